What follows belongs to an exercise in optimizing a design on an open flow for small area and a short achievable clock period; a production flow would make more cautious choices. At most, simulation tests tie the RTL to the original design; equivalence was not proved. Order is by start time. A run may have started before the one above it ended, and the first run may already hold edits. Not every run is shown, and edits may drop behaviour that the tests do not exercise. No functional check of the RTL was part of runs 2 and 3. Power figures rest on the tool's default switching activity, not on a simulated workload.

--- design.v ---
module sdp_1clk_ram #(
  parameter int P_DATA_WIDTH = 8,
  parameter int P_ADDR_WIDTH = 4
) (
  input  logic clk_i,
  input  logic wr_i,
  input  logic [P_ADDR_WIDTH-1:0] addr_wr_i,
  input  logic [P_DATA_WIDTH-1:0] data_wr_i,
  input  logic rd_i,
  input  logic [P_ADDR_WIDTH-1:0] addr_rd_i,
  output logic [P_DATA_WIDTH-1:0] data_rd_o
); 
  (* ramstyle = "M10K" *) logic [P_DATA_WIDTH-1:0] ram [2**P_ADDR_WIDTH];
  always_ff @(posedge clk_i) begin
    if (wr_i) ram[addr_wr_i] <= data_wr_i;
    if (rd_i) data_rd_o <= ram[addr_rd_i];
  end
endmodule
module sync_fifo_core #(
  parameter int P_DATA_WIDTH = 32,
  parameter int P_ADDR_WIDTH = 7,
  parameter int P_FWFT = 0
) (
  input  logic clk_i,
  input  logic rst_i,
  input  logic wr_i,
  input  logic [P_DATA_WIDTH-1:0] data_i,
  input  logic rd_i,
  output logic [P_DATA_WIDTH-1:0] data_o,
  output logic [P_ADDR_WIDTH:0] fill_level_o,
  output logic empty_o,
  output logic full_o
);
  logic [P_ADDR_WIDTH:0] wr_ptr;
  logic [P_ADDR_WIDTH:0] rd_ptr;
  logic wr_fifo_mem;
  logic rd_fifo_mem;
  wire [P_DATA_WIDTH-1:0] data_raw;
  sdp_1clk_ram #(
    .P_DATA_WIDTH(P_DATA_WIDTH),
    .P_ADDR_WIDTH(P_ADDR_WIDTH)
  ) u_sdp_1clk_ram (
    .clk_i(clk_i),
    .wr_i(wr_fifo_mem),
    .addr_wr_i(wr_ptr[P_ADDR_WIDTH-1:0]),
    .data_wr_i(data_i),
    .rd_i(rd_fifo_mem),
    .addr_rd_i(rd_ptr[P_ADDR_WIDTH-1:0]),
    .data_rd_o(data_o)
  );
  assign full_o       = ({~wr_ptr[P_ADDR_WIDTH],wr_ptr[P_ADDR_WIDTH-1:0]} == rd_ptr);
  assign fill_level_o = (wr_ptr - rd_ptr);
  assign wr_fifo_mem = (wr_i & ~full_o);
  generate
    if (P_FWFT == 1) begin: g_fwft_fifo
      logic has_data;
      assign has_data = (wr_ptr != rd_ptr);
      assign rd_fifo_mem = ((rd_i | empty_o) & has_data);
      always_ff @(posedge clk_i) begin
        if (rst_i) begin
          empty_o <= 1;
        end else begin
          if (rd_fifo_mem) begin
            empty_o <= 0;
          end else if (rd_i) begin
            empty_o <= 1;
          end
        end
      end
    end else begin: g_no_fwft_fifo
      assign empty_o     = (wr_ptr == rd_ptr);
      assign rd_fifo_mem = (rd_i & ~empty_o);
    end
  endgenerate
  always_ff @(posedge clk_i) begin
    if (rst_i) begin
      wr_ptr <= 0; 
      rd_ptr <= 0;
    end else begin
      if (wr_fifo_mem) wr_ptr <= wr_ptr + 1;
      if (rd_fifo_mem) rd_ptr <= rd_ptr + 1;
    end
  end
endmodule
module arbiter #(
  parameter int P_WIDTH = 3  
) (
  input  logic               clk_i,
  input  logic               rst_i,
  input  logic [P_WIDTH-1:0] request_i,
  output logic [P_WIDTH-1:0] grant_o
);
  logic [P_WIDTH-1:0]        last_grant; 
  logic [P_WIDTH-1:0]        cur_priority;
  logic [P_WIDTH*2-1:0]      carry_chain;
  logic [P_WIDTH-1:0]        temp_grant;
  logic [P_WIDTH-1:0]        hold;
  logic [P_WIDTH - 1:0]      next_priority;
  always_comb begin  
    for (int i = 0; i < (P_WIDTH*2); i++) begin
      if (i == 0) carry_chain[i] = 0;  
      else        carry_chain[i] = (~request_i[(i-1)%P_WIDTH] & (carry_chain[i-1] | cur_priority[(i-1)%P_WIDTH]));
    end
  end
  assign temp_grant = (request_i & (carry_chain[P_WIDTH*2-1:P_WIDTH] | cur_priority)) | (request_i & (carry_chain[P_WIDTH-1:0] | cur_priority));
  assign hold = request_i & last_grant;
  assign grant_o = (|hold) ? hold : temp_grant;
  assign next_priority = (|grant_o) ? {grant_o[P_WIDTH-2:0], grant_o[P_WIDTH-1]} : cur_priority;
  always_ff @(posedge clk_i) begin
    if(rst_i) begin
      last_grant   <= 0;
      cur_priority <= 1;  
    end else begin
      last_grant   <= grant_o;  
      cur_priority <= next_priority;  
    end
  end
endmodule
module crossbar #(
  parameter int P_QUEUE_ADDR_WIDTH = 12  
) (
  input  logic clk_i,
  input  logic rst_i,
  input  logic [3:0][7:0] rx_data,
  input  logic [3:0]      rx_done,  
  input  logic [3:0][2:0] rx_dest,  
  output logic [3:0][7:0] tx_data,
  output logic [3:0]      tx_ctrl  
);
  logic [3:0][2:0] requests_tx;
  logic [3:0][2:0] grants_tx;
  logic [2:0][3:0]      vc_empty;
  logic [2:0][3:0]      vc_read;  
  logic [2:0][3:0]      vc_write;
  logic [2:0][3:0]      vc_eof_delay;
  logic [2:0][3:0][8:0] vc_data; 
  logic [2:0][3:0][8:0] vc_temp;  
  logic [3:0][3:0] tx_delay_countdown;  
  generate  
    genvar tx;
    genvar rx_idx;
    for (tx = 0; tx < 4; tx++) begin: g_tx_dimension
      for (rx_idx = 0; rx_idx < 3; rx_idx++) begin: g_rx_dimension
        localparam int rx_p = (rx_idx>=tx) ? (rx_idx+1) : rx_idx;  
        sync_fifo_core #(
          .P_DATA_WIDTH(9),  
          .P_ADDR_WIDTH(P_QUEUE_ADDR_WIDTH),
          .P_FWFT(1)
        ) u_sync_fifo_core (
          .clk_i(clk_i),
          .rst_i(rst_i),
          .wr_i(vc_write[rx_idx][tx]),
          .data_i({rx_done[rx_p],rx_data[rx_p]}),
          .rd_i(vc_read[rx_idx][tx]),
          .data_o(vc_temp[rx_idx][tx]),
          .fill_level_o(),
          .empty_o(vc_empty[rx_idx][tx]),
          .full_o()
        );
      end: g_rx_dimension
      arbiter #(.P_WIDTH(3)) arbiter_tx (
        .clk_i(clk_i),
        .rst_i(rst_i),
        .request_i(requests_tx[tx]),
        .grant_o(grants_tx[tx])
      );
    end: g_tx_dimension
  endgenerate
  always_comb begin
    for (int tx = 0; tx < 4; tx++) begin: tx_comb
      for (int rx_idx = 0; rx_idx < 3; rx_idx++) begin: rx_comb
        vc_write[rx_idx][tx] = ((rx_dest[(rx_idx>=tx) ? (rx_idx+1) : rx_idx] == (3)'(tx)) || (rx_dest[(rx_idx>=tx) ? (rx_idx+1) : rx_idx] == 3'h4));
        vc_data[rx_idx][tx] = (vc_empty[rx_idx][tx] == 0) ? vc_temp[rx_idx][tx] : 9'h0;  
      end: rx_comb
      if (tx_delay_countdown[tx] == 0) begin
      requests_tx[tx] = {~vc_empty[2][tx] & ~vc_eof_delay[2][tx], ~vc_empty[1][tx] & ~vc_eof_delay[1][tx], ~vc_empty[0][tx] & ~vc_eof_delay[0][tx]};
      end else begin
        requests_tx[tx] = 3'b000;  
      end
      {vc_read[2][tx], vc_read[1][tx], vc_read[0][tx]} = grants_tx[tx];
      unique case (grants_tx[tx])
        3'b001: begin  
          tx_data[tx] = vc_data[0][tx][7:0];
          tx_ctrl[tx] = 1'b1;
        end
        3'b010: begin  
          tx_data[tx] = vc_data[1][tx][7:0];
          tx_ctrl[tx] = 1'b1;
        end
        3'b100: begin  
          tx_data[tx] = vc_data[2][tx][7:0];
          tx_ctrl[tx] = 1'b1;
        end
        default: begin  
          tx_data[tx] = 8'b0;
          tx_ctrl[tx] = 1'b0;
        end
      endcase
    end: tx_comb
  end
  always_ff @(posedge clk_i) begin
    if (rst_i) begin
      vc_eof_delay <= 0;  
      tx_delay_countdown <= 0;  
    end else begin  
      for (int tx = 0; tx < 4; tx++) begin: tx_sequential
        if (tx_delay_countdown[tx] > 0) begin  
          tx_delay_countdown[tx] <= tx_delay_countdown[tx] - 4'h1;
        end else if (vc_data[0][tx][8] | vc_data[1][tx][8] | vc_data[2][tx][8]) begin  
          tx_delay_countdown[tx] <= 12;  
        end
        for (int rx_idx = 0; rx_idx < 3; rx_idx++) begin: rx_sequential
          vc_eof_delay[rx_idx][tx] <= vc_data[rx_idx][tx][8];  
        end: rx_sequential
      end: tx_sequential
    end
  end
endmodule
module crossbar_top (
  input  logic        clk_i,
  input  logic        rst_i,
  input  logic [31:0] rx_data,   
  input  logic [3:0]  rx_done,   
  input  logic [11:0] rx_dest,   
  output logic [31:0] tx_data,   
  output logic [3:0]  tx_ctrl    
);
  crossbar #(.P_QUEUE_ADDR_WIDTH(6)) u_crossbar (
    .clk_i  (clk_i),
    .rst_i  (rst_i),
    .rx_data(rx_data),
    .rx_done(rx_done),
    .rx_dest(rx_dest),
    .tx_data(tx_data),
    .tx_ctrl(tx_ctrl)
  );
endmodule
--- run.sh ---
#!/bin/bash
# synth_recipe.tcl (not shown) runs the flow's synth.tcl, then flattens the netlist and writes it again
# the make line also repeats each setting of config.mk as NAME=value (left out here)
make -C /OpenROAD-flow-scripts/flow DESIGN_CONFIG=/design/flow/config.mk WORK_HOME=/design/flow/orfs CLKGATE_MAP_FILE= SYNTH_SCRIPT=/design/flow/synth_recipe.tcl finish
--- config.mk ---
export PLATFORM = sky130hd
export DESIGN_NAME = crossbar_top
export DESIGN_NICKNAME = crossbar_top
export VERILOG_FILES = /design/flow/design.v
export SDC_FILE = /design/flow/constraint.sdc
export NUM_CORES = 4
export LEC_CHECK = 0
export CAP_MARGIN = 20
export CORE_MARGIN = 2
export CORE_UTILIZATION = 40
export SLEW_MARGIN = 20
--- constraint.sdc ---
create_clock -name core_clock -period 5.5 [get_ports {clk_i}]
set_input_delay 1.1000 -clock core_clock [delete_from_list [all_inputs] [get_ports {clk_i}]]
set_output_delay 1.1000 -clock core_clock [all_outputs]
set_load 0.01 [all_outputs]
==> flow_metrics.py, run 1 <==
metrics = {
    "run_status": {
        "status": "finished clean",
    },
    "pwr": {
        "p_total_mw": 134,
        "ir_worst_vdd_v": 0.000373,
        "p_leak_nw": 97.3,
        "powerDensity_nw_per_um2": 418,
    },
    "sta": {
        "report.final.slew_viol_count": 0,
        "worst_pin_slew_ns": 1.24,
        "fin_crit_ns": 5.33,
        "finalHoldViolations": 0,
        "fmax_ghz": 0.188,
        "finalCritPeriodShare_pct": 96.9,
        "fin_skew_ns": 0.0369,
        "hold_ws_ns": 0.344,
        "setup_viol": 0,
        "setup_tns_ns": 0,
        "relSlewSlack_pct": 17.4,
    },
    "clocking": {
        "cts_hold_buf": 0,
        "clock_sinks": 7252,
        "cts-root-buf": "clkbuf_16",
        "clk_latency_ns": 1.11,
        "numCtsBuffers": 722,
        "h-tree-depth": 6,
        "cts_tree": "done",
        "cts_max_path_buffers": 4,
        "clk_pin_slew_ns": 0.07,
    },
    "global_route": {
        "grt_antenna_before_repair": 25,
        "met3_usage_pct": 2.89,
        "grt_pass1_vias": 132140,
        "grt_busiest_layer": "met2",
        "grt_max_degree": 153,
        "gr-usage-met2_pct": 28.7,
        "grt_use_total_pct": 18.0,
        "met1_usage_pct": 26.4,
        "grt-ovfl-total": 0,
        "grt_first_pass_wirelength_mm": 953,
    },
    "synth": {
        "ys_ff_latch": 7252,
        "netlist_top_cells_count": "7,020 x edfxtp_1, 2,160 x mux4_2, 988 x nor2_1",
        "yosysWarnings": 4,
        "syn_avg_cell_area_um2": 22.1,
        "yosysTopAreaCell": "edfxtp_1",
        "synth.most_common_cell": "edfxtp_1",
        "async_reset_ff_share_pct": 0,
        "yosysTopAreaCellShare_pct": 75.0,
        "synth-main-ff-cell": "edfxtp_1",
        "synthTopCellsByArea": "edfxtp_1 75%, mux4_2 17%, dfxtp_1 1.7%",
        "synth_cell_types": 73,
        "syn_area_um2": 281000,
        "synth_edf_count": 7020,
        "yosysSeqAreaShare_pct": 76.6,
        "syn_inst": 12732,
        "syn-num-nets": 12806,
    },
    "place": {
        "hpwl_mm": 390,
        "place_area_um2": 297000,
        "gp_congestion": 0.834,
        "port_buffers": 85,
    },
    "die": {
        "core_area_um2": 700000,
        "io_pins": 86,
        "row_count": 307,
        "die_h_um": 842,
        "initial_utilization_pct": 40.2,
        "die_x_um": 842,
        "die_area_um2": 710000,
    },
    "critical_path": {
        "path_max_fanout": 15,
        "start_kind": "flip-flop",
        "worstSetupPathType": "flip-flop to output pin",
        "worstPathArrival_ns": 4.23,
        "cp.required_ns": 4.40,
        "cp-end-kind": "output pin",
    },
    "routing": {
        "drtPass1Iterations": 6,
        "vias": 130944,
        "drc_errors": 0,
        "wire_per_inst_um": 28.0,
        "ant_nets": 0,
        "dr.first_iter.drc_count": 14112,
        "finalWirelength_mm": 656,
        "viasPerCell": 5.59,
    },
    "cells_and_area": {
        "final_area_um2": 321000,
        "drive_above_1_share_pct": 29.4,
        "final_util_pct": 45.8,
        "area_delta_synth_final_pct": 14.0,
        "final_nets": 13602,
    },
    "job": {
        "maxCapViolations": 0,
    },
    "min_path": {
        "hp-class": "primary input to flip-flop",
    },
}
-- worst max-delay path, cell delays in order, from the launching register on --
cell             delay (ns)
dfxtp_1                0.37
or4_1                  0.71
nor3_4                 0.26
o211a_1                0.24
a21oi_1                0.08
buf_4                  0.20
nand2b_1               0.29
o221ai_1               0.34
clkdlybuf4s50_1        0.63
-- path summary, 6_finish.rpt --
check	endpoint	slack, ns	start	depth (start not counted)
setup / recovery	tx_data[19]	0.17	u_crossbar.tx_delay_countdown[8]	8
setup reg to reg	flip-flop	1.47	flip-flop	6
hold reg to reg	flip-flop	0.50	flip-flop	2
hold / removal	flip-flop	0.34	rst_i	2
-- cell families (layout without fill, tap and decap cells) --
logic type | Yosys count | count (layout) | share of synthesized area, %
xor gates and xnor gates | 159 | 159 | 0.495
other | 0 | 10 | 0
adders and majority gates | 24 | 24 | 0.107
and+or+nand+nor | 1790 | 1790 | 2.91
buffers and inverters | 814 | 2219 | 1.15
muxes | 2206 | 2206 | 17.5
AOI/OAI and AO/OA | 487 | 487 | 1.24
DFF | 7252 | 7252 | 76.6
-- metal layers --
metal  vias to the layer above  share of wire (%)
met5                         -              0.073
met4                        12                2.1
met3                       790                6.4
met2                      4402                 48
met1                     70700                 43
li1                      55040                  -
-- stage by stage --
step | setup WS, ns | std cells
5_1_grt | -0.0277 | 23408
4_1_cts | 0.0567 | 23405
6_report | 0.170 | 23417
3_3_place_gp | 0.676 | 22072
2_1_floorplan | 2.05 | 12732
3_5_place_dp | 0.579 | 22072
-- power by group --
part,internal (mW),total (mW),switching [mW]
Clock,27.9,48.9,21.0
Combinational,10.4,21.9,11.5
Sequential,61.5,63.1,1.58
-- layout by cell type (no fill, tap or decap), drive strengths merged, types with 24 or more instances in the layout --
cell type and instances:
xor2 124, nor3 32, clkbuf 875, clkdlybuf4s50 48, nand3 106, o221ai 32, nand2 268, a21oi 77
buf 778, dfxtp 232, nand4 62, a22oi 216, xnor2 35, nand3b 58, nor2b 57, mux4 2160
clkinv 337, inv 90, o21ai 60, or3b 31, or3 53, bufinv 68, nor2 988, edfxtp 7020
ha 24
-- timing repair --
item / 4_1_cts / 5_1_grt
endpoints found under the setup margin: 0 / 34
hold endpoints to repair: 0 / 0
setup buffers: 0 / 2
gates resized for setup: 0 / 10
-- area by class of cell --
type	instances	area (um^2)
antenna	10	25.0
tap	9270	11600
inverter	60	228
multi-input combinational	4666	62600
fill	57812	379000
sequential	7252	216000
clock inverter	458	4500
timing repair buffer	826	7050
clock buffer	875	19000
==> inputs of run 2 (changes only) <==
==> design.v (replaced) <==
module sdp_1clk_ram #(
  parameter int P_DATA_WIDTH = 9,
  parameter int P_DEPTH      = 63
) (
  input  logic                    clk_i,
  input  logic                    wr_i,
  input  logic [P_DATA_WIDTH-1:0] data_wr_i,
  input  logic [P_DEPTH-1:0]      sel_i,
  output logic [P_DATA_WIDTH-1:0] data_rd_o
);
  logic [P_DEPTH*P_DATA_WIDTH-1:0] sh_q;
  always_ff @(posedge clk_i)
    if (wr_i) sh_q <= {sh_q[(P_DEPTH-1)*P_DATA_WIDTH-1:0], data_wr_i};
  always_comb begin
    data_rd_o = '0;
    for (int i = 0; i < P_DEPTH; i++)
      data_rd_o = data_rd_o | ({P_DATA_WIDTH{sel_i[i]}} & sh_q[i*P_DATA_WIDTH +: P_DATA_WIDTH]);
  end
endmodule
module sync_fifo_core #(
  parameter int P_DATA_WIDTH = 9
) (
  input  logic clk_i,
  input  logic rst_i,
  input  logic wr_i,                         
  input  logic [P_DATA_WIDTH-1:0] data_i,
  input  logic rd_i,                         
  output logic [P_DATA_WIDTH-1:0] head_o,    
  output logic empty_o,                      
  output logic [P_DATA_WIDTH-1:0] head_n_o,  
  output logic empty_n_o                     
);
  localparam int D = 63;
  logic [6:0] cnt;
  logic [P_DATA_WIDTH-1:0] head, nh, rdata, nh_n, head_n;
  logic empty;
  logic full, has_data, wrm, rdm, empty_n, sh_en, nh_from_in;
  logic [D-1:0] sel;
  assign full       = cnt[6];
  assign has_data   = (cnt != 7'd0);
  assign wrm        = wr_i & ~full;
  assign rdm        = (rd_i | empty) & has_data;
  assign empty_n    = ~rdm & (rd_i | empty);
  assign head_n     = rdm ? nh : head;
  assign nh_from_in = rdm ? (cnt == 7'd1) : (cnt == 7'd0);
  assign sh_en      = wrm & ~nh_from_in;
  assign nh_n       = nh_from_in ? data_i : (rdm ? rdata : nh);
  always_comb
    for (int i = 0; i < D; i++) sel[i] = (cnt == 7'(i + 2));
  sdp_1clk_ram #(.P_DATA_WIDTH(P_DATA_WIDTH), .P_DEPTH(D)) u_ram (
    .clk_i    (clk_i),
    .wr_i     (sh_en),
    .data_wr_i(data_i),
    .sel_i    (sel),
    .data_rd_o(rdata)
  );
  always_ff @(posedge clk_i) begin
    if (rst_i) begin
      cnt   <= 7'd0;
      empty <= 1'b1;
    end else begin
      cnt   <= cnt + 7'(wrm) - 7'(rdm);
      empty <= empty_n;
    end
  end
  always_ff @(posedge clk_i) begin
    head <= head_n;
    nh   <= nh_n;
  end
  assign head_o    = head;
  assign empty_o   = empty;
  assign head_n_o  = head_n;
  assign empty_n_o = empty_n;
endmodule
module arbiter #(
  parameter int P_WIDTH = 3
) (
  input  logic               clk_i,
  input  logic               rst_i,
  input  logic [P_WIDTH-1:0] request_n_i,  
  output logic [P_WIDTH-1:0] grant_o,      
  output logic [P_WIDTH-1:0] grant_n_o     
);
  logic [P_WIDTH-1:0] grant_q, prio_q, prio_n, hold, rr;
  logic [P_WIDTH*2-1:0] carry;
  assign prio_n = (|grant_q) ? {grant_q[P_WIDTH-2:0], grant_q[P_WIDTH-1]} : prio_q;
  always_comb begin
    for (int i = 0; i < P_WIDTH*2; i++) begin
      if (i == 0) carry[i] = 1'b0;
      else        carry[i] = ~request_n_i[(i-1)%P_WIDTH] & (carry[i-1] | prio_n[(i-1)%P_WIDTH]);
    end
  end
  assign rr        = request_n_i & (carry[P_WIDTH*2-1:P_WIDTH] | carry[P_WIDTH-1:0] | prio_n);
  assign hold      = request_n_i & grant_q;
  assign grant_n_o = (|hold) ? hold : rr;
  always_ff @(posedge clk_i) begin
    if (rst_i) begin
      grant_q <= '0;
      prio_q  <= P_WIDTH'(1);
    end else begin
      grant_q <= grant_n_o;
      prio_q  <= prio_n;
    end
  end
  assign grant_o = grant_q;
endmodule
module crossbar #(
  parameter int P_QUEUE_ADDR_WIDTH = 6
) (
  input  logic clk_i,
  input  logic rst_i,
  input  logic [3:0][7:0] rx_data,
  input  logic [3:0]      rx_done,
  input  logic [3:0][2:0] rx_dest,
  output logic [3:0][7:0] tx_data,
  output logic [3:0]      tx_ctrl
);
  logic [11:0]     empty, empty_n, vdone, req_n, grant, grant_n, wr;
  logic [11:0][8:0] head, head_n;
  logic [3:0][3:0] cd, cd_n;
  logic [3:0][7:0] txd_n, txd_q;
  logic [3:0]      txc_q;
  genvar tx, k;
  generate
    for (tx = 0; tx < 4; tx++) begin: g_tx
      for (k = 0; k < 3; k++) begin: g_q
        localparam int RX = (k >= tx) ? (k + 1) : k;
        localparam int Q  = 3*tx + k;
        assign wr[Q] = (rx_dest[RX] == 3'(tx)) || (rx_dest[RX] == 3'd4);
        sync_fifo_core #(.P_DATA_WIDTH(9)) u_q (
          .clk_i    (clk_i),
          .rst_i    (rst_i),
          .wr_i     (wr[Q]),
          .data_i   ({rx_done[RX], rx_data[RX]}),
          .rd_i     (grant[Q]),
          .head_o   (head[Q]),
          .empty_o  (empty[Q]),
          .head_n_o (head_n[Q]),
          .empty_n_o(empty_n[Q])
        );
        assign vdone[Q] = ~empty[Q] & head[Q][8];
      end
      assign cd_n[tx] = (cd[tx] != 4'd0) ? (cd[tx] - 4'd1) :
                        ((|vdone[3*tx +: 3]) ? 4'd12 : 4'd0);
      assign req_n[3*tx +: 3] = {3{cd_n[tx] == 4'd0}} & ~empty_n[3*tx +: 3] & ~vdone[3*tx +: 3];
      arbiter #(.P_WIDTH(3)) u_arb (
        .clk_i      (clk_i),
        .rst_i      (rst_i),
        .request_n_i(req_n[3*tx +: 3]),
        .grant_o    (grant[3*tx +: 3]),
        .grant_n_o  (grant_n[3*tx +: 3])
      );
      assign txd_n[tx] = ({8{grant_n[3*tx+0]}} & head_n[3*tx+0][7:0]) |
                         ({8{grant_n[3*tx+1]}} & head_n[3*tx+1][7:0]) |
                         ({8{grant_n[3*tx+2]}} & head_n[3*tx+2][7:0]);
      always_ff @(posedge clk_i) begin
        if (rst_i) begin
          cd[tx]    <= 4'd0;
          txd_q[tx] <= 8'd0;
          txc_q[tx] <= 1'b0;
        end else begin
          cd[tx]    <= cd_n[tx];
          txd_q[tx] <= txd_n[tx];
          txc_q[tx] <= |grant_n[3*tx +: 3];
        end
      end
    end
  endgenerate
  assign tx_data = txd_q;
  assign tx_ctrl = txc_q;
endmodule
module crossbar_top (
  input  logic        clk_i,
  input  logic        rst_i,
  input  logic [31:0] rx_data,   
  input  logic [3:0]  rx_done,   
  input  logic [11:0] rx_dest,   
  output logic [31:0] tx_data,   
  output logic [3:0]  tx_ctrl    
);
  crossbar #(.P_QUEUE_ADDR_WIDTH(6)) u_crossbar (
    .clk_i  (clk_i),
    .rst_i  (rst_i),
    .rx_data(rx_data),
    .rx_done(rx_done),
    .rx_dest(rx_dest),
    .tx_data(tx_data),
    .tx_ctrl(tx_ctrl)
  );
endmodule
--- a/config.mk
+++ b/config.mk
@@ -7,5 +7,9 @@
 export LEC_CHECK = 0
+export ABC_CLOCK_PERIOD_IN_PS = 2000
 export CAP_MARGIN = 20
 export CORE_MARGIN = 2
-export CORE_UTILIZATION = 40
+export CORE_UTILIZATION = 60
+export CTS_CLUSTER_DIAMETER = 80
+export CTS_CLUSTER_SIZE = 30
+export SETUP_SLACK_MARGIN = 2.5
 export SLEW_MARGIN = 20
==> run 2 against run 1 <==
Compared with the run above:
- clock-buffer cell count shrank 481
- still clean on timing, DRC and antenna
- via count is 25% higher
- total power shrank 1.3%
- register-to-register slack better by 0.90 ns
==> flow_metrics.py, run 2 <==
metrics = {
    "sta": {
        "fin_crit_ns": 3.13,
        "relSlewSlack_pct": 15.0,
        "finalCritPeriodShare_pct": 57.0,
        "finalHoldViolations": 0,
        "worst_pin_slew_ns": 1.27,
        "setup_viol": 0,
        "fin_skew_ns": 0.0539,
        "fmax_ghz": 0.319,
        "setup_ws_ns": 2.37,
        "report.final.slew_viol_count": 0,
        "setup_tns_ns": 0,
        "rsz0062_at_grt": "true",
    },
    "place": {
        "port_buffers": 85,
        "gp_congestion": 0.981,
        "placed_cells": 20642,
        "dp_slack_ns": 1.05,
        "hpwl_mm": 573,
    },
    "synth": {
        "ys_ff_latch": 7192,
        "yosysTopAreaCellShare_pct": 79.6,
        "yosysTopAreaCell": "edfxtp_1",
        "synth.most_common_cell": "edfxtp_1",
        "syn_avg_cell_area_um2": 18.3,
        "netlist_top_cells_count": "6,924 x edfxtp_1, 1,905 x a22oi_1, 914 x nor2_1",
        "syn_inst": 14313,
        "async_reset_ff_share_pct": 0,
        "synthTopCellsByArea": "edfxtp_1 80%, a22oi_1 5.5%, a22o_1 2.3%",
        "syn_area_um2": 261000,
        "syn-num-nets": 14531,
        "yosysSeqAreaShare_pct": 81.6,
        "synth_edf_count": 6924,
        "yosysWarnings": 4,
        "synth-main-ff-cell": "edfxtp_1",
        "synth_cell_types": 76,
    },
    "run_status": {
        "status": "finished clean",
    },
    "clocking": {
        "cts_max_path_buffers": 4,
        "cts-root-buf": "clkbuf_16",
        "clk_latency_ns": 1.03,
        "cts_tree": "done",
        "clk_pin_slew_ns": 0.12,
        "clock_sinks": 7192,
        "h-tree-depth": 5,
        "numCtsBuffers": 287,
    },
    "critical_path": {
        "crit_buf_inv": 3,
        "cp-end-kind": "flip-flop",
        "cp_top_family": "simple AND/OR/NAND/NOR gates",
        "worstPathArrival_ns": 3.91,
        "start_kind": "flip-flop",
        "worstSetupPathType": "flip-flop to flip-flop",
        "path_max_fanout": 6,
        "slowest_stage": "nor2_2",
        "rr_startpoint": "u_crossbar.g_tx[0].g_q[0].u_q.cnt[2]",
        "crit_chain": "inv_4, ha_4, or3b_4, buf_4, nor2_2, buf_4, a22oi_1, nand4_1, nor3_1, nand2_1, o22a_1",
        "cp_slowest_stage_delay_ns": 0.56,
        "crit_path_frequent_cell": "buf_4",
        "worstSetupStartpoint": "u_crossbar.g_tx[0].g_q[0].u_q.cnt[2]",
        "cp.required_ns": 6.28,
    },
    "cells_and_area": {
        "fillers": 28579,
        "final_nets": 15808,
        "final_cell_mix": "6,924 x edfxtp_1, 1,904 x a22oi_1, 1,040 x buf_4",
        "area_delta_synth_final_pct": 12.0,
        "layout.cells.most_common": "edfxtp_1",
        "area.sequential_um2": 213000,
        "reg_top3": "u_crossbar.g_tx.g_q.u_q.u_ram.sh_q (6804), u_crossbar.g_tx.g_q.u_q.head (108), u_crossbar.g_tx.g_q.u_q.nh (108)",
        "final-instance-count-excl-fill": 21536,
        "largest_reg_flops": 6804,
        "drive_above_1_share_pct": 17.4,
        "largest-register": "u_crossbar.g_tx.g_q.u_q.u_ram.sh_q",
        "multiInputGateArea_um2": 51500,
    },
    "routing": {
        "dr.first_iter.drc_count": 32452,
        "drc_errors": 0,
        "finalWirelength_mm": 884,
        "drtPass1Iterations": 9,
        "ant_nets": 0,
        "wire_per_inst_um": 41.0,
        "vias": 164016,
        "viasPerCell": 7.62,
    },
    "die": {
        "die_x_um": 664,
        "row_count": 242,
        "core_area_um2": 434000,
        "die_h_um": 664,
        "io_pins": 86,
        "die_area_um2": 441000,
        "initial_utilization_pct": 60.2,
    },
    "global_route": {
        "grt-ovfl-total": 0,
        "grt_use_total_pct": 38.8,
        "grt_first_pass_wirelength_mm": 1190,
        "grt_max_degree": 196,
        "grt_pass1_vias": 151603,
        "grt_antenna_before_repair": 66,
    },
    "pwr": {
        "powerDensity_nw_per_um2": 451,
        "p_leak_nw": 88.8,
        "ir_worst_vdd_v": 0.000355,
    },
    "min_path": {
        "hp-class": "flip-flop to flip-flop",
        "min-delay-start": "u_crossbar.g_tx[0].g_q[1].u_q.nh[8]",
    },
    "job": {
        "maxCapViolations": 0,
    },
}
-- run 2: kinds of logic after synthesis --
| group | Yosys count | synth area share, % |
|---|---|---|
| muxes | 104 | 0.420 |
| and+or+nand+nor | 2615 | 5.02 |
| DFF | 7192 | 81.6 |
| xor gates and xnor gates | 54 | 0.181 |
| adders and majority gates | 168 | 0.839 |
| AOI/OAI and AO/OA | 3724 | 11.2 |
| buffers and inverters | 456 | 0.679 |
-- run 2: cell type report --
cell class | count | area share [%]
antenna | 57 | 0.0487
clock buffer | 394 | 2.75
clock inverter | 50 | 0.194
inverter | 197 | 0.260
multi-input combinational | 6667 | 17.6
sequential | 7192 | 72.9
tap | 5734 | 2.45
timing repair buffer | 1245 | 3.76
-- run 2: stage by stage --
step	hold slack (ns)	instance area [um^2]	power (mW)	utilization [%]
after floorplan	0.400	261000	90.6	-
final	0.425	293000	132	67.5
after detailed placement	0.405	277000	101	63.7
after CTS	0.429	289000	129	66.7
after global routing	0.441	293000	135	67.4
after global placement	0.404	276000	100	63.7
-- run 2: metal layers --
layer,vias up,wire length [um],track usage (%)
met5,-,568,0.358
met4,56,63400,21.6
met3,3401,127000,11.4
met2,15289,385000,56.8
met1,82580,308000,52.6
li1,62690,-,-
-- run 2: path summary, 6_finish.rpt --
path / end / slack [ns] / cells after the start
worst max-delay path: u_crossbar.g_tx[0].g_q[0].u_q.nh[7] / 2.37 / 11
worst min-delay path: u_crossbar.g_tx[0].g_q[1].u_q.head[8] / 0.43 / 0
worst max register to register: u_crossbar.g_tx[0].g_q[0].u_q.nh[7] / 2.37 / 11
worst min register to register: u_crossbar.g_tx[0].g_q[1].u_q.head[8] / 0.43 / 0
-- run 2: power breakdown --
group          switching, mW  leakage (nW)  internal (mW)
clock                   16.6          4.19           10.8
combinational           19.3          22.8           9.05
sequential              5.22          61.8           71.1
total                   41.1          88.8           91.0
-- run 2: what timing repair did --
action                                   CTS  global route
endpoints found under the setup margin  3227          1315
endpoints found under the hold margin      0             0
setup buffers                            177           209
cloned                                     3             3
pin swaps                                 88           178
resized for setup                        691           347
hold buffers                               0             0
==> inputs of run 3 (changes only) <==
--- a/design.v
+++ b/design.v
@@ -33,3 +33,3 @@
   localparam int D = 63;
-  logic [6:0] cnt;
+  logic [6:0] cnt, cnt_inc, cnt_dec;
   logic [P_DATA_WIDTH-1:0] head, nh, rdata, nh_n, head_n;
@@ -38,2 +38,7 @@
   logic [D-1:0] sel;
+  always_comb
+    for (int i = 0; i < 7; i++) begin
+      cnt_inc[i] = cnt[i] ^ ((cnt & 7'((1 << i) - 1)) == 7'((1 << i) - 1));
+      cnt_dec[i] = cnt[i] ^ ((cnt & 7'((1 << i) - 1)) == 7'd0);
+    end
   assign full       = cnt[6];
@@ -61,3 +66,4 @@
     end else begin
-      cnt   <= cnt + 7'(wrm) - 7'(rdm);
+      if (wrm & ~rdm)      cnt <= cnt_inc;
+      else if (rdm & ~wrm) cnt <= cnt_dec;
       empty <= empty_n;
==> run 3 against run 2 <==
Compared with the run above:
- first-iteration DRC count is 4.7% lower
- clock-buffer cell count is 29 higher
- total power is 10% higher
- synthesized area is 2.2% higher
- critical path type is now primary input to flip-flop
- largest power group unchanged
==> flow_metrics.py, run 3 <==
metrics = {
    "clocking": {
        "h-tree-depth": 5,
        "cts-root-buf": "clkbuf_16",
        "cts_tree": "done",
        "numCtsBuffers": 289,
        "clk_latency_ns": 1.02,
        "clk_pin_slew_ns": 0.11,
        "clock_sinks": 7192,
        "cts_max_path_buffers": 4,
    },
    "global_route": {
        "grt_pass1_vias": 156057,
        "grt_max_degree": 139,
        "grt-ovfl-total": 0,
        "grt_antenna_before_repair": 47,
        "grt_use_total_pct": 34.7,
        "grt_first_pass_wirelength_mm": 1140,
    },
    "cells_and_area": {
        "final_util_pct": 65.9,
        "final-instance-count-excl-fill": 21637,
        "drive_above_1_share_pct": 12.1,
        "largest-register": "u_crossbar.g_tx.g_q.u_q.u_ram.sh_q",
        "area_delta_synth_final_pct": 9.19,
        "final_cell_mix": "6,924 x edfxtp_1, 1,635 x a22oi_1, 720 x buf_4",
        "largest_reg_flops": 6804,
        "layout.cells.most_common": "edfxtp_1",
        "reg_top3": "u_crossbar.g_tx.g_q.u_q.u_ram.sh_q (6804), u_crossbar.g_tx.g_q.u_q.head (108), u_crossbar.g_tx.g_q.u_q.nh (108)",
        "final_nets": 15571,
        "final_area_um2": 291000,
        "fillers": 30015,
    },
    "synth": {
        "yosysWarnings": 4,
        "synth.most_common_cell": "edfxtp_1",
        "synth_compound_area_share_pct": 12.9,
        "synth_edf_count": 6924,
        "syn_area_um2": 267000,
        "synthXorXnorAreaFrac_pct": 0.243,
        "syn_inst": 15276,
        "syn-num-nets": 15338,
        "synth_top_family_by_area": "compound AO/OA/AOI/OAI gates",
        "async_reset_ff_share_pct": 0,
        "yosysSeqAreaShare_pct": 79.9,
        "synth-main-ff-cell": "edfxtp_1",
        "synthTopCellsByArea": "edfxtp_1 78%, a22oi_1 4.6%, dfxtp_1 2.0%",
        "synth-simple-area-share_pct": 4.78,
        "synthMuxAreaShare_pct": 0.445,
        "netlist_top_cells_count": "6,924 x edfxtp_1, 1,638 x a22oi_1, 787 x clkbuf_1",
        "synth_cell_types": 90,
        "ys_ff_latch": 7192,
        "yosysTopAreaCellShare_pct": 77.9,
        "yosysTopAreaCell": "edfxtp_1",
        "syn_avg_cell_area_um2": 17.5,
        "synthAdderAreaFrac_pct": 0.0562,
    },
    "sta": {
        "fin_crit_ns": 3.07,
        "setup_ws_ns": 2.43,
        "finalCritPeriodShare_pct": 55.7,
        "finalHoldViolations": 0,
        "fmax_ghz": 0.326,
        "relSlewSlack_pct": 21.2,
        "report.final.slew_viol_count": 0,
        "setup_tns_ns": 0,
        "hold_ws_ns": 0.434,
        "worst_pin_slew_ns": 1.18,
        "setup_viol": 0,
        "fin_skew_ns": 0.0658,
        "rsz0062_at_grt": "true",
    },
    "place": {
        "gp_congestion": 0.937,
        "dp_slack_ns": 1.09,
        "hpwl_mm": 501,
        "placed_cells": 20920,
        "port_buffers": 85,
        "place_area_um2": 279000,
    },
    "critical_path": {
        "crit_chain": "clkdlybuf4s50_1, xnor2_1, nor3_1, and2_4, buf_12",
        "reg2reg_setup_slack_ns": 2.45,
        "worstSetupPathType": "primary input to flip-flop",
        "cp_slowest_stage_delay_ns": 0.75,
        "r2r_end": "u_crossbar.g_tx[3].g_q[2].u_q.nh[8]",
        "path_max_fanout": 103,
        "cp_top_family": "simple AND/OR/NAND/NOR gates",
        "cp-end-kind": "flip-flop",
        "rr_startpoint": "u_crossbar.g_tx[3].g_q[2].u_q.cnt[6]",
        "slowest_stage": "nor3_1",
        "start_kind": "primary input",
        "reg2reg_depth": 8,
        "crit_buf_inv": 2,
        "worstSetupStartpoint": "rx_dest[1]",
        "worstPathArrival_ns": 3.71,
        "cp.required_ns": 6.15,
    },
    "routing": {
        "finalWirelength_mm": 810,
        "wire_per_inst_um": 37.4,
        "drc_errors": 0,
        "drtPass1Iterations": 9,
        "vias": 164411,
        "ant_nets": 0,
        "dr.first_iter.drc_count": 30935,
        "viasPerCell": 7.60,
    },
    "pwr": {
        "p_total_mw": 146,
        "p_leak_nw": 84.8,
        "p_seq_share_pct": 56.3,
        "ir_worst_vdd_v": 0.000388,
        "powerDensity_nw_per_um2": 500,
        "p_comb_share_pct": 24.9,
        "switchingPower_mw": 48.8,
        "clkPwrFrac_pct": 18.8,
        "sw_frac_of_total_pct": 33.5,
        "internal_power_mw": 97.0,
    },
    "die": {
        "die_h_um": 671,
        "initial_utilization_pct": 60.3,
        "core_area_um2": 442000,
        "die_x_um": 671,
        "row_count": 244,
        "die_area_um2": 450000,
        "io_pins": 86,
    },
    "min_path": {
        "min-delay-start": "u_crossbar.g_tx[3].g_q[1].u_q.nh[8]",
        "min_path_cells": 0,
        "holdPathEnd": "u_crossbar.g_tx[3].g_q[1].u_q.head[8]",
        "hp-class": "flip-flop to flip-flop",
    },
    "run_status": {
        "status": "finished clean",
    },
    "job": {
        "maxCapViolations": 0,
    },
}
==> run 3: changes by cell type after synthesis, sizes merged, moves of 162 or more <==
cell / previous run / this run
o21ai: 58 / 220
nand4: 472 / 201
o22ai: 2 / 176
a222oi: 35 / 228
a21oi: 149 / 392
buf: 63 / 258
a22oi: 1906 / 1638
a32oi: 1 / 450
a221oi: 688 / 330
nor2: 920 / 475
clkbuf: 196 / 788
a22o: 700 / 425
a31oi: 60 / 286
==> run 3: final cells by class <==
type	count	area, um^2	share of cell area (%)
well taps	5904	7390	2.53
repair buffers	965	9070	3.11
inverters	90	342	0.117
flip-flops and latches	7192	214000	73.3
clock buffers	423	8120	2.78
clock inverters	51	636	0.218
multi-input cells	6971	52300	17.9
diodes	41	103	0.0352
==> run 3: layer usage <==
| layer | vias to the layer above | GRT usage [%] | wire (um) |
|---|---|---|---|
| li1 | 64802 | - | - |
| met1 | 84344 | 51.6 | 312000 |
| met2 | 13256 | 50.8 | 356000 |
| met3 | 1985 | 7.60 | 106000 |
| met4 | 24 | 13.6 | 36400 |
| met5 | - | 0 | 177 |
==> run 3: timing repair <==
action / 4_1_cts / 5_1_grt
setup buffers: 102 / 74
resized for setup: 430 / 170
pin swaps: 53 / 25
endpoints found under the setup margin: 6681 / 1927
gates cloned: 23 / 3
hold buffers: 0 / 0
==> run 3: kinds of logic (layout without fill, tap and decap cells) <==
family / after synthesis / in the layout
simple gates: 2237 / 2260
xor+xnor: 74 / 74
flops: 7192 / 7192
compound gates: 4512 / 4512
mux: 113 / 113
buf+inv: 1136 / 1529
other cells: 0 / 41
fa+ha+maj: 12 / 12
==> run 3: worst max path at each step <==
stage,to,slack [ns],cells after the start
2_1_floorplan,u_crossbar.g_tx[3].g_q[0].u_q.u_ram.sh_q[0],-9.68,4
3_3_place_gp,u_crossbar.g_tx[3].g_q[1].u_q.u_ram.sh_q[270],1.17,7
3_5_place_dp,u_crossbar.g_tx[3].g_q[1].u_q.u_ram.sh_q[523],1.09,6
4_1_cts,u_crossbar.g_tx[0].g_q[1].u_q.nh[1],2.49,9
5_1_grt,u_crossbar.g_tx[1].g_q[0].u_q.nh[0],2.37,11
6_report,u_crossbar.g_tx[2].g_q[0].u_q.u_ram.sh_q[358],2.43,5
==> run 3: power by group through the flow <==
stage | clock network (mW) | logic [mW] | registers [mW]
after global placement | 0 | 32.8 | 82.5
after floorplan | 0 | 19.5 | 82.2
after detailed placement | 0 | 33.4 | 82.7
final | 27.4 | 36.2 | 82.1
after global routing | 29.5 | 37.8 | 82.7
after CTS | 27.8 | 34.6 | 81.8
==> inputs of run 4 (changes only) <==
--- a/design.v
+++ b/design.v
@@ -33,19 +33,16 @@
   localparam int D = 63;
-  logic [6:0] cnt, cnt_inc, cnt_dec;
+  logic [7:0] lo;
+  logic [8:0] hi;
   logic [P_DATA_WIDTH-1:0] head, nh, rdata, nh_n, head_n;
   logic empty;
-  logic full, has_data, wrm, rdm, empty_n, sh_en, nh_from_in;
+  logic full, has_data, wrm, rdm, up, dn, empty_n, sh_en, nh_from_in;
   logic [D-1:0] sel;
-  always_comb
-    for (int i = 0; i < 7; i++) begin
-      cnt_inc[i] = cnt[i] ^ ((cnt & 7'((1 << i) - 1)) == 7'((1 << i) - 1));
-      cnt_dec[i] = cnt[i] ^ ((cnt & 7'((1 << i) - 1)) == 7'd0);
-    end
-  assign full       = cnt[6];
-  assign has_data   = (cnt != 7'd0);
+  assign full       = hi[8];
   assign wrm        = wr_i & ~full;
   assign rdm        = (rd_i | empty) & has_data;
+  assign up         = wrm & ~rdm;
+  assign dn         = rdm & ~wrm;
   assign empty_n    = ~rdm & (rd_i | empty);
   assign head_n     = rdm ? nh : head;
-  assign nh_from_in = rdm ? (cnt == 7'd1) : (cnt == 7'd0);
+  assign nh_from_in = hi[0] & (rdm ? lo[1] : lo[0]);
   assign sh_en      = wrm & ~nh_from_in;
@@ -53,3 +50,3 @@
   always_comb
-    for (int i = 0; i < D; i++) sel[i] = (cnt == 7'(i + 2));
+    for (int i = 0; i < D; i++) sel[i] = lo[(i + 2) % 8] & hi[(i + 2) / 8];
   sdp_1clk_ram #(.P_DATA_WIDTH(P_DATA_WIDTH), .P_DEPTH(D)) u_ram (
@@ -63,7 +60,15 @@
     if (rst_i) begin
-      cnt   <= 7'd0;
+      lo       <= 8'd1;
+      hi       <= 9'd1;
+      has_data <= 1'b0;
       empty <= 1'b1;
     end else begin
-      if (wrm & ~rdm)      cnt <= cnt_inc;
-      else if (rdm & ~wrm) cnt <= cnt_dec;
+      if (up) begin
+        lo <= {lo[6:0], lo[7]};
+        if (lo[7]) hi <= {hi[7:0], 1'b0};
+      end else if (dn) begin
+        lo <= {lo[0], lo[7:1]};
+        if (lo[0]) hi <= {1'b0, hi[8:1]};
+      end
+      has_data <= up | (has_data & ~(dn & hi[0] & lo[1]));
       empty <= empty_n;
--- a/config.mk
+++ b/config.mk
@@ -7,9 +7,8 @@
 export LEC_CHECK = 0
-export ABC_CLOCK_PERIOD_IN_PS = 2000
 export CAP_MARGIN = 20
 export CORE_MARGIN = 2
-export CORE_UTILIZATION = 60
+export CORE_UTILIZATION = 55
 export CTS_CLUSTER_DIAMETER = 80
 export CTS_CLUSTER_SIZE = 30
-export SETUP_SLACK_MARGIN = 2.5
+export SETUP_SLACK_MARGIN = 2.8
 export SLEW_MARGIN = 20
==> run 4 against run 3 <==
Compared with the run above:
- still clean
- combinational power fell by 61%
- routed wire length fell by 2.9%
- core utilization fell by 6.2 points
- worst hold slack got worse by 0.0036 ns
- critical endpoint is now tx_ctrl[0]
- largest power group unchanged
==> flow_metrics.py, run 4 <==
metrics = {
    "critical_path": {
        "worstSetupPathType": "flip-flop to output pin",
        "crit_chain": "buf_6",
        "crit_buf_inv": 1,
        "reg2reg_depth": 6,
        "cp-end-kind": "output pin",
        "slowest_stage": "dfxtp_4",
        "path_max_fanout": 1,
        "worstPathArrival_ns": 1.71,
        "path_depth": 1,
        "start_kind": "flip-flop",
        "cp.required_ns": 4.40,
        "cp_top_family": "flip-flops",
        "cp_slowest_stage_delay_ns": 0.52,
    },
    "synth": {
        "synth.most_common_cell": "edfxtp_1",
        "netlist_top_cells_count": "6,924 x edfxtp_1, 1,118 x a22oi_1, 1,000 x nand3_1",
        "syn_avg_cell_area_um2": 16.8,
        "syn_inst": 16232,
        "async_reset_ff_share_pct": 0,
        "ys_ff_latch": 7324,
        "yosysSeqAreaShare_pct": 79.2,
        "synthTopCellsByArea": "edfxtp_1 76%, a22oi_1 3.1%, dfxtp_1 2.9%",
        "yosysTopAreaCell": "edfxtp_1",
        "synth_cell_types": 86,
        "syn_area_um2": 273000,
        "synth_edf_count": 6924,
        "synth-main-ff-cell": "edfxtp_1",
        "yosysTopAreaCellShare_pct": 76.3,
        "syn-num-nets": 16306,
        "yosysWarnings": 4,
    },
    "clocking": {
        "clk_pin_slew_ns": 0.11,
        "clk_latency_ns": 1.03,
        "cts_max_path_buffers": 4,
        "numCtsBuffers": 319,
        "cts_tree": "done",
        "h-tree-depth": 5,
        "clock_sinks": 7324,
        "cts-root-buf": "clkbuf_16",
    },
    "run_status": {
        "status": "finished clean",
    },
    "cells_and_area": {
        "drive_above_1_share_pct": 9.78,
        "final-instance-count-excl-fill": 22703,
        "largest-register": "u_crossbar.g_tx.g_q.u_q.u_ram.sh_q",
        "final_util_pct": 59.7,
        "fillers": 36651,
        "final_cell_mix": "6,924 x edfxtp_1, 1,118 x a22oi_1, 1,000 x nand3_1",
        "largest_reg_flops": 6804,
        "layout.cells.most_common": "edfxtp_1",
        "area_delta_synth_final_pct": 8.05,
        "final_nets": 16036,
    },
    "sta": {
        "fmax_ghz": 0.355,
        "setup_viol": 0,
        "setup_tns_ns": 0,
        "setup_ws_ns": 2.69,
        "finalCritPeriodShare_pct": 51.1,
        "report.final.slew_viol_count": 0,
        "hold_ws_ns": 0.430,
        "worst_pin_slew_ns": 1.28,
        "fin_crit_ns": 2.81,
        "fin_skew_ns": 0.0567,
        "relSlewSlack_pct": 14.3,
        "finalHoldViolations": 0,
        "rsz0062_at_grt": "true",
    },
    "routing": {
        "viasPerCell": 7.18,
        "dr.first_iter.drc_count": 28199,
        "ant_nets": 0,
        "vias": 162958,
        "drc_errors": 0,
        "finalWirelength_mm": 787,
        "drtPass1Iterations": 9,
        "wire_per_inst_um": 34.7,
    },
    "die": {
        "die_area_um2": 501000,
        "core_area_um2": 494000,
        "die_h_um": 708,
        "die_x_um": 708,
        "row_count": 258,
        "io_pins": 86,
        "initial_utilization_pct": 55.2,
    },
    "pwr": {
        "p_leak_nw": 90.1,
        "powerDensity_nw_per_um2": 388,
        "ir_worst_vdd_v": 0.000374,
    },
    "global_route": {
        "grt_use_total_pct": 30.2,
        "grt_max_degree": 171,
        "grt_antenna_before_repair": 37,
        "grt-ovfl-total": 0,
        "grt_first_pass_wirelength_mm": 1110,
        "grt_pass1_vias": 154760,
    },
    "place": {
        "dp_slack_ns": 1.09,
        "hpwl_mm": 471,
        "placed_cells": 22073,
        "gp_congestion": 0.864,
        "port_buffers": 85,
    },
    "min_path": {
        "min_path_cells": 0,
        "hp-class": "flip-flop to flip-flop",
    },
    "job": {
        "maxCapViolations": 0,
    },
}
==> run 4: cell types whose count changed in the layout (fill, tap and decap cells not counted), moves of 143 or more <==
cell      before   now
a222oi_1     228   371
a211oi_1      25   173
nand3_1      289  1000
a221oi_1     321   145
a22oi_1     1635  1118
buf_4        720   387
==> run 4: layout make-up <==
cell class                 instances  area (um^2)  area share (%)
sequential                      7324       216000            73.5
multi-input combinational       7463        51800            17.6
timing repair buffer             635         6730            2.29
inverter                         219          930           0.316
clock inverter                   129         1760           0.597
tap                             6500         8130            2.76
antenna                           16         40.0          0.0136
clock buffer                     417         8750            2.97
==> run 4: logic make-up (layout without fill, tap and decap cells) <==
logic type,Yosys count,count (layout),share of synthesized area [%]
compound gates,4314,4314,12.3
xor+xnor,6,6,0.0193
other cells,0,16,0
simple gates,2883,2886,5.35
fa+ha+maj,24,24,0.110
flops,7324,7324,79.2
mux,233,233,0.886
buf+inv,1448,1400,2.07
==> run 4: layer usage <==
metal | track usage (%) | vias to the layer above | share of wire, %
li1 | - | 66735 | -
met1 | 44.6 | 84265 | 41
met2 | 45.9 | 10614 | 45
met3 | 5.94 | 1322 | 11
met4 | 9.16 | 22 | 3.4
met5 | 0 | - | 0.018
==> run 4: repair_timing <==
item / CTS / global route
pin swaps: 7 / 5
cloned: 8 / 6
setup buffers: 30 / 24
hold buffers: 0 / 0
resized for setup: 539 / 158
endpoints found under the setup margin: 4652 / 1876
==> run 4: final timing paths <==
check	startpoint	to	slack (ns)
worst max-delay path	u_crossbar.txc_q[0]	tx_ctrl[0]	2.69
worst min register to register	u_crossbar.g_tx[1].g_q[2].u_q.nh[8]	u_crossbar.g_tx[1].g_q[2].u_q.head[8]	0.43
worst min-delay path	u_crossbar.g_tx[1].g_q[2].u_q.nh[8]	u_crossbar.g_tx[1].g_q[2].u_q.head[8]	0.43
worst max register to register	u_crossbar.g_tx[0].g_q[0].u_q.lo[5]	u_crossbar.g_tx[0].g_q[0].u_q.nh[0]	2.72
==> run 4: power by group <==
group	switching [mW]	internal (mW)	leakage [nW]	total (mW)
Combinational	9.86	4.25	19.0	14.1
Sequential	3.75	66.1	66.0	69.9
Clock	18.0	12.5	5.08	30.4
Total	31.6	82.8	90.1	114
==> run 4: through the flow <==
step / power [mW] / cell area [um^2]
floorplan: 78.2 / 273000
global placement: 84.2 / 282000
detailed placement: 84.3 / 282000
CTS: 114 / 294000
global route: 118 / 294000
finish: 114 / 295000
==> inputs of run 5 (changes only) <==
--- a/design.v
+++ b/design.v
@@ -47,3 +47,3 @@
   assign nh_from_in = hi[0] & (rdm ? lo[1] : lo[0]);
-  assign sh_en      = wrm & ~nh_from_in;
+  assign sh_en      = wrm;
   assign nh_n       = nh_from_in ? data_i : (rdm ? rdata : nh);
--- a/config.mk
+++ b/config.mk
@@ -9,6 +9,6 @@
 export CORE_MARGIN = 2
-export CORE_UTILIZATION = 55
-export CTS_CLUSTER_DIAMETER = 80
-export CTS_CLUSTER_SIZE = 30
-export SETUP_SLACK_MARGIN = 2.8
+export CORE_UTILIZATION = 50
+export CTS_CLUSTER_DIAMETER = 70
+export CTS_CLUSTER_SIZE = 24
+export SETUP_SLACK_MARGIN = 2.9
 export SLEW_MARGIN = 20
==> run 5 against run 4 <==
Compared with the run above:
- still clean on timing, DRC and antenna
- routed wire length decreased by 4.4%
- worst hold slack worse by 0.036 ns
- total power grew 6.1%
- largest cell class unchanged
- sequential power is 2% lower
- highest routed layer unchanged
- flip-flop and latch count did not move
- setup slack improved by 0.070 ns
- clock skew is 0.0050 ns higher
- clock-buffer cell count increased by 68
- synthesized cell count rose by 0.83%
==> flow_metrics.py, run 5 <==
metrics = {
    "run_status": {
        "status": "finished clean",
    },
    "synth": {
        "syn_area_um2": 272000,
        "yosysTopAreaCell": "edfxtp_1",
        "async_reset_ff_share_pct": 0,
        "synth_cell_types": 77,
        "syn_avg_cell_area_um2": 16.6,
        "yosysTopAreaCellShare_pct": 76.5,
        "syn_inst": 16366,
        "yosysSeqAreaShare_pct": 79.5,
        "syn-num-nets": 16440,
        "synth_edf_count": 6924,
        "synth-main-ff-cell": "edfxtp_1",
        "synth.most_common_cell": "edfxtp_1",
        "ys_ff_latch": 7324,
        "yosysWarnings": 4,
        "netlist_top_cells_count": "6,924 x edfxtp_1, 1,768 x a22oi_1, 1,262 x nand3_1",
        "synthTopCellsByArea": "edfxtp_1 77%, a22oi_1 4.9%, dfxtp_1 2.9%",
    },
    "place": {
        "gp_congestion": 0.830,
        "hpwl_mm": 428,
        "port_buffers": 85,
    },
    "cells_and_area": {
        "area.sequential_um2": 216000,
        "largest-register": "u_crossbar.g_tx.g_q.u_q.u_ram.sh_q",
        "final_cell_mix": "6,924 x edfxtp_1, 1,767 x a22oi_1, 1,250 x nand3_1",
        "largest_reg_flops": 6804,
        "multiInputGateArea_um2": 51900,
        "area_delta_synth_final_pct": 10.9,
        "drive_above_1_share_pct": 12.4,
        "layout.cells.most_common": "edfxtp_1",
        "final_nets": 16343,
        "fillers": 41909,
    },
    "sta": {
        "fmax_ghz": 0.365,
        "finalHoldViolations": 0,
        "setup_viol": 0,
        "setup_tns_ns": 0,
        "fin_crit_ns": 2.74,
        "rsz0062_at_grt": "true",
        "finalCritPeriodShare_pct": 49.9,
        "fin_skew_ns": 0.0617,
        "relSlewSlack_pct": 21.3,
        "report.final.slew_viol_count": 0,
        "hold_ws_ns": 0.394,
        "worst_pin_slew_ns": 1.18,
    },
    "critical_path": {
        "crit_buf_inv": 1,
        "cp_slowest_stage_delay_ns": 0.44,
        "start_kind": "flip-flop",
        "cp-end-kind": "output pin",
        "cp.required_ns": 4.40,
        "worstPathArrival_ns": 1.64,
        "slowest_stage": "dfxtp_4",
        "cp_top_family": "flip-flops",
        "worstSetupPathType": "flip-flop to output pin",
        "path_max_fanout": 1,
        "crit_chain": "buf_8",
    },
    "routing": {
        "drc_errors": 0,
        "vias": 162452,
        "finalWirelength_mm": 753,
        "drtPass1Iterations": 10,
        "wire_per_inst_um": 31.5,
        "viasPerCell": 6.80,
        "dr.first_iter.drc_count": 25906,
        "ant_nets": 0,
    },
    "clocking": {
        "clk_latency_ns": 1.07,
        "numCtsBuffers": 451,
        "cts_max_path_buffers": 4,
        "clock_sinks": 7324,
        "cts_tree": "done",
        "clk_pin_slew_ns": 0.09,
        "h-tree-depth": 5,
        "cts-root-buf": "clkbuf_16",
    },
    "die": {
        "initial_utilization_pct": 50.2,
        "row_count": 270,
        "core_area_um2": 541000,
        "io_pins": 86,
        "die_area_um2": 549000,
        "die_x_um": 741,
        "die_h_um": 741,
    },
    "global_route": {
        "grt-ovfl-total": 0,
        "grt_antenna_before_repair": 31,
        "grt_use_total_pct": 26.2,
        "grt_max_degree": 227,
        "grt_first_pass_wirelength_mm": 1080,
        "grt_pass1_vias": 154890,
    },
    "job": {
        "maxCapViolations": 0,
    },
    "pwr": {
        "powerDensity_nw_per_um2": 403,
        "p_leak_nw": 94.7,
        "p_total_mw": 121,
        "ir_worst_vdd_v": 0.000284,
    },
    "min_path": {
        "hp-class": "primary input to flip-flop",
    },
}
## run 5: cell count changes in the layout (fill, tap and decap cells not counted), sizes merged, moves of 101 or more
cell and delta:
a22oi +649, a32oi -496, nand3 +262, o22ai +139, a21oi +132, and2 -119, inv +119, and3 -104
a22o -101
## run 5: kinds of logic (layout without fill, tap and decap cells)
group / Yosys count / after routing / synth area share (%)
and+or+nand+nor: 2856 / 2857 / 5.21
buffers and inverters: 1471 / 1750 / 2.05
AOI/OAI and AO/OA: 4467 / 4467 / 12.3
xor gates and xnor gates: 6 / 6 / 0.0193
muxes: 218 / 218 / 0.826
adders and majority gates: 24 / 24 / 0.111
other: 0 / 23 / 0
DFF: 7324 / 7324 / 79.5
## run 5: final cells by class
| cell class | instances | share of cell area, % |
|---|---|---|
| antenna | 23 | 0.0191 |
| multi-input combinational | 7572 | 17.2 |
| sequential | 7324 | 71.8 |
| clock inverter | 345 | 1.29 |
| timing repair inverter | 1 | 0.00166 |
| timing repair buffer | 658 | 2.40 |
| tap | 7208 | 2.99 |
| clock buffer | 485 | 3.88 |
| inverter | 261 | 0.408 |
## run 5: layer usage
layer | share of wire, % | wire length, um | track usage (%)
met2 | 45 | 341000 | 39.9
met1 | 42 | 317000 | 39.6
met3 | 9.7 | 72800 | 3.81
met5 | 0.0049 | 37 | 0
met4 | 2.9 | 21800 | 7.12
## run 5: timing repair
action                     4_1_cts  5_1_grt
setup endpoints to repair     4195     2411
buffers inserted                82       49
pin swaps                       20       28
gates cloned                    12       10
gates resized for setup        560      213
hold buffers                     0        0
## run 5: per-stage QoR
step / std cells / worst slack [ns] / cell area, um^2 / utilization, %
floorplan: 16366 / -5.93 / 273000 / -
global placement: 22866 / 0.941 / 282000 / 52.1
detailed placement: 22866 / 0.895 / 282000 / 52.1
CTS: 23790 / 2.65 / 300000 / 55.4
global route: 23870 / 2.68 / 301000 / 55.7
finish: 23877 / 2.76 / 301000 / 55.7
## run 5: worst reg2reg max path, stage by stage, from the launching register on
cell        delay (ns)
dfxtp_2           0.71
buf_4             0.48
clkinvlp_4        0.45
o22ai_1           0.29
nor2_1            0.08
nand3_1           0.10
nor4_2            0.06
a21oi_1           0.32
## run 5: path summary, 6_finish.rpt
check | startpoint | end | slack (ns) | cells after the start
max | u_crossbar.txc_q[0] | tx_ctrl[0] | 2.76 | 1
min | rst_i | u_crossbar.g_tx[3].g_q[2].u_q.has_data | 0.39 | 2
max reg2reg | u_crossbar.g_tx[1].g_q[0].u_q.hi[5] | u_crossbar.g_tx[1].g_q[0].u_q.nh[7] | 2.83 | 7
min reg2reg | u_crossbar.g_tx[0].g_q[1].u_q.u_ram.sh_q[503] | u_crossbar.g_tx[0].g_q[1].u_q.u_ram.sh_q[512] | 0.41 | 0
## run 5: where the power goes
group / switching [mW] / internal [mW] / leakage [nW]
Combinational: 10.3 / 4.77 / 18.8
Clock: 20.4 / 17.2 / 7.57
Sequential: 3.33 / 65.3 / 68.4
Total: 34.0 / 87.3 / 94.7
==> inputs of run 6 (changes only) <==
--- a/config.mk
+++ b/config.mk
@@ -9,6 +9,6 @@
 export CORE_MARGIN = 2
-export CORE_UTILIZATION = 50
-export CTS_CLUSTER_DIAMETER = 70
-export CTS_CLUSTER_SIZE = 24
-export SETUP_SLACK_MARGIN = 2.9
+export CORE_UTILIZATION = 55
+export CTS_CLUSTER_DIAMETER = 80
+export CTS_CLUSTER_SIZE = 27
+export SETUP_SLACK_MARGIN = 2.65
 export SLEW_MARGIN = 20
==> run 6 against run 5 <==
Compared with the run above:
- still clean on timing, DRC and antenna
- routed wire length decreased by 1.5%
- register-to-register slack got worse by 0.15 ns
- combinational power decreased by 5%
- worst hold slack improved by 0.022 ns
- via count decreased by 1.2%
- setup slack got worse by 0.079 ns
- first-iteration DRC count increased by 2.2%
- core utilization increased by 3.7 points
- die area decreased by 9.0%
- highest routed layer unchanged
==> flow_metrics.py, run 6 <==
metrics = {
    "sta": {
        "fin_crit_ns": 2.82,
        "fmax_ghz": 0.354,
        "setup_viol": 0,
        "worst_pin_slew_ns": 1.14,
        "finalHoldViolations": 0,
        "report.final.slew_viol_count": 0,
        "finalCritPeriodShare_pct": 51.3,
        "setup_tns_ns": 0,
        "relSlewSlack_pct": 24.3,
        "fin_skew_ns": 0.0480,
        "setup_ws_ns": 2.68,
        "rsz0062_at_grt": "true",
    },
    "critical_path": {
        "path_max_fanout": 191,
        "start_kind": "primary input",
        "rr_startpoint": "u_crossbar.g_tx[2].g_q[2].u_q.hi[7]",
        "path_depth": 6,
        "reg2reg_setup_slack_ns": 2.68,
        "cp_slowest_stage_delay_ns": 0.57,
        "slowest_stage": "buf_16",
        "cp.required_ns": 6.14,
        "crit_chain": "clkdlybuf4s50_1, nand3b_1, a21o_1, clkinvlp_4, buf_4, buf_16",
        "worstPathArrival_ns": 3.47,
        "worstSetupStartpoint": "rx_dest[5]",
        "cp-end-kind": "flip-flop",
        "crit_end": "u_crossbar.g_tx[3].g_q[1].u_q.u_ram.sh_q[426]",
        "reg2reg_depth": 6,
        "r2r_end": "u_crossbar.g_tx[2].g_q[2].u_q.nh[7]",
        "cp_top_family": "buffers and inverters",
        "worstSetupPathType": "primary input to flip-flop",
        "crit_buf_inv": 4,
    },
    "pwr": {
        "ir_worst_vdd_v": 0.000278,
        "powerDensity_nw_per_um2": 386,
        "p_leak_nw": 91.3,
    },
    "place": {
        "placed_cells": 22180,
        "port_buffers": 85,
        "gp_congestion": 0.829,
        "hpwl_mm": 430,
        "dp_slack_ns": 0.976,
    },
    "synth": {
        "synth.most_common_cell": "edfxtp_1",
        "ys_ff_latch": 7324,
        "syn-num-nets": 16440,
        "yosysWarnings": 4,
        "syn_avg_cell_area_um2": 16.6,
        "yosysTopAreaCell": "edfxtp_1",
        "synthTopCellsByArea": "edfxtp_1 77%, a22oi_1 4.9%, dfxtp_1 2.9%",
        "netlist_top_cells_count": "6,924 x edfxtp_1, 1,768 x a22oi_1, 1,262 x nand3_1",
        "synth-main-ff-cell": "edfxtp_1",
        "syn_inst": 16366,
        "yosysSeqAreaShare_pct": 79.5,
        "syn_area_um2": 272000,
        "async_reset_ff_share_pct": 0,
        "synth_edf_count": 6924,
        "yosysTopAreaCellShare_pct": 76.5,
        "synth_cell_types": 77,
    },
    "die": {
        "die_h_um": 707,
        "die_area_um2": 500000,
        "core_area_um2": 493000,
        "initial_utilization_pct": 55.1,
        "io_pins": 86,
        "die_x_um": 707,
        "row_count": 258,
    },
    "routing": {
        "viasPerCell": 7.03,
        "wire_per_inst_um": 32.5,
        "ant_nets": 0,
        "drc_errors": 0,
        "dr.first_iter.drc_count": 26480,
        "drtPass1Iterations": 9,
        "vias": 160559,
        "finalWirelength_mm": 741,
    },
    "cells_and_area": {
        "layout.cells.most_common": "edfxtp_1",
        "largest_reg_flops": 6804,
        "final_cell_mix": "6,924 x edfxtp_1, 1,768 x a22oi_1, 1,251 x nand3_1",
        "final-instance-count-excl-fill": 22837,
        "area_delta_synth_final_pct": 7.81,
        "final_util_pct": 59.4,
        "drive_above_1_share_pct": 9.42,
        "largest-register": "u_crossbar.g_tx.g_q.u_q.u_ram.sh_q",
        "final_nets": 16157,
    },
    "global_route": {
        "grt_antenna_before_repair": 31,
        "grt_use_total_pct": 28.5,
        "grt-ovfl-total": 0,
        "grt_max_degree": 213,
        "grt_first_pass_wirelength_mm": 1060,
        "grt_pass1_vias": 152594,
    },
    "clocking": {
        "clk_pin_slew_ns": 0.11,
        "cts-root-buf": "clkbuf_16",
        "clk_latency_ns": 1.05,
        "cts_tree": "done",
        "cts_max_path_buffers": 4,
        "cts_hold_buf": 0,
        "numCtsBuffers": 336,
        "h-tree-depth": 5,
        "clock_sinks": 7324,
    },
    "job": {
        "maxCapViolations": 0,
    },
    "run_status": {
        "status": "finished clean",
    },
    "min_path": {
        "hp-class": "flip-flop to flip-flop",
    },
}
==> run 6: changes by cell type in the layout (fill, tap and decap cells not counted), sizes merged, moves of 13 or more <==
cell | before | now
buf | 592 | 510
bufinv | 18 | 5
clkdlybuf4s15 | 0 | 16
clkinv | 172 | 84
clkinvlp | 84 | 40
diode | 23 | 8
inv | 333 | 237
==> run 6: kinds of logic after synthesis <==
| group | share of synthesized area, % |
|---|---|
| muxes | 0.826 |
| and+or+nand+nor | 5.21 |
| DFF | 79.5 |
| AOI/OAI and AO/OA | 12.3 |
| adders and majority gates | 0.111 |
| xor gates and xnor gates | 0.0193 |
| buffers and inverters | 2.05 |
==> run 6: what timing repair did <==
item / in CTS / in global routing
gates resized for setup: 240 / 78
pin swaps: 7 / 7
endpoints found under the setup margin: 1328 / 1202
cloned: 7 / 5
endpoints found under the hold margin: 0 / 0
buffers inserted: 28 / 22
==> run 6: worst min-delay path by stage <==
stage	start	to	slack [ns]	cells past startpoint
global placement	u_crossbar.g_tx[2].g_q[1].u_q.nh[8]	u_crossbar.g_tx[2].g_q[1].u_q.head[8]	0.40	0
floorplan	u_crossbar.g_tx[0].g_q[0].u_q.nh[8]	u_crossbar.g_tx[0].g_q[0].u_q.head[8]	0.40	0
finish	u_crossbar.g_tx[2].g_q[1].u_q.u_ram.sh_q[436]	u_crossbar.g_tx[2].g_q[1].u_q.u_ram.sh_q[445]	0.42	0
CTS	u_crossbar.g_tx[3].g_q[0].u_q.u_ram.sh_q[513]	u_crossbar.g_tx[3].g_q[0].u_q.u_ram.sh_q[522]	0.42	0
detailed placement	u_crossbar.g_tx[0].g_q[0].u_q.nh[8]	u_crossbar.g_tx[0].g_q[0].u_q.head[8]	0.41	0
global route	u_crossbar.g_tx[2].g_q[1].u_q.u_ram.sh_q[436]	u_crossbar.g_tx[2].g_q[1].u_q.u_ram.sh_q[445]	0.43	0
==> run 6: power breakdown <==
group	internal (mW)	switching (mW)	total, mW
registers	65.3	3.42	68.8
logic	4.36	9.91	14.3
clock network	12.4	17.7	30.2
==> run 6: cell type report <==
class / count / area, um^2
repair inverters: 3 / 15.0
clock inverters: 102 / 1160
clock buffers: 482 / 9250
repair buffers: 586 / 5510
diodes: 8 / 20.0
multi-input cells: 7571 / 51500
flip-flops and latches: 7324 / 216000
well taps: 6500 / 8130
inverters: 261 / 1110
fillers: 36824 / 200000
==> run 6: worst reg2reg max path, cell delays in order (launching register included) <==
cell and delay (ns):
dfxtp_2 1.10, clkinv_2 0.74, a21oi_1 0.32, a2111oi_0 0.10
nand3_1 0.12, nor4_1 0.06, a21oi_1 0.20
==> run 6: stage by stage <==
| step | cell area, um^2 | total power [mW] | hold slack, ns |
|---|---|---|---|
| 3_5_place_dp | 281000 | 83.7 | 0.405 |
| 4_1_cts | 292000 | 113 | 0.424 |
| 5_1_grt | 293000 | 117 | 0.430 |
| 3_3_place_gp | 281000 | 83.6 | 0.402 |
| 2_1_floorplan | 273000 | 77.6 | 0.400 |
| 6_report | 293000 | 113 | 0.415 |
==> run 6: routing by layer <==
| layer | GRT usage [%] | up-vias | wire length [um] |
|---|---|---|---|
| li1 | - | 66666 | - |
| met1 | 44.1 | 83346 | 314000 |
| met2 | 43.0 | 9471 | 333000 |
| met3 | 3.98 | 1070 | 73500 |
| met4 | 7.48 | 6 | 20900 |
| met5 | 0 | - | 32 |
==> inputs of run 7 (changes only) <==
--- a/config.mk
+++ b/config.mk
@@ -12,3 +12,3 @@
 export CTS_CLUSTER_SIZE = 27
-export SETUP_SLACK_MARGIN = 2.65
+export SETUP_SLACK_MARGIN = 2.95
 export SLEW_MARGIN = 20
==> run 7 against run 6 <==
Compared with the run above:
- still clean on timing, DRC and antenna
- via count increased by 0.69%
- clock-buffer cell count did not move
- design area rose by 1.1%
- cell count rose by 0.53%
==> flow_metrics.py, run 7 <==
metrics = {
    "place": {
        "gp_congestion": 0.829,
        "port_buffers": 85,
        "hpwl_mm": 430,
        "place_area_um2": 281000,
    },
    "synth": {
        "synth_edf_count": 6924,
        "synth.most_common_cell": "edfxtp_1",
        "ys_ff_latch": 7324,
        "yosysTopAreaCell": "edfxtp_1",
        "synth_cell_types": 77,
        "syn-num-nets": 16440,
        "yosysSeqAreaShare_pct": 79.5,
        "syn_area_um2": 272000,
        "synthTopCellsByArea": "edfxtp_1 77%, a22oi_1 4.9%, dfxtp_1 2.9%",
        "async_reset_ff_share_pct": 0,
        "syn_inst": 16366,
        "netlist_top_cells_count": "6,924 x edfxtp_1, 1,768 x a22oi_1, 1,262 x nand3_1",
        "syn_avg_cell_area_um2": 16.6,
        "synth-main-ff-cell": "edfxtp_1",
        "yosysTopAreaCellShare_pct": 76.5,
        "yosysWarnings": 4,
    },
    "routing": {
        "vias": 161671,
        "ant_nets": 0,
        "drtPass1Iterations": 10,
        "wire_per_inst_um": 32.6,
        "drc_errors": 0,
        "dr.first_iter.drc_count": 26654,
        "viasPerCell": 7.04,
        "finalWirelength_mm": 749,
    },
    "pwr": {
        "powerDensity_nw_per_um2": 385,
        "p_leak_nw": 92.5,
        "p_comb_share_pct": 13.3,
        "sw_frac_of_total_pct": 27.5,
        "p_seq_share_pct": 60.2,
        "internal_power_mw": 82.6,
        "clkPwrFrac_pct": 26.5,
        "switchingPower_mw": 31.4,
        "ir_worst_vdd_v": 0.000285,
    },
    "cells_and_area": {
        "fillers": 36526,
        "area_delta_synth_final_pct": 8.99,
        "largest_reg_flops": 6804,
        "area.sequential_um2": 216000,
        "largest-register": "u_crossbar.g_tx.g_q.u_q.u_ram.sh_q",
        "final_area_um2": 296000,
        "drive_above_1_share_pct": 11.0,
        "final_cell_mix": "6,924 x edfxtp_1, 1,764 x a22oi_1, 1,250 x nand3_1",
        "multiInputGateArea_um2": 52100,
        "final_nets": 16280,
        "layout.cells.most_common": "edfxtp_1",
    },
    "critical_path": {
        "slowest_stage": "dfxtp_4",
        "start_kind": "flip-flop",
        "cp-end-kind": "output pin",
        "cp_top_family": "flip-flops",
        "path_max_fanout": 1,
        "cp.required_ns": 4.40,
        "crit_buf_inv": 1,
        "crit_chain": "buf_6",
        "worstPathArrival_ns": 1.61,
        "cp_slowest_stage_delay_ns": 0.45,
        "worstSetupPathType": "flip-flop to output pin",
    },
    "die": {
        "die_h_um": 707,
        "initial_utilization_pct": 55.1,
        "row_count": 258,
        "core_area_um2": 493000,
        "die_x_um": 707,
        "die_area_um2": 500000,
        "io_pins": 86,
    },
    "clocking": {
        "clock_sinks": 7324,
        "clk_latency_ns": 1.02,
        "cts_max_path_buffers": 4,
        "cts_hold_buf": 0,
        "cts-root-buf": "clkbuf_16",
        "clk_pin_slew_ns": 0.11,
        "h-tree-depth": 5,
        "cts_tree": "done",
        "numCtsBuffers": 336,
    },
    "global_route": {
        "grt-ovfl-total": 0,
        "grt_use_total_pct": 28.7,
        "grt_first_pass_wirelength_mm": 1070,
        "grt_antenna_before_repair": 28,
        "grt_pass1_vias": 153156,
        "grt_max_degree": 213,
    },
    "sta": {
        "rsz0062_at_grt": "true",
        "setup_tns_ns": 0,
        "hold_ws_ns": 0.425,
        "fin_skew_ns": 0.0464,
        "fmax_ghz": 0.369,
        "relSlewSlack_pct": 31.8,
        "report.final.slew_viol_count": 0,
        "finalCritPeriodShare_pct": 49.3,
        "fin_crit_ns": 2.71,
        "finalHoldViolations": 0,
        "worst_pin_slew_ns": 1.02,
        "setup_viol": 0,
    },
    "min_path": {
        "hp-class": "flip-flop to flip-flop",
    },
    "job": {
        "maxCapViolations": 0,
    },
    "run_status": {
        "status": "finished clean",
    },
}
==> run 7: stage by stage <==
| stage | util [%] | std cells | total power [mW] | worst slack [ns] |
|---|---|---|---|---|
| after CTS | 59.7 | 22885 | 114 | 2.68 |
| final | 60.1 | 22957 | 114 | 2.79 |
| after detailed placement | 57.0 | 22180 | 83.7 | 0.976 |
| after global placement | 57.0 | 22180 | 83.6 | 0.948 |
| after global routing | 60.1 | 22953 | 117 | 2.74 |
| after floorplan | - | 16366 | 77.6 | -5.93 |
==> run 7: cell type report <==
type	count	area share (%)
timing repair buffer	706	2.62
timing repair inverter	3	0.00507
clock buffer	482	3.12
antenna	5	0.00423
sequential	7324	73.1
multi-input combinational	7574	17.6
clock inverter	102	0.392
inverter	261	0.412
tap	6500	2.75
==> run 7: power by group through the flow <==
| stage | Sequential, mW | Clock, mW | Combinational (mW) |
|---|---|---|---|
| floorplan | 68.6 | 0 | 9.07 |
| global placement | 69.8 | 0 | 13.8 |
| detailed placement | 69.8 | 0 | 13.9 |
| CTS | 68.7 | 30.7 | 14.5 |
| global route | 69.0 | 32.5 | 16.0 |
| finish | 68.7 | 30.2 | 15.1 |
==> run 7: final timing paths <==
| kind | start | endpoint | slack, ns | cells past startpoint |
|---|---|---|---|---|
| setup / recovery | u_crossbar.txd_q[21] | tx_data[21] | 2.79 | 1 |
| hold / removal | u_crossbar.g_tx[1].g_q[0].u_q.nh[8] | u_crossbar.g_tx[1].g_q[0].u_q.head[8] | 0.43 | 0 |
| setup reg to reg | u_crossbar.g_tx[3].g_q[0].u_q.lo[5] | u_crossbar.g_tx[3].g_q[0].u_q.nh[0] | 2.95 | 6 |
| hold reg to reg | u_crossbar.g_tx[1].g_q[0].u_q.nh[8] | u_crossbar.g_tx[1].g_q[0].u_q.head[8] | 0.43 | 0 |
==> run 7: repair_timing <==
| action | CTS | global route |
|---|---|---|
| gates resized for setup | 601 | 233 |
| pin swaps | 25 | 40 |
| gates cloned | 17 | 10 |
| setup buffers | 104 | 56 |
| setup endpoints to repair | 3224 | 3167 |
==> run 7: metal layers <==
layer | global-route usage (%) | vias up | wire (um)
met5 | 0 | - | 23
met4 | 7.40 | 4 | 20400
met3 | 4.05 | 1080 | 75400
met2 | 43.3 | 9783 | 338000
met1 | 44.4 | 83866 | 316000
li1 | - | 66938 | -
==> run 7: kinds of logic after synthesis <==
logic type / after synthesis / share of synthesized area (%)
compound gates: 4467 / 12.3
xor+xnor: 6 / 0.0193
fa+ha+maj: 24 / 0.111
buf+inv: 1471 / 2.05
flops: 7324 / 79.5
mux: 218 / 0.826
simple gates: 2856 / 5.21

[re-timing with driven ports]
No port has a modelled driver above. Below, the same layouts with a new extraction and two added sets of constraints. Step 1 (the two cells are an assumption about what drives the block):
set clk [get_ports {clk_i}]
set_driving_cell -lib_cell sky130_fd_sc_hd__clkbuf_16 $clk
set_driving_cell -lib_cell sky130_fd_sc_hd__buf_2 [delete_from_list [all_inputs] $clk]
Step 2 also shifts input and output timing later by t, the mid clock arrival at the registers, as if the neighbouring blocks saw the same clock. Slacks: no drivers / after step 1 / after step 2; pairs: no drivers / after step 1.
run	shift t [ns]	setup slack, ns	slew at the worst register clock pin (ns)
run 1	1.208	0.170 / 0.048 / 0.437	0.07 / 0.07
run 2	1.133	2.368 / 2.368 / 1.485	0.12 / 0.12
run 3	1.119	2.434 / 2.442 / 1.413	0.12 / 0.12
run 4	1.128	2.687 / 2.565 / 1.619	0.12 / 0.12
run 5	1.164	2.757 / 2.638 / 1.806	0.10 / 0.10
run 6	1.132	2.677 / 2.595 / 1.600	0.11 / 0.11
run 7	1.127	2.790 / 2.675 / 1.830	0.11 / 0.11
After both steps every run listed still meets setup and hold. For run 6, which loses most, drivers alone change the setup slack by -0.082 ns; drivers and shift together by -1.077 ns.
